This design comes from an exercise in tuning for small area, a short achievable clock period and few clock cycles on the open sky130 flow, not from production work. Where RTL was checked, it was by simulation tests only, not by an equivalence proof against the original. The runs stand in the order in which they began. Some may have run side by side, so a run need not build on the results above it, and the first need not be the original design. Not every run is shown, and edits may drop behaviour that the tests do not exercise. No functional check of the RTL was part of run 15.

==> run.sh <==
#!/bin/bash
# synth_recipe.tcl (not shown) runs the flow's synth.tcl, then flattens the netlist and writes it again
# the make line also repeats each setting of config.mk as NAME=value (left out here)
make -C /OpenROAD-flow-scripts/flow DESIGN_CONFIG=/design/flow/config.mk WORK_HOME=/design/flow/orfs CLKGATE_MAP_FILE= SYNTH_SCRIPT=/design/flow/synth_recipe.tcl finish
==> config.mk <==
export PLATFORM = sky130hd
export DESIGN_NAME = expr_unit
export DESIGN_NICKNAME = expr_unit
export VERILOG_FILES = /design/flow/design.v
export SDC_FILE = /design/flow/constraint.sdc
export NUM_CORES = 4
export LEC_CHECK = 0
export CAP_MARGIN = 20
export CORE_MARGIN = 2
export CORE_UTILIZATION = 40
export SLEW_MARGIN = 20
==> constraint.sdc <==
create_clock -name core_clock -period 90.0 [get_ports {clk}]
set_input_delay 18.0000 -clock core_clock [delete_from_list [all_inputs] [get_ports {clk}]]
set_output_delay 18.0000 -clock core_clock [all_outputs]
set_load 0.01 [all_outputs]
==> design.v <==
module controller(
  input clk, rst, start,
  output reg op_ready,
  output reg [3:0] alu1_sel1, alu1_sel2, log1_sel1, log1_sel2, mul1_sel1, mul1_sel2,
  output reg alu1_op,
  output reg [1:0] log1_op,
  output reg mul1_op,
  output reg done_next, result_en,
  output reg reg_alu0_en, reg_alu5_en, reg_log3_en, reg_mul1_en, reg_mul2_en, reg_mul4_en
);
reg [2:0] state, next_state;
localparam S_IDLE = 0, S_DONE = 5;
localparam S_CYCLE_1 = 1;
localparam S_CYCLE_2 = 2;
localparam S_CYCLE_3 = 3;
localparam S_CYCLE_4 = 4;
always @(posedge clk or posedge rst) begin
  if (rst) state <= S_IDLE;
  else state <= next_state;
end
always @(*) begin
  op_ready = 1'b0;
  next_state = state;
  reg_alu0_en = 0;
  reg_mul1_en = 0;
  reg_mul2_en = 0;
  reg_log3_en = 0;
  reg_mul4_en = 0;
  reg_alu5_en = 0;
  alu1_sel1 = 0;
  alu1_sel2 = 0;
  mul1_sel1 = 0;
  mul1_sel2 = 0;
  log1_sel1 = 0;
  log1_sel2 = 0;
  alu1_op = 0;
  mul1_op = 0;
  log1_op = 0;
  result_en = 0;
  done_next = 0;
  case (state)
    S_IDLE: begin
      op_ready = 1'b1;
      if (start) next_state = S_CYCLE_1;
    end
    S_CYCLE_1: begin
      alu1_op = 1'b0;
      alu1_sel1 = 0;
      alu1_sel2 = 1;
      reg_alu0_en = 1'b1;
      mul1_op = 1'b1;
      mul1_sel1 = 0;
      mul1_sel2 = 2;
      reg_mul1_en = 1'b1;
      log1_op = 2'b00;
      log1_sel1 = 1;
      log1_sel2 = 2;
      reg_log3_en = 1'b1;
      next_state = S_CYCLE_2;
    end
    S_CYCLE_2: begin
      mul1_op = 1'b0;
      mul1_sel1 = 3;
      mul1_sel2 = 4;
      reg_mul2_en = 1'b1;
      next_state = S_CYCLE_3;
    end
    S_CYCLE_3: begin
      mul1_op = 1'b0;
      mul1_sel1 = 6;
      mul1_sel2 = 0;
      reg_mul4_en = 1'b1;
      next_state = S_CYCLE_4;
    end
    S_CYCLE_4: begin
      alu1_op = 1'b0;
      alu1_sel1 = 5;
      alu1_sel2 = 7;
      reg_alu5_en = 1'b1;
      result_en = 1'b1;
      next_state = S_DONE;
    end
    S_DONE: begin
      done_next = 1'b1;
      next_state = S_IDLE;
    end
  endcase
end
endmodule
module datapath(
  input clk, rst,
  input [31:0] i1,
  input [31:0] i2,
  input [31:0] i3,
  input [3:0] alu1_sel1,
  input [3:0] alu1_sel2,
  input [3:0] log1_sel1,
  input [3:0] log1_sel2,
  input [3:0] mul1_sel1,
  input [3:0] mul1_sel2,
  input alu1_op,
  input [1:0] log1_op,
  input mul1_op,
  input done_next,
  input result_en,
  input reg_alu0_en,
  input reg_alu5_en,
  input reg_log3_en,
  input reg_mul1_en,
  input reg_mul2_en,
  input reg_mul4_en,
  output reg [31:0] result,
  output reg done
);
wire [31:0] alu1_out;
wire [31:0] alu1_op1, alu1_op2;
wire [31:0] mul1_out;
wire [31:0] mul1_op1, mul1_op2;
wire [31:0] log1_out;
wire [31:0] log1_op1, log1_op2;
reg [31:0] reg_alu0;
reg [31:0] reg_alu5;
reg [31:0] reg_log3;
reg [31:0] reg_mul1;
reg [31:0] reg_mul2;
reg [31:0] reg_mul4;
reg [31:0] alu1_op1_reg;
always @(*) begin
  case (alu1_sel1)
    4'd0: alu1_op1_reg = i1;
    4'd1: alu1_op1_reg = i2;
    4'd2: alu1_op1_reg = i3;
    4'd3: alu1_op1_reg = reg_alu0;
    4'd4: alu1_op1_reg = reg_mul1;
    4'd5: alu1_op1_reg = reg_mul2;
    4'd6: alu1_op1_reg = reg_log3;
    4'd7: alu1_op1_reg = reg_mul4;
    4'd8: alu1_op1_reg = reg_alu5;
    default: alu1_op1_reg = 0;
  endcase
end
assign alu1_op1 = alu1_op1_reg;
reg [31:0] alu1_op2_reg;
always @(*) begin
  case (alu1_sel2)
    4'd0: alu1_op2_reg = i1;
    4'd1: alu1_op2_reg = i2;
    4'd2: alu1_op2_reg = i3;
    4'd3: alu1_op2_reg = reg_alu0;
    4'd4: alu1_op2_reg = reg_mul1;
    4'd5: alu1_op2_reg = reg_mul2;
    4'd6: alu1_op2_reg = reg_log3;
    4'd7: alu1_op2_reg = reg_mul4;
    4'd8: alu1_op2_reg = reg_alu5;
    default: alu1_op2_reg = 0;
  endcase
end
assign alu1_op2 = alu1_op2_reg;
reg [31:0] mul1_op1_reg;
always @(*) begin
  case (mul1_sel1)
    4'd0: mul1_op1_reg = i1;
    4'd1: mul1_op1_reg = i2;
    4'd2: mul1_op1_reg = i3;
    4'd3: mul1_op1_reg = reg_alu0;
    4'd4: mul1_op1_reg = reg_mul1;
    4'd5: mul1_op1_reg = reg_mul2;
    4'd6: mul1_op1_reg = reg_log3;
    4'd7: mul1_op1_reg = reg_mul4;
    4'd8: mul1_op1_reg = reg_alu5;
    default: mul1_op1_reg = 0;
  endcase
end
assign mul1_op1 = mul1_op1_reg;
reg [31:0] mul1_op2_reg;
always @(*) begin
  case (mul1_sel2)
    4'd0: mul1_op2_reg = i1;
    4'd1: mul1_op2_reg = i2;
    4'd2: mul1_op2_reg = i3;
    4'd3: mul1_op2_reg = reg_alu0;
    4'd4: mul1_op2_reg = reg_mul1;
    4'd5: mul1_op2_reg = reg_mul2;
    4'd6: mul1_op2_reg = reg_log3;
    4'd7: mul1_op2_reg = reg_mul4;
    4'd8: mul1_op2_reg = reg_alu5;
    default: mul1_op2_reg = 0;
  endcase
end
assign mul1_op2 = mul1_op2_reg;
reg [31:0] log1_op1_reg;
always @(*) begin
  case (log1_sel1)
    4'd0: log1_op1_reg = i1;
    4'd1: log1_op1_reg = i2;
    4'd2: log1_op1_reg = i3;
    4'd3: log1_op1_reg = reg_alu0;
    4'd4: log1_op1_reg = reg_mul1;
    4'd5: log1_op1_reg = reg_mul2;
    4'd6: log1_op1_reg = reg_log3;
    4'd7: log1_op1_reg = reg_mul4;
    4'd8: log1_op1_reg = reg_alu5;
    default: log1_op1_reg = 0;
  endcase
end
assign log1_op1 = log1_op1_reg;
reg [31:0] log1_op2_reg;
always @(*) begin
  case (log1_sel2)
    4'd0: log1_op2_reg = i1;
    4'd1: log1_op2_reg = i2;
    4'd2: log1_op2_reg = i3;
    4'd3: log1_op2_reg = reg_alu0;
    4'd4: log1_op2_reg = reg_mul1;
    4'd5: log1_op2_reg = reg_mul2;
    4'd6: log1_op2_reg = reg_log3;
    4'd7: log1_op2_reg = reg_mul4;
    4'd8: log1_op2_reg = reg_alu5;
    default: log1_op2_reg = 0;
  endcase
end
assign log1_op2 = log1_op2_reg;
reg [31:0] alu1_out_reg;
always @(*) begin
  case (alu1_op)
    1'b0: alu1_out_reg = alu1_op1 + alu1_op2;
    1'b1: alu1_out_reg = alu1_op1 - alu1_op2;
    default: alu1_out_reg = 0;
  endcase
end
assign alu1_out = alu1_out_reg;
reg [31:0] mul1_out_reg;
always @(*) begin
  case (mul1_op)
    1'b0: mul1_out_reg = mul1_op1 * mul1_op2;
    1'b1: mul1_out_reg = (mul1_op2 == 32'd0) ? 32'hFFFFFFFF : mul1_op1 / mul1_op2;  
    default: mul1_out_reg = 0;
  endcase
end
assign mul1_out = mul1_out_reg;
reg [31:0] log1_out_reg;
always @(*) begin
  case (log1_op)
    2'b00: log1_out_reg = log1_op1 & log1_op2;
    2'b01: log1_out_reg = log1_op1 | log1_op2;
    2'b10: log1_out_reg = log1_op1 ^ log1_op2;
    default: log1_out_reg = 0;
  endcase
end
assign log1_out = log1_out_reg;
always @(posedge clk or posedge rst) begin
  if (rst) begin
    reg_alu0 <= 0;
    reg_alu5 <= 0;
    reg_log3 <= 0;
    reg_mul1 <= 0;
    reg_mul2 <= 0;
    reg_mul4 <= 0;
    result <= 0;
    done <= 0;
  end else begin
    done <= done_next;
    if (reg_alu0_en) reg_alu0 <= alu1_out;
    if (reg_mul1_en) reg_mul1 <= mul1_out;
    if (reg_mul2_en) reg_mul2 <= mul1_out;
    if (reg_log3_en) reg_log3 <= log1_out;
    if (reg_mul4_en) reg_mul4 <= mul1_out;
    if (reg_alu5_en) reg_alu5 <= alu1_out;
    if (result_en) result <= alu1_out;
  end
end
endmodule
module expr_unit(
  input clk,
  input rst,
  input start,
  input [31:0] i1,
  input [31:0] i2,
  input [31:0] i3,
  output op_ready,
  output done,
  output [31:0] result
);
wire [3:0] alu1_sel1, alu1_sel2, log1_sel1, log1_sel2, mul1_sel1, mul1_sel2;
wire alu1_op;
wire [1:0] log1_op;
wire mul1_op;
wire done_next, result_en;
wire reg_alu0_en, reg_alu5_en, reg_log3_en, reg_mul1_en, reg_mul2_en, reg_mul4_en;
controller u_ctrl(
  .clk(clk), .rst(rst), .start(start),
  .op_ready(op_ready),
  .alu1_sel1(alu1_sel1), .alu1_sel2(alu1_sel2),
  .log1_sel1(log1_sel1), .log1_sel2(log1_sel2),
  .mul1_sel1(mul1_sel1), .mul1_sel2(mul1_sel2),
  .alu1_op(alu1_op), .log1_op(log1_op), .mul1_op(mul1_op),
  .done_next(done_next), .result_en(result_en),
  .reg_alu0_en(reg_alu0_en), .reg_alu5_en(reg_alu5_en), .reg_log3_en(reg_log3_en),
  .reg_mul1_en(reg_mul1_en), .reg_mul2_en(reg_mul2_en), .reg_mul4_en(reg_mul4_en)
);
datapath u_dp(
  .clk(clk), .rst(rst),
  .i1(i1), .i2(i2), .i3(i3),
  .alu1_sel1(alu1_sel1), .alu1_sel2(alu1_sel2),
  .log1_sel1(log1_sel1), .log1_sel2(log1_sel2),
  .mul1_sel1(mul1_sel1), .mul1_sel2(mul1_sel2),
  .alu1_op(alu1_op), .log1_op(log1_op), .mul1_op(mul1_op),
  .done_next(done_next), .result_en(result_en),
  .reg_alu0_en(reg_alu0_en), .reg_alu5_en(reg_alu5_en), .reg_log3_en(reg_log3_en),
  .reg_mul1_en(reg_mul1_en), .reg_mul2_en(reg_mul2_en), .reg_mul4_en(reg_mul4_en),
  .result(result), .done(done)
);
endmodule
==> results.yml, run 1 <==
clock_network:
  clock-root-buffer: "clkbuf_16"
  tritoncts: "built"
  cts_hold_buf: 0
  numCtsBuffers: 17
  clockBufferDepth: 2
  clkLatencyLatePin_ps: 540
  clock-sinks: 196
  htree_levels: 4
  clkSlewWorstSetupHoldPaths_ps: 80
cells_and_area:
  stdcell_area_mm2: 0.0697
  drive_above_1_share_pct: 21.3
  nets: 9745
  areaGrowthSynthToFinish_pct: 27.1
synth:
  synth_commonest_cells: "1279 x nand2_1, 687 x ha_1, 686 x inv_1"
  netlist_top_cells_area: "ha_1 16%, fa_1 15%, dfrtp_1 8.9%, nand2_1 8.8%, inv_1 4.7%"
  synth_edf_count: 0
  yosys.area.top_type: "ha_1"
  syn_nets: 8596
  async_flop_share_pct: 100
  netlist_area_mm2: 0.0548
  yosysMostFrequentCell: "nand2_1"
  synthFlopType: "dfrtp_1"
  synth.avg_cell_area_um2: 7.41
  yosys_warnings: 2
  ys_types: 99
  yosysTopAreaCellShare_pct: 15.7
  syn_inst: 7401
  ys_ff_latch: 196
  ys_seq_area_share_pct: 8.94
worst_setup_path:
  max_stage_delay_ps: 570
  crit_path_max_fanout: 15
  critical_path.most_common_cell: "o21a_1"
  cp-start-kind: "input pin"
  cp_num_buf_inv: 40
  path_delay_family: "compound AO/OA/AOI/OAI gates"
  worst_path_max_delay_cell: "or4_4"
  worstSetupEndpointType: "register"
  crit_type: "in2reg"
  arrival_ps: 87750
  crit_required_ps: 90380
sta:
  finalCritPeriodShare_pct: 97.1
  slew-limit-headroom_pct: 15.9
  min_period_ps: 87370
  slew_viol_final: 0
  hold_viol: 0
  tns_ps: 0
  setup_viol: 0
  clock_skew_ps: 39.5
  tightest_slew_ps: 1250
  max_freq_ghz: 0.0114
floorplanning:
  initial_utilization_pct: 40.4
  dieHeight_um: 374
  fp-row-count: 135
  num_io_pins: 133
  core_mm2: 0.136
  dieWidth_um: 374
  die_area_mm2: 0.140
job:
  drv_cap: 0
drt:
  via_per_inst: 5.81
  wire_per_inst_um: 23.3
  dr.pass1.iters: 9
  route.detailed.drc: 0
  drtIter0Drc: 6020
  vias: 60100
  ant_nets: 0
  wl_mm: 241
global_route:
  track_usage_pct: 33.3
  antenna_found_initial: 11
  grt_max_degree: 89
  grt_pass1_wl_mm: 359
  grt_pass1_vias: 58000
  grt_overflow: 0
min_path:
  min_path_type: "reg2reg"
status:
  status: "finished clean"
placed_design:
  dp_hpwl_mm: 188
  gp_congestion: 0.989
  port_buffers: 132
  placed_area_mm2: 0.0665
## path summary, 6_finish.rpt
path,to,slack (ps),cells past startpoint,startpoint
setup / recovery,u_dp.reg_mul4[0],2630,349,i3[20]
hold / removal,u_dp.reg_log3[3],470,2,u_dp.reg_log3[3]
setup reg to reg,u_dp.reg_mul4[0],18750,349,u_ctrl.state[1]
hold reg to reg,u_dp.reg_log3[3],470,2,u_dp.reg_log3[3]
max in group asynchronous,u_ctrl.state[1],69690,4,rst
min in group asynchronous,u_dp.reg_mul1[2],17950,2,rst
## what timing repair did
action                                 4_1_cts  5_1_grt
endpoints found under the hold margin        0        0
buffers inserted                             7      110
pin swaps                                    9      150
setup endpoints to repair                    3        5
gates cloned                                 0        2
resized for setup                           48      333
## metal layers
metal  track usage, %  vias up  share of wire (%)
met2             51.5     2628                 43
met5                0        -              0.027
met1             45.8    29100                 43
met3             6.17      536                9.0
met4             13.1        8                4.7
li1                 -    27900                  -
## through the flow
| step | hold slack [ps] | util (%) | instances | setup slack (ps) |
|---|---|---|---|---|
| after CTS | 469 | 49.6 | 10200 | 18.9 |
| after detailed placement | 450 | 48.9 | 10200 | -3020 |
| final | 470 | 51.3 | 10300 | 2630 |
| after floorplan | 433 | - | 7401 | 11.0 |
| after global routing | 492 | 51.3 | 10300 | -726 |
| after global placement | 443 | 48.9 | 10200 | -2050 |
## state kept, by name, summed over array words and instances (netlist names)
register,cells
u_dp.done,1
u_dp.result,32
u_dp.reg_alu0,32
u_ctrl.state,3
u_dp.reg_mul1,32
u_dp.reg_log3,32
u_dp.reg_mul2,32
u_dp.reg_mul4,32
## worst reg2reg max path, delay by kind of cell (launching register included)
kind                     cells  cell delay, ps
AO/OA/AOI/OAI              196           38070
adder cells (fa/ha/maj)     31            8720
buffers and inverters       40            6560
flip-flops                   1             840
multiplexers                 7            2010
AND/OR/NAND/NOR             75           14960
## final cells by class
| cell class | instances | area [um^2] |
|---|---|---|
| diodes | 5 | 12.5 |
| clock buffers | 17 | 425 |
| clock inverters | 15 | 165 |
| fillers | 13300 | 66100 |
| multi-input cells | 6207 | 48000 |
| inverters | 691 | 2610 |
| flip-flops and latches | 196 | 4910 |
| well taps | 1781 | 2230 |
| repair buffers | 1437 | 11400 |
## logic make-up after synthesis
group           after synthesis  synth area share, %
simple gates               2740                 22.1
compound gates             1804                 21.8
fa+ha+maj                  1096                 30.6
buf+inv                     998                 7.08
xor+xnor                    433                 6.92
flops                       196                 8.94
mux                         134                 2.62
## cell usage in the layout (no fill, tap or decap), types with 73 or more instances in the layout
cell type | synthesis | routed
ha_1 | 687 | 665
mux2_2 | 74 | 73
nor2_1 | 660 | 636
nand2b_1 | 87 | 83
nor2b_1 | 74 | 73
clkdlybuf4s50_1 | 0 | 110
inv_1 | 686 | 681
o21a_1 | 156 | 149
buf_4 | 6 | 1277
o21ai_0 | 375 | 317
nand3_1 | 155 | 151
nand2_1 | 1279 | 1275
nor3_1 | 151 | 141
fa_1 | 409 | 409
o211ai_1 | 83 | 83
a21o_1 | 166 | 166
xor2_1 | 149 | 149
a21oi_1 | 422 | 372
xnor2_1 | 284 | 284
dfrtp_1 | 196 | 193
Testbench counts, summed over its fixed seeds: cycles 3,072.
Power of run 1 is not shown: default switching activity piles up to over one toggle a cycle in this logic, so the estimate is an artifact.
==> inputs of run 2 (changes only) <==
==> design.v (replaced) <==
module expr_unit(
  input clk,
  input rst,
  input start,
  input [31:0] i1,
  input [31:0] i2,
  input [31:0] i3,
  output op_ready,
  output reg done,
  output [31:0] result
);
localparam SB = 5;                  
localparam NG = 7;                  
localparam W  = SB * NG;
reg [31:0] a_q, b_q, d_q;           
reg [31:0] r_q;                     
reg [31:0] acc_q;                   
reg [2:0]  grp_q;                   
reg        busy_q, first_q;
assign op_ready = ~busy_q;
assign result   = acc_q;
always @(posedge clk) begin
  a_q <= i1;
  b_q <= i2;
  d_q <= i3;
end
wire [W-1:0] ap = {{(W-32){1'b0}}, a_q};
wire [31:0]  s_w = a_q + b_q;
wire [31:0]  m_w = b_q & d_q;
wire         d_zero = (d_q == 32'd0);
reg [2:0] g0;
integer gi;
always @(*) begin
  g0 = NG - 1;
  for (gi = NG - 1; gi >= 0; gi = gi - 1)
    if (ap[W-1-SB*gi -: SB] != 0) g0 = gi;
  if (d_zero) g0 = 0;
end
wire [2:0] grp = first_q ? g0 : grp_q;
wire [SB-1:0] abits = ap[W-1-SB*grp -: SB];
wire last = (grp == NG - 1);
reg [32:0] rr, t;
reg [31:0] rc, ac;
reg q;
integer k;
always @(*) begin
  rc = first_q ? 32'd0 : r_q;
  ac = first_q ? 32'd0 : acc_q;
  for (k = 0; k < SB; k = k + 1) begin
    rr = {rc, abits[SB-1-k]};
    t  = rr - {1'b0, d_q};
    q  = ~t[32];
    rc = q ? t[31:0] : rr[31:0];
    ac = {ac[30:0], 1'b0} + (q ? s_w : 32'd0) + (abits[SB-1-k] ? m_w : 32'd0);
  end
end
always @(posedge clk) begin
  if (busy_q) begin
    r_q   <= rc;
    acc_q <= ac;
    grp_q <= grp + 3'd1;
  end
end
always @(posedge clk or posedge rst) begin
  if (rst) begin
    busy_q  <= 1'b0;
    first_q <= 1'b0;
    done    <= 1'b0;
  end else begin
    done <= busy_q & last;
    if (~busy_q) begin
      busy_q  <= start;
      first_q <= 1'b1;
    end else begin
      first_q <= 1'b0;
      if (last) busy_q <= 1'b0;
    end
  end
end
endmodule
==> run 2 against run 1 <==
Area after synthesis is 48% lower; hold slack improved by 400 ps; utilization decreased by 6.7 points; non-clock buffer count decreased by 1273; synthesized cell count shrank 51%; global-route usage decreased by 8.2 points; first-iteration DRC count fell by 70%; die area is 47% lower; largest cell class unchanged.
==> results.yml, run 2 <==
synth:
  ys_seq_area_share_pct: 14.0
  syn_inst: 3597
  yosysTopAreaCellShare_pct: 14.9
  async_flop_share_pct: 1.81
  synthFlopType: "dfxtp_1"
  netlist_area_mm2: 0.0286
  netlist_top_cells_area: "ha_1 15%, fa_1 11%, edfxtp_1 7.0%, dfxtp_1 6.7%, xnor2_1 5.4%"
  yosys.area.top_type: "ha_1"
  ys_ff_latch: 166
  ys_types: 88
  synth.avg_cell_area_um2: 7.96
  synth_commonest_cells: "383 x inv_1, 367 x nand2_1, 341 x ha_1"
  synth_edf_count: 67
  yosysMostFrequentCell: "inv_1"
  yosys_warnings: 1
  syn_nets: 4191
placed_design:
  placed_area_mm2: 0.0311
  dp_hpwl_mm: 75.0
  preCtsSetupSlack_ps: 58390
  gp_congestion: 0.929
  dp.cells: 4625
  port_buffers: 132
global_route:
  grt_pass1_vias: 26200
  grt_pass1_wl_mm: 146
  grt_overflow: 0
  track_usage_pct: 25.1
  antenna_found_initial: 2
  grt_max_degree: 64
status:
  status: "finished clean"
drt:
  dr.pass1.iters: 5
  route.detailed.drc: 0
  via_per_inst: 5.71
  wire_per_inst_um: 19.8
  ant_nets: 0
  vias: 26600
  wl_mm: 92.3
  drtIter0Drc: 1817
worst_setup_path:
  cp_num_buf_inv: 12
  crit_required_ps: 90270
  crit_path_max_fanout: 63
  cp-start-kind: "register"
  critical_path.most_common_cell: "a21oi_1"
  worstSetupEndpointType: "register"
  arrival_ps: 31950
  r2r_start: "d_q[0]"
  path_delay_family: "compound AO/OA/AOI/OAI gates"
  worst_path_max_delay_cell: "xor2_1"
  crit_type: "reg2reg"
  worstRegToRegCells: 114
  r2r_slack_ps: 58320
  r2r-end: "acc_q[31]"
  max_stage_delay_ps: 780
min_path:
  min_path_type: "reg2reg"
  min_to: "acc_q[30]"
  hold_start: "busy_q"
  min_path_cells: 0
clock_network:
  clock-root-buffer: "clkbuf_16"
  clockBufferDepth: 2
  cts_setup_buffers: 0
  cts_hold_buf: 0
  clkSlewWorstSetupHoldPaths_ps: 80
  clock-sinks: 166
  clkLatencyLatePin_ps: 520
  htree_levels: 4
  tritoncts: "built"
  cts_resized: 0
  numCtsBuffers: 17
floorplanning:
  initial_utilization_pct: 40.2
  num_io_pins: 133
  fp-row-count: 98
  die_area_mm2: 0.0737
  core_mm2: 0.0711
  dieWidth_um: 272
  dieHeight_um: 272
sta:
  tns_ps: 0
  min_period_ps: 31680
  clock_skew_ps: 15.0
  layout_setup_ws_ps: 58320
  slew_viol_final: 0
  tightest_slew_ps: 967
  setup_viol: 0
  max_freq_ghz: 0.0316
  hold_viol: 0
  slew-limit-headroom_pct: 34.7
  rsz0062_at_grt: "false"
  finalCritPeriodShare_pct: 35.2
cells_and_area:
  areaGrowthSynthToFinish_pct: 10.7
  final_common_cell: "inv_1"
  stdcell_area_mm2: 0.0317
  nets: 4288
  drive_above_1_share_pct: 4.64
  antenna_cells: 0
  final_cells: 4657
  mostFrequentLayoutCells: "383 x inv_1, 365 x nand2_1, 341 x ha_1, 283 x a21oi_1, 218 x nor2_1"
job:
  drv_cap: 0
-- run 2: worst reg2reg max path, delay by kind of cell (launching register included) --
kind / cells / cell delay (ps)
xor+xnor: 6 / 2510
simple gates: 21 / 4410
compound gates: 61 / 15260
mux: 3 / 1150
buf+inv: 12 / 3420
flops: 1 / 440
fa+ha+maj: 11 / 4300
-- run 2: per-layer routing --
layer | track usage [%] | routed length, um | up-vias
met5 | 0 | 13 | -
met3 | 3.10 | 4940 | 112
met4 | 6.78 | 1970 | 2
met1 | 34.1 | 42500 | 12700
met2 | 42.0 | 42900 | 799
li1 | - | - | 13000
-- run 2: cell type report --
cell class | instances | area, um^2
clock inverters | 15 | 145
fillers | 7181 | 39400
multi-input cells | 2959 | 22900
well taps | 950 | 1190
repair buffers | 164 | 1560
clock buffers | 17 | 425
inverters | 386 | 1450
flip-flops and latches | 166 | 4010
-- run 2: logic make-up (layout without fill, tap and decap cells) --
kind of cell | Yosys count | after routing | synth area share (%)
flops | 166 | 166 | 14.0
compound gates | 920 | 920 | 21.3
buf+inv | 472 | 582 | 6.32
simple gates | 1175 | 1175 | 19.5
fa+ha+maj | 495 | 495 | 25.7
mux | 75 | 75 | 3.79
xor+xnor | 294 | 294 | 9.40
-- run 2: metrics by stage --
| step | util [%] | hold slack, ps |
|---|---|---|
| finish | 44.6 | 873 |
| global route | 44.6 | 909 |
| CTS | 44.6 | 893 |
| detailed placement | 43.8 | 876 |
| global placement | 43.8 | 879 |
| floorplan | - | 723 |
-- run 2: worst max-delay path by stage --
| stage | start | to | slack (ps) | cells after the start |
|---|---|---|---|---|
| floorplan | a_q[20] | acc_q[31] | 63580 | 122 |
| global placement | d_q[0] | acc_q[31] | 58780 | 114 |
| detailed placement | d_q[0] | acc_q[31] | 58390 | 114 |
| CTS | d_q[0] | acc_q[31] | 58290 | 114 |
| global route | d_q[0] | acc_q[31] | 56170 | 116 |
| finish | d_q[0] | acc_q[31] | 58320 | 114 |
Testbench counts for the RTL of run 2, summed over its fixed seeds: cycles 2,336.
Power of run 2 is left out for the same reason.
==> inputs of run 3 (changes only) <==
==> design.v (replaced) <==
module expr_unit(
  input clk,
  input rst,
  input start,
  input [31:0] i1,
  input [31:0] i2,
  input [31:0] i3,
  output op_ready,
  output reg done,
  output [31:0] result
);
localparam SB = 5;                
localparam NG = (32 + SB - 1) / SB;  
localparam W  = SB * NG;
reg [31:0]   a_q, b_q, d_q;          
reg [31:0]   r_q;                    
reg [31:0]   acc_q;                  
reg [NG-1:0] grp_q;                  
reg          busy_q;
assign op_ready = ~busy_q;
assign result   = acc_q;
always @(posedge clk) begin
  a_q <= i1;
  b_q <= i2;
  d_q <= i3;
end
wire [W-1:0] ip = {{(W-32){1'b0}}, i1};
reg [NG-1:0] g0;
reg          seen;
integer gi;
always @(*) begin
  seen = (i3 == 32'd0);
  for (gi = 0; gi < NG; gi = gi + 1) begin
    g0[gi] = ~seen & ((ip[W-1-SB*gi -: SB] != 0) | (gi == NG - 1));
    seen   = seen | (ip[W-1-SB*gi -: SB] != 0);
  end
  if (i3 == 32'd0) g0 = {{(NG-1){1'b0}}, 1'b1};
end
wire [W-1:0] ap = {{(W-32){1'b0}}, a_q};
reg [SB-1:0] abits;
integer bi;
always @(*) begin
  abits = {SB{1'b0}};
  for (bi = 0; bi < NG; bi = bi + 1)
    abits = abits | (ap[W-1-SB*bi -: SB] & {SB{grp_q[bi]}});
end
wire last = grp_q[NG-1];
wire [31:0] s_w = a_q + b_q;
wire [31:0] m_w = b_q & d_q;
reg [32:0] rr, t;
reg [31:0] rc;
reg [SB-1:0] q;
integer k;
always @(*) begin
  rc = r_q;
  for (k = 0; k < SB; k = k + 1) begin
    rr = {rc, abits[SB-1-k]};
    t  = rr - {1'b0, d_q};
    q[SB-1-k] = ~t[32];
    rc = q[SB-1-k] ? t[31:0] : rr[31:0];
  end
end
reg [31:0] cs, cc, v, ns, nc, x0, x1;
integer j;
always @(*) begin
  cs = acc_q << SB;
  cc = 32'd0;
  for (j = 0; j < SB; j = j + 1) begin
    v  = abits[j] ? (m_w << j) : 32'd0;
    ns = cs ^ cc ^ v;
    nc = (cs & cc) | (cs & v) | (cc & v);
    cs = ns;
    cc = {nc[30:0], 1'b0};
  end
  for (j = SB - 1; j >= 1; j = j - 1) begin
    v  = q[j] ? (s_w << j) : 32'd0;
    ns = cs ^ cc ^ v;
    nc = (cs & cc) | (cs & v) | (cc & v);
    cs = ns;
    cc = {nc[30:0], 1'b0};
  end
  x0 = cs + cc;
  ns = cs ^ cc ^ s_w;
  nc = (cs & cc) | (cs & s_w) | (cc & s_w);
  x1 = ns + {nc[30:0], 1'b0};
end
wire [31:0] acc_n = q[0] ? x1 : x0;
always @(posedge clk) begin
  if (busy_q) begin
    r_q   <= rc;
    acc_q <= acc_n;
    grp_q <= grp_q << 1;
  end else begin
    r_q   <= 32'd0;
    acc_q <= 32'd0;
    grp_q <= g0;
  end
end
always @(posedge clk or posedge rst) begin
  if (rst) begin
    busy_q <= 1'b0;
    done   <= 1'b0;
  end else begin
    done <= busy_q & last;
    if (~busy_q) busy_q <= start;
    else if (last) busy_q <= 1'b0;
  end
end
endmodule
==> run 3 against run 2 <==
Still clean on timing, DRC and antenna; setup slack improved by 11000 ps; fmax grew 54%; count of clock-buffer cells in the layout up 3; non-clock buffer count shrank 14; die area down 9.7%; synthesized cell count is 13% lower; critical path depth is 40 lower; final area shrank 9.6%; via count down 16%; utilization rose by 0.11 points; hold slack got worse by 340 ps; area after synthesis down 9.9%; critical path type unchanged; largest cell class unchanged; highest routed layer unchanged.
==> results.yml, run 3 <==
status:
  status: "finished clean"
floorplanning:
  die_area_mm2: 0.0665
  dieHeight_um: 258
  core_mm2: 0.0641
  dieWidth_um: 258
  fp-row-count: 93
  num_io_pins: 133
  initial_utilization_pct: 40.2
cells_and_area:
  final_cells: 4111
  nets: 3885
  n_fill_cell: 6449
  drive_above_1_share_pct: 4.02
  final_common_cell: "inv_1"
  antenna_cells: 0
  multiInputGateArea_mm2: 0.0209
  areaGrowthSynthToFinish_pct: 11.0
  regArea_mm2: 0.00339
  mostFrequentLayoutCells: "342 x inv_1, 340 x nand2_1, 290 x ha_1, 264 x nor2_1, 253 x fa_1"
  utilization_pct: 44.7
worst_setup_path:
  arrival_ps: 21020
  path_delay_family: "compound AO/OA/AOI/OAI gates"
  r2r_start: "grp_q[3]"
  max_stage_delay_ps: 850
  worst_path_max_delay_cell: "xnor2_4"
  worstSetupEndpointType: "register"
  path_depth: 74
  r2r_slack_ps: 69410
  cp_num_buf_inv: 9
  crit_path_max_fanout: 51
  worstRegToRegCells: 74
  crit_required_ps: 90430
  cp-start-kind: "register"
  r2r-end: "acc_q[31]"
  crit_type: "reg2reg"
sta:
  setup_viol: 0
  slew-limit-headroom_pct: 30.5
  tightest_slew_ps: 1040
  layout_setup_ws_ps: 69410
  max_freq_ghz: 0.0486
  tns_ps: 0
  slew_viol_final: 0
  finalCritPeriodShare_pct: 22.9
  min_period_ps: 20590
  clock_skew_ps: 19.1
  rsz0062_at_grt: "false"
  hold_viol: 0
synth:
  async_flop_share_pct: 1.18
  synth_commonest_cells: "343 x inv_1, 341 x nand2_1, 290 x ha_1"
  ys_types: 98
  netlist_top_cells_area: "fa_1 20%, ha_1 14%, dfxtp_1 13%, xnor2_1 5.3%, inv_1 5.0%"
  yosysMostFrequentCell: "inv_1"
  yosys_warnings: 1
  ys_seq_area_share_pct: 13.2
  synth_edf_count: 0
  syn_nets: 3785
  yosys.area.top_type: "fa_1"
  ys_ff_latch: 169
  syn_inst: 3143
  synth.avg_cell_area_um2: 8.21
  yosysTopAreaCellShare_pct: 19.6
  netlist_area_mm2: 0.0258
  synthFlopType: "dfxtp_1"
drt:
  dr_wl_met2_mm: 35.7
  wl_met1_mm: 35.1
  route.detailed.drc: 0
  drtIter0Drc: 1228
  ant_nets: 0
  wl_met3_mm: 4.54
  via_per_inst: 5.45
  dr.pass1.iters: 5
  wl_mm: 77.8
  vias: 22400
  top_layer: "met5"
  wire_per_inst_um: 18.9
global_route:
  grt_max_degree: 52
  track_usage_pct: 23.9
  antenna_found_initial: 1
  grt_pass1_vias: 22600
  grt_pass1_wl_mm: 124
  grt_overflow: 0
clock_network:
  clockBufferDepth: 2
  numCtsBuffers: 17
  tritoncts: "built"
  clock-sinks: 169
  htree_levels: 4
  cts_setup_buffers: 0
  cts_hold_buf: 0
  clkLatencyLatePin_ps: 510
  clock-root-buffer: "clkbuf_16"
  cts_resized: 0
  clkSlewWorstSetupHoldPaths_ps: 90
min_path:
  hold_start: "grp_q[0]"
  min_to: "grp_q[1]"
  min_path_cells: 1
  min_path_type: "reg2reg"
job:
  drv_cap: 0
placed_design:
  dp.cells: 4079
  dp_hpwl_mm: 64.4
  preCtsSetupSlack_ps: 69130
  port_buffers: 132
  gp_congestion: 0.931
## run 3: layout make-up
type                       instances  area share [%]
sequential                       169            11.8
timing repair buffer             150            5.09
clock inverter                    12           0.489
tap                              855            3.74
clock buffer                      20            1.52
multi-input combinational       2561            72.8
inverter                         344            4.51
## run 3: how the worst max path moves through the flow
stage / from / endpoint / slack (ps)
finish: grp_q[3] / acc_q[31] / 69410
global route: grp_q[3] / acc_q[31] / 67890
CTS: grp_q[6] / acc_q[31] / 69440
detailed placement: i3[1] / grp_q[5] / 69130
global placement: i3[1] / grp_q[5] / 69180
floorplan: i1[28] / grp_q[5] / 70110
## run 3: metal layers
layer / track usage (%) / vias up
li1: - / 10900
met1: 31.9 / 10800
met2: 39.2 / 559
met3: 3.85 / 96
met4: 8.48 / 2
met5: 0 / -
## run 3: logic make-up after synthesis
group / Yosys count / share of synthesized area, %
XOR/XNOR: 234 / 8.22
multiplexers: 63 / 2.70
buffers and inverters: 413 / 6.23
AO/OA/AOI/OAI: 714 / 18.2
flip-flops: 169 / 13.2
AND/OR/NAND/NOR: 1007 / 17.8
adder cells (fa/ha/maj): 543 / 33.7
## run 3: stage by stage
step | hold WS [ps] | instance area [um^2]
after global placement | 514 | 28100
after floorplan | 469 | 25800
final | 530 | 28600
after detailed placement | 514 | 28100
after CTS | 519 | 28600
after global routing | 532 | 28600
Testbench counts for the RTL of run 3, summed over its fixed seeds: cycles 2,336.
Power of run 3 is left out for the same reason.
==> inputs of run 4 (changes only) <==
==> design.v (replaced) <==
module divstage(
  input  [31:0] r,
  input         a,
  input  [31:0] d,
  output [31:0] rn,
  output        q
);
  wire [32:0] rr = {r, a};
  wire [32:0] t  = rr - {1'b0, d};
  assign q  = ~t[32];
  assign rn = q ? t[31:0] : rr[31:0];
endmodule
module and2k(input a, input b, output y);
  assign y = a & b;
endmodule
module sfxzero(input [31:0] x, output [31:0] z);
  wire [31:0] l0 = ~x;
  wire [31:0] l1, l2, l3, l4, l5;
  genvar j;
  generate
    for (j = 0; j < 32; j = j + 1) begin : g
      if (j + 1 < 32) begin : a1 and2k u(l0[j], l0[j + 1], l1[j]); end else begin : b1 assign l1[j] = l0[j]; end
      if (j + 2 < 32) begin : a2 and2k u(l1[j], l1[j + 2], l2[j]); end else begin : b2 assign l2[j] = l1[j]; end
      if (j + 4 < 32) begin : a3 and2k u(l2[j], l2[j + 4], l3[j]); end else begin : b3 assign l3[j] = l2[j]; end
      if (j + 8 < 32) begin : a4 and2k u(l3[j], l3[j + 8], l4[j]); end else begin : b4 assign l4[j] = l3[j]; end
      if (j + 16 < 32) begin : a5 and2k u(l4[j], l4[j + 16], l5[j]); end else begin : b5 assign l5[j] = l4[j]; end
    end
  endgenerate
  assign z = l5;
endmodule
module grpsel #(parameter SB = 4, parameter NG = 8) (
  input  [31:0]   az,                
  input  [31:0]   d,
  input  [31:0]   m,
  output [NG-1:0] g1
);
  localparam W = SB * NG;
  wire [32:0] azx = {1'b1, az};
  reg [NG-1:0] need, oh;
  reg skq, mzp;
  integer gi, pg, kk;
  always @(*) begin
    for (gi = 0; gi < NG; gi = gi + 1) begin
      pg = W - SB * (gi + 1);
      skq = 1'b0;
      for (kk = 0; kk < 32; kk = kk + 1)
        if (pg + kk <= 32) skq = skq | (d[kk] & azx[pg + kk]);
        else skq = skq | d[kk];
      mzp = (pg >= 32) ? 1'b1 : ~|(m >> pg);
      need[gi] = (gi == NG - 1) | ~(skq & (azx[pg > 32 ? 32 : pg] | mzp));
    end
    for (gi = 0; gi < NG; gi = gi + 1)
      oh[gi] = need[gi] & ((need & ((1 << gi) - 1)) == 0);
  end
  assign g1 = oh;
endmodule
module hacc #(parameter SB = 4) (
  input  [31:0]   acc,
  input  [31:0]   x,
  input  [31:0]   s,
  input  [SB-1:0] yb,
  input  [SB-1:0] q,
  output [31:0]   accn
);
  reg [31:0] cs, cc, v, ns, nc, x0, x1;
  integer j;
  always @(*) begin
    cs = acc << SB;
    cc = 32'd0;
    for (j = 0; j < SB; j = j + 1) begin
      v  = yb[j] ? (x << j) : 32'd0;
      ns = cs ^ cc ^ v;
      nc = (cs & cc) | (cs & v) | (cc & v);
      cs = ns;
      cc = {nc[30:0], 1'b0};
    end
    for (j = SB - 1; j >= 1; j = j - 1) begin
      v  = q[j] ? (s << j) : 32'd0;
      ns = cs ^ cc ^ v;
      nc = (cs & cc) | (cs & v) | (cc & v);
      cs = ns;
      cc = {nc[30:0], 1'b0};
    end
    x0 = cs + cc;
    ns = cs ^ cc ^ s;
    nc = (cs & cc) | (cs & s) | (cc & s);
    x1 = ns + {nc[30:0], 1'b0};
  end
  assign accn = q[0] ? x1 : x0;
endmodule
module expr_unit(
  input clk,
  input rst,
  input start,
  input [31:0] i1,
  input [31:0] i2,
  input [31:0] i3,
  output op_ready,
  output reg done,
  output [31:0] result
);
localparam SB = 4;                
localparam NG = (32 + SB - 1) / SB;  
localparam W  = SB * NG;
reg [31:0]   a_q, b_q, d_q;          
reg [31:0]   az_q;                   
reg [31:0]   r_q;                    
reg [31:0]   acc_q;                  
reg [NG-1:0] grp_q;                  
reg          busy_q, first_q;
assign op_ready = ~busy_q;
assign result   = acc_q;
wire [31:0] az_in;
sfxzero u_az(.x(i1), .z(az_in));
always @(posedge clk) begin
  a_q  <= i1;
  b_q  <= i2;
  d_q  <= i3;
  az_q <= az_in;
end
wire [31:0] m_w = b_q & d_q;
wire [NG-1:0] g1;
grpsel #(.SB(SB), .NG(NG)) u_grp(.az(az_q), .d(d_q), .m(m_w), .g1(g1));
wire [NG-1:0] grp = first_q ? g1 : grp_q;
wire last = grp[NG-1];
wire        sel_m = (m_w <= a_q);
wire [31:0] x_w   = sel_m ? a_q : m_w;
wire [31:0] y_w   = sel_m ? m_w : a_q;
wire [31:0] s_w   = a_q + b_q;
wire [W-1:0] ap = {{(W-32){1'b0}}, a_q};
wire [W-1:0] yp = {{(W-32){1'b0}}, y_w};
reg [SB-1:0] abits, ybits;
reg [31:0]   rinit;
integer bi;
always @(*) begin
  abits = {SB{1'b0}};
  ybits = {SB{1'b0}};
  rinit = 32'd0;
  for (bi = 0; bi < NG; bi = bi + 1) begin
    abits = abits | (ap[W-1-SB*bi -: SB] & {SB{grp[bi]}});
    ybits = ybits | (yp[W-1-SB*bi -: SB] & {SB{grp[bi]}});
    rinit = rinit | ((a_q >> (W - SB * bi)) & {32{grp[bi]}});
  end
end
wire [31:0] rs [0:SB];
wire [SB-1:0] q;
assign rs[0] = first_q ? rinit : r_q;
genvar k;
generate
  for (k = 0; k < SB; k = k + 1) begin : st
    divstage u(.r(rs[k]), .a(abits[SB-1-k]), .d(d_q), .rn(rs[k+1]), .q(q[SB-1-k]));
  end
endgenerate
wire [31:0] acc_n;
hacc #(.SB(SB)) u_acc(.acc(acc_q), .x(x_w), .s(s_w), .yb(ybits), .q(q), .accn(acc_n));
always @(posedge clk) begin
  if (busy_q) begin
    r_q   <= rs[SB];
    acc_q <= acc_n;
    grp_q <= grp << 1;
  end else begin
    r_q   <= 32'd0;
    acc_q <= 32'd0;
  end
end
always @(posedge clk or posedge rst) begin
  if (rst) begin
    busy_q  <= 1'b0;
    first_q <= 1'b0;
    done    <= 1'b0;
  end else begin
    done    <= busy_q & last;
    first_q <= ~busy_q;
    if (~busy_q) busy_q <= start;
    else if (last) busy_q <= 1'b0;
  end
end
endmodule
--- a/config.mk
+++ b/config.mk
@@ -10,2 +10,3 @@
 export CORE_UTILIZATION = 40
 export SLEW_MARGIN = 20
+export SYNTH_HIERARCHICAL = 1
==> run 4 against run 3 <==
Fmax up 1.5%; area after synthesis up 14%; non-clock buffer count down 5; global-route usage up 2.2 points; first-iteration DRC count up 100%; wire length up 26%; flip-flop and latch count up 29; hold slack better by 310 ps.
==> results.yml, run 4 <==
status:
  status: "finished clean"
clock_network:
  htree_levels: 4
  clockBufferDepth: 2
  cts_hold_buf: 0
  clock-root-buffer: "clkbuf_16"
  cts_setup_buffers: 0
  clkLatencyLatePin_ps: 540
  tritoncts: "built"
  clock-sinks: 198
  numCtsBuffers: 17
  clkSlewWorstSetupHoldPaths_ps: 110
  cts_resized: 0
global_route:
  grt_pass1_vias: 26000
  grt_max_degree: 82
  antenna_found_initial: 4
  grt_overflow: 0
  track_usage_pct: 26.2
  grt_pass1_wl_mm: 151
floorplanning:
  num_io_pins: 133
  dieWidth_um: 275
  dieHeight_um: 275
  core_mm2: 0.0730
  fp-row-count: 99
  initial_utilization_pct: 40.4
  die_area_mm2: 0.0758
min_path:
  min_path_type: "reg2reg"
  hold_start: "grp_q[1]"
cells_and_area:
  stdcell_area_mm2: 0.0318
  areaGrowthSynthToFinish_pct: 7.83
  antenna_cells: 0
  nets: 4070
  drive_above_1_share_pct: 8.15
  final_common_cell: "inv_1"
  utilization_pct: 43.5
  mostFrequentLayoutCells: "367 x inv_1, 318 x nand2_1, 286 x ha_1, 262 x and2_1, 204 x a21oi_1"
  final_cells: 4456
synth:
  syn_nets: 4045
  netlist_area_mm2: 0.0294
  yosys_warnings: 9
  synth.avg_cell_area_um2: 8.51
  syn_inst: 3459
job:
  drv_cap: 0
worst_setup_path:
  startpoint: "busy_q"
  worstSetupEndpointType: "output port"
  cp-start-kind: "register"
  crit_type: "reg2out"
  arrival_ps: 2290
  crit_required_ps: 72000
  r2r_start: "d_q[25]"
  r2r_slack_ps: 71710
  crit_path_max_fanout: 73
sta:
  tightest_slew_ps: 1110
  slew-limit-headroom_pct: 25.2
  clock_skew_ps: 38.2
  min_period_ps: 20290
  finalCritPeriodShare_pct: 22.5
  setup_viol: 0
  slew_viol_final: 0
  hold_viol: 0
  max_freq_ghz: 0.0493
  rsz0062_at_grt: "false"
  tns_ps: 0
placed_design:
  port_buffers: 132
  placed_area_mm2: 0.0311
  gp_congestion: 0.971
  dp.cells: 4424
  dp_hpwl_mm: 77.9
drt:
  wl_mm: 98.4
  drtIter0Drc: 2461
  via_per_inst: 5.82
  vias: 26000
  route.detailed.drc: 0
  wire_per_inst_um: 22.1
  dr.pass1.iters: 6
  ant_nets: 0
[run 4: final timing paths]
kind,to,cells past startpoint
max,op_ready,3
min,grp_q[2],1
max reg2reg,acc_q[31],60
min reg2reg,grp_q[2],1
max in group asynchronous,done,2
min in group asynchronous,busy_q,2
[run 4: metrics by stage]
step                      hold WS, ps  worst slack (ps)
after detailed placement          832             70260
after global placement            832             70260
after global routing              864             69560
after floorplan                   656             71140
after CTS                         835             69640
final                             844             69710
[run 4: area by class of cell]
cell class	instances	area, um^2
clock buffers	17	425
clock inverters	15	233
fillers	7326	41200
inverters	371	1420
multi-input cells	2751	23000
flip-flops and latches	198	4050
well taps	959	1200
repair buffers	145	1420
[run 4: routing by layer]
layer / track usage [%] / wire length (um)
met3: 4.51 / 6550
met5: 0 / 16
met2: 42.5 / 44100
met4: 12.0 / 4720
met1: 33.9 / 43000
[run 4: critical path: stages, from the launching register on]
cell	delay [ps]
dfrtp_2	360
buf_4	660
inv_1	190
clkdlybuf4s50_1	530
Testbench counts for the RTL of run 4, summed over its fixed seeds: cycles 2,079.
Power of run 4 is left out for the same reason.
==> inputs of run 5 (changes only) <==
==> design.v (replaced) <==
module and2k(input a, input b, output y);
  assign y = a & b;
endmodule
module sfxzero(input [31:0] x, output [31:0] z);
  wire [31:0] l0 = ~x;
  wire [31:0] l1, l2, l3, l4, l5;
  genvar j;
  generate
    for (j = 0; j < 32; j = j + 1) begin : g
      if (j + 1 < 32) begin : a1 and2k u(l0[j], l0[j + 1], l1[j]); end else begin : b1 assign l1[j] = l0[j]; end
      if (j + 2 < 32) begin : a2 and2k u(l1[j], l1[j + 2], l2[j]); end else begin : b2 assign l2[j] = l1[j]; end
      if (j + 4 < 32) begin : a3 and2k u(l2[j], l2[j + 4], l3[j]); end else begin : b3 assign l3[j] = l2[j]; end
      if (j + 8 < 32) begin : a4 and2k u(l3[j], l3[j + 8], l4[j]); end else begin : b4 assign l4[j] = l3[j]; end
      if (j + 16 < 32) begin : a5 and2k u(l4[j], l4[j + 16], l5[j]); end else begin : b5 assign l5[j] = l4[j]; end
    end
  endgenerate
  assign z = l5;
endmodule
module expr_unit(
  input clk,
  input rst,
  input start,
  input [31:0] i1,
  input [31:0] i2,
  input [31:0] i3,
  output op_ready,
  output reg done,
  output [31:0] result
);
localparam SB = 4;                
localparam NG = (32 + SB - 1) / SB;  
localparam W  = SB * NG;
reg [31:0]   a_q, b_q, d_q;          
reg [31:0]   r_q;                    
reg [31:0]   acc_q;                  
reg [NG-1:0] grp_q;                  
reg          busy_q, first_q;
assign op_ready = ~busy_q;
assign result   = acc_q;
always @(posedge clk) begin
  a_q <= i1;
  b_q <= i2;
  d_q <= i3;
end
reg [31:0] az_q;
wire [31:0] az_in;
sfxzero u_az(.x(i1), .z(az_in));
always @(posedge clk) az_q <= az_in;
wire [32:0] az = {1'b1, az_q};
reg [NG-1:0] g1, need;
reg skq, mzp;
integer gi, pg, kk;
always @(*) begin
  for (gi = 0; gi < NG; gi = gi + 1) begin
    pg = W - SB * (gi + 1);
    skq = 1'b0;
    for (kk = 0; kk < 32; kk = kk + 1)
      if (pg + kk <= 32) skq = skq | (d_q[kk] & az[pg + kk]);
      else skq = skq | d_q[kk];
    mzp = (pg >= 32) ? 1'b1 : ~|((b_q & d_q) >> pg);
    need[gi] = (gi == NG - 1) | ~(skq & (az[pg > 32 ? 32 : pg] | mzp));
  end
  for (gi = 0; gi < NG; gi = gi + 1)
    g1[gi] = need[gi] & ((need & ((1 << gi) - 1)) == 0);
end
wire [NG-1:0] grp = first_q ? g1 : grp_q;
wire [31:0] m_w   = b_q & d_q;
wire        sel_m = (m_w <= a_q);
wire [31:0] x_w   = sel_m ? a_q : m_w;
wire [31:0] y_w   = sel_m ? m_w : a_q;
wire [31:0] s_w   = a_q + b_q;
wire [W-1:0] ap = {{(W-32){1'b0}}, a_q};
wire [W-1:0] yp = {{(W-32){1'b0}}, y_w};
reg [SB-1:0] abits, ybits;
reg [31:0]   rinit;
integer bi;
always @(*) begin
  abits = {SB{1'b0}};
  ybits = {SB{1'b0}};
  rinit = 32'd0;
  for (bi = 0; bi < NG; bi = bi + 1) begin
    abits = abits | (ap[W-1-SB*bi -: SB] & {SB{grp[bi]}});
    ybits = ybits | (yp[W-1-SB*bi -: SB] & {SB{grp[bi]}});
    rinit = rinit | ((a_q >> (W - SB * bi)) & {32{grp[bi]}});
  end
end
wire last = grp[NG-1];
reg [32:0] rr, t;
reg [31:0] rc;
reg [SB-1:0] q;
integer k;
always @(*) begin
  rc = first_q ? rinit : r_q;
  for (k = 0; k < SB; k = k + 1) begin
    rr = {rc, abits[SB-1-k]};
    t  = rr - {1'b0, d_q};
    q[SB-1-k] = ~t[32];
    rc = q[SB-1-k] ? t[31:0] : rr[31:0];
  end
end
reg [31:0] cs, cc, v, ns, nc, x0, x1;
integer j;
always @(*) begin
  cs = acc_q << SB;
  cc = 32'd0;
  for (j = 0; j < SB; j = j + 1) begin
    v  = ybits[j] ? (x_w << j) : 32'd0;
    ns = cs ^ cc ^ v;
    nc = (cs & cc) | (cs & v) | (cc & v);
    cs = ns;
    cc = {nc[30:0], 1'b0};
  end
  for (j = SB - 1; j >= 1; j = j - 1) begin
    v  = q[j] ? (s_w << j) : 32'd0;
    ns = cs ^ cc ^ v;
    nc = (cs & cc) | (cs & v) | (cc & v);
    cs = ns;
    cc = {nc[30:0], 1'b0};
  end
  x0 = cs + cc;
  ns = cs ^ cc ^ s_w;
  nc = (cs & cc) | (cs & s_w) | (cc & s_w);
  x1 = ns + {nc[30:0], 1'b0};
end
wire [31:0] acc_n = q[0] ? x1 : x0;
always @(posedge clk) begin
  if (busy_q) begin
    r_q   <= rc;
    acc_q <= acc_n;
    grp_q <= grp << 1;
  end else begin
    r_q   <= 32'd0;
    acc_q <= 32'd0;
  end
end
always @(posedge clk or posedge rst) begin
  if (rst) begin
    busy_q  <= 1'b0;
    first_q <= 1'b0;
    done    <= 1'b0;
  end else begin
    done    <= busy_q & last;
    first_q <= ~busy_q;
    if (~busy_q) busy_q <= start;
    else if (last) busy_q <= 1'b0;
  end
end
endmodule
==> run 5 against run 4 <==
Still clean; global-route usage increased by 0.17 points; die area decreased by 4.0%; final cell count increased by 1.6%; critical path type unchanged; critical endpoint unchanged; largest cell class unchanged.
==> results.yml, run 5 <==
cells_and_area:
  final_common_cell: "inv_1"
  areaGrowthSynthToFinish_pct: 9.96
  drive_above_1_share_pct: 5.16
  mostFrequentLayoutCells: "436 x inv_1, 312 x nand2_1, 288 x ha_1, 244 x nor2_1, 228 x a21oi_1"
  nets: 4160
  final_cells: 4526
global_route:
  grt_pass1_wl_mm: 149
  grt_pass1_vias: 25400
  antenna_found_initial: 1
  grt_overflow: 0
  grt_max_degree: 57
  track_usage_pct: 26.3
sta:
  min_period_ps: 20120
  setup_viol: 0
  clock_skew_ps: 27.4
  tightest_slew_ps: 1140
  slew-limit-headroom_pct: 23.3
  layout_setup_ws_ps: 69880
  hold_viol: 0
  rsz0062_at_grt: "false"
  tns_ps: 0
  max_freq_ghz: 0.0497
  finalCritPeriodShare_pct: 22.4
  slew_viol_final: 0
clock_network:
  cts_setup_buffers: 0
  cts_hold_buf: 0
  clockBufferDepth: 2
  cts_resized: 0
  htree_levels: 4
  clock-sinks: 198
  clkLatencyLatePin_ps: 520
  numCtsBuffers: 17
  clock-root-buffer: "clkbuf_16"
  clkSlewWorstSetupHoldPaths_ps: 90
  tritoncts: "built"
floorplanning:
  dieWidth_um: 270
  die_area_mm2: 0.0727
  core_mm2: 0.0699
  fp-row-count: 97
  num_io_pins: 133
  dieHeight_um: 270
  initial_utilization_pct: 40.4
synth:
  syn_nets: 4109
  syn_inst: 3521
  synth.avg_cell_area_um2: 8.02
  netlist_area_mm2: 0.0282
  yosys_warnings: 7
drt:
  ant_nets: 0
  via_per_inst: 5.71
  dr.pass1.iters: 10
  vias: 25800
  drtIter0Drc: 2479
  wl_mm: 96.1
  route.detailed.drc: 0
  wire_per_inst_um: 21.2
status:
  status: "finished clean"
job:
  drv_cap: 0
placed_design:
  preCtsSetupSlack_ps: 70420
  gp_congestion: 1.00
  dp.cells: 4493
  dp_hpwl_mm: 78.2
  port_buffers: 132
min_path:
  min_path_type: "reg2reg"
worst_setup_path:
  arrival_ps: 2120
  cp-start-kind: "register"
  crit_path_max_fanout: 28
  worstSetupEndpointType: "output port"
  crit_type: "reg2out"
  crit_required_ps: 72000
[run 5: worst paths after layout]
kind	from	end	slack, ps	cells past startpoint
worst min-delay path	busy_q	first_q	810	1
worst min register to register	busy_q	first_q	810	1
worst max-delay path	busy_q	op_ready	69880	2
min in group asynchronous	rst	busy_q	17750	2
max in group asynchronous	rst	first_q	71980	2
worst max register to register	d_q[30]	r_q[16]	70750	61
[run 5: through the flow]
step           utilization (%)  instance area [um^2]  hold slack (ps)
6_report                  44.4                 31100              809
5_1_grt                   44.4                 31000              849
4_1_cts                   44.4                 31000              799
3_5_place_dp              43.5                 30400              784
3_3_place_gp              43.5                 30400              767
2_1_floorplan                -                 28200              659
[run 5: worst max-delay path, stage by stage, from the launching register on]
cell and delay, ps:
dfrtp_1 390, inv_2 530, clkdlybuf4s50_1 670
[run 5: per-layer routing]
layer,global-route usage [%],vias to the layer above,part of all wire [%]
met3,3.88,245,6.2
met4,13.2,0,5.4
li1,-,12300,-
met1,34.1,12300,44
met2,42.7,933,45
met5,0,-,0
[run 5: cell type report]
class	instances	area (um^2)
Antenna cell	1	2.50
Clock buffer	17	425
Clock inverter	15	218
Fill cell	7136	38900
Inverter	438	1640
Multi-Input combinational cell	2758	22000
Sequential cell	198	4050
Tap cell	940	1180
Timing Repair Buffer	159	1520
Testbench counts for the RTL of run 5, summed over its fixed seeds: cycles 2,079.
Power of run 5 is left out for the same reason.
==> inputs of run 6 (changes only) <==
--- a/design.v
+++ b/design.v
@@ -36,5 +36,6 @@
 reg [NG-1:0] grp_q;                  
 reg          busy_q, first_q;
-assign op_ready = ~busy_q;
+reg          ready_q;                 
+assign op_ready = ready_q;
 assign result   = acc_q;
 always @(posedge clk) begin
@@ -102,5 +103,5 @@
 integer j;
 always @(*) begin
-  cs = acc_q << SB;
+  cs = first_q ? 32'd0 : (acc_q << SB);
   cc = 32'd0;
   for (j = 0; j < SB; j = j + 1) begin
@@ -125,12 +126,11 @@
 wire [31:0] acc_n = q[0] ? x1 : x0;
 always @(posedge clk) begin
-  if (busy_q) begin
-    r_q   <= rc;
-    acc_q <= acc_n;
-    grp_q <= grp << 1;
-  end else begin
-    r_q   <= 32'd0;
-    acc_q <= 32'd0;
-  end
+  r_q   <= rc;
+  acc_q <= acc_n;
+  grp_q <= grp << 1;
+end
+always @(posedge clk or posedge rst) begin
+  if (rst) ready_q <= 1'b1;
+  else     ready_q <= busy_q ? last : ~start;
 end
 always @(posedge clk or posedge rst) begin
==> run 6 against run 5 <==
Non-clock buffer count grew 8; largest cell class unchanged; setup slack gained 150 ps; hold slack lost 370 ps; area after synthesis shrank 3.1%; critical endpoint is now acc_q[22]; final cell count shrank 4.2%.
==> results.yml, run 6 <==
synth:
  synth.avg_cell_area_um2: 8.08
  syn_inst: 3386
  netlist_area_mm2: 0.0274
  syn_nets: 3974
  yosys_warnings: 7
placed_design:
  dp_hpwl_mm: 77.7
  port_buffers: 132
  placed_area_mm2: 0.0296
  dp.cells: 4305
  gp_congestion: 1.10
floorplanning:
  die_area_mm2: 0.0705
  num_io_pins: 133
  dieWidth_um: 266
  dieHeight_um: 266
  core_mm2: 0.0674
  initial_utilization_pct: 40.6
  fp-row-count: 95
worst_setup_path:
  worst_path_max_delay_cell: "xnor2_4"
  crit_required_ps: 90370
  arrival_ps: 20350
  worstSetupEndpointType: "register"
  crit_path_max_fanout: 56
  max_stage_delay_ps: 860
  cp-start-kind: "register"
  crit_type: "reg2reg"
clock_network:
  clkSlewWorstSetupHoldPaths_ps: 80
  clockBufferDepth: 2
  numCtsBuffers: 17
  clock-sinks: 199
  cts_resized: 0
  cts_setup_buffers: 0
  clock-root-buffer: "clkbuf_16"
  clkLatencyLatePin_ps: 510
  htree_levels: 4
  cts_hold_buf: 0
  tritoncts: "built"
drt:
  wl_mm: 95.1
  drtIter0Drc: 2594
  route.detailed.drc: 0
  via_per_inst: 5.72
  wire_per_inst_um: 21.9
  dr.pass1.iters: 9
  vias: 24800
  ant_nets: 0
cells_and_area:
  mostFrequentLayoutCells: "396 x inv_1, 320 x nand2_1, 288 x ha_1, 237 x nor2_1, 217 x a21oi_1"
  nets: 4039
  final_common_cell: "inv_1"
  multiInputGateArea_mm2: 0.0214
  areaGrowthSynthToFinish_pct: 10.3
  utilization_pct: 44.8
  final_cells: 4338
  n_fill_cell: 6796
  drive_above_1_share_pct: 4.94
  stdcell_area_mm2: 0.0302
  regArea_mm2: 0.00401
sta:
  setup_viol: 0
  slew_viol_final: 0
  slew-limit-headroom_pct: 30.4
  hold_viol: 0
  clock_skew_ps: 23.7
  finalCritPeriodShare_pct: 22.2
  max_freq_ghz: 0.0501
  rsz0062_at_grt: "false"
  tns_ps: 0
  min_period_ps: 19970
  tightest_slew_ps: 1040
global_route:
  track_usage_pct: 27.0
  grt_pass1_vias: 24500
  grt_max_degree: 57
  antenna_found_initial: 3
  grt_overflow: 0
  grt_pass1_wl_mm: 146
job:
  drv_cap: 0
min_path:
  min_path_type: "reg2reg"
status:
  status: "finished clean"
run 6: cell types whose count changed in the layout (fill, tap and decap cells not counted), sizes merged, moves of 11 or more:
cell / before / now
inv: 451 / 401
a211oi: 47 / 18
mux2i: 45 / 18
a22oi: 56 / 82
nor2b: 69 / 88
or3: 26 / 8
xor2: 51 / 69
nand3: 57 / 42
nand4: 35 / 21
a221oi: 35 / 22
mux2: 73 / 85
a21oi: 229 / 218
run 6: final timing paths:
path / startpoint / to / slack (ps) / depth (start not counted)
worst max-delay path: d_q[30] / acc_q[22] / 70030 / 63
worst min-delay path: busy_q / first_q / 440 / 1
worst max register to register: d_q[30] / acc_q[22] / 70030 / 63
worst min register to register: busy_q / first_q / 440 / 1
max in group asynchronous: rst / ready_q / 72080 / 2
min in group asynchronous: rst / busy_q / 17700 / 2
run 6: routing by layer:
metal	vias to the layer above	track usage, %	share of wire, %
met1	11800	36.9	45
met4	2	8.24	3.0
li1	11800	-	-
met2	1015	42.8	44
met5	-	0	0.16
met3	195	5.80	8.0
run 6: cell type report:
class / instances / area share, %
Inverter: 397 / 4.94
Tap cell: 873 / 3.62
Timing Repair Buffer: 167 / 5.25
Antenna cell: 1 / 0.00829
Clock buffer: 20 / 1.51
Clock inverter: 12 / 0.514
Multi-Input combinational cell: 2669 / 70.9
Sequential cell: 199 / 13.3
run 6: through the flow:
step                      setup WS, ps  hold WS (ps)
final                            70030           441
after detailed placement         70370           432
after CTS                        70310           441
after global placement           70460           423
after floorplan                  71140           406
after global routing             68560           455
run 6: critical path, delay by kind of cell, from the launching register on:
kind / cells / cell delay (ps)
AO/OA/AOI/OAI: 34 / 9220
AND/OR/NAND/NOR: 8 / 2440
flip-flops: 1 / 470
buffers and inverters: 8 / 2850
multiplexers: 5 / 1750
adder cells (fa/ha/maj): 5 / 1710
XOR/XNOR: 3 / 1190
Testbench counts for the RTL of run 6, summed over its fixed seeds: cycles 2,079.
Power of run 6 is left out for the same reason.
==> inputs of run 7 (changes only) <==
==> flow/run.sh (new file) <==
#!/bin/bash
# The standard layout (standard.sh: the ORFS flow with the standard
# synthesis), with the port buffers that ORFS inserts made plain buf_2
# cells instead of the delay buffers buffer_ports picks by default.
set -euo pipefail
export BUFFER_PORTS_ARGS="-buffer_cell sky130_fd_sc_hd__buf_2"
bash standard.sh > flow.log 2>&1
==> standard.sh (new file) <==
#!/bin/bash
# synth_recipe.tcl (not shown) runs the flow's synth.tcl, then flattens the netlist and writes it again
# the make line also repeats each setting of config.mk as NAME=value (left out here)
make -C /OpenROAD-flow-scripts/flow DESIGN_CONFIG=/design/flow/config.mk WORK_HOME=/design/flow/orfs CLKGATE_MAP_FILE= SYNTH_SCRIPT=/design/flow/synth_recipe.tcl "${@:-finish}"
removed: run.sh
==> run 7 against run 6 <==
Die area stayed put; fmax increased by 0.94%; hold slack lost 19 ps; register-to-register slack gained 190 ps; highest routed layer is now met4; first-iteration DRC count decreased by 1.2%.
==> results.yml, run 7 <==
status:
  status: "finished clean"
worst_setup_path:
  critical_path.most_common_cell: "o21ai_0"
  cp_num_buf_inv: 6
  worst_path_max_delay_cell: "xnor2_4"
  worstSetupEndpointType: "register"
  r2r-end: "acc_q[31]"
  worstRegToRegCells: 64
  max_stage_delay_ps: 790
  crit_required_ps: 90410
  crit_type: "reg2reg"
  path_delay_family: "compound AO/OA/AOI/OAI gates"
  cp-start-kind: "register"
  arrival_ps: 20200
  crit_path_max_fanout: 43
  r2r_slack_ps: 70210
  r2r_start: "d_q[30]"
floorplanning:
  fp-row-count: 95
  dieWidth_um: 266
  dieHeight_um: 266
  num_io_pins: 133
  die_area_mm2: 0.0705
  core_mm2: 0.0674
  initial_utilization_pct: 40.6
min_path:
  min_path_type: "reg2reg"
  min_path_cells: 1
  hold_start: "busy_q"
  min_to: "first_q"
global_route:
  grt_max_degree: 57
  grt_pass1_vias: 24000
  track_usage_pct: 26.8
  grt_pass1_wl_mm: 145
  antenna_found_initial: 5
  grt_overflow: 0
synth:
  yosys_warnings: 7
  syn_inst: 3386
  netlist_area_mm2: 0.0274
  synth.avg_cell_area_um2: 8.08
  syn_nets: 3974
cells_and_area:
  stdcell_area_mm2: 0.0295
  areaGrowthSynthToFinish_pct: 7.72
  final_common_cell: "inv_1"
  nets: 4032
  drive_above_1_share_pct: 8.59
  mostFrequentLayoutCells: "396 x inv_1, 320 x nand2_1, 288 x ha_1, 237 x nor2_1, 217 x a21oi_1"
sta:
  max_freq_ghz: 0.0505
  slew-limit-headroom_pct: 34.8
  setup_viol: 0
  min_period_ps: 19790
  tightest_slew_ps: 978
  finalCritPeriodShare_pct: 22.0
  clock_skew_ps: 23.5
  hold_viol: 0
  tns_ps: 0
  rsz0062_at_grt: "false"
  slew_viol_final: 0
placed_design:
  port_buffers: 132
  dp_hpwl_mm: 77.3
  gp_congestion: 1.09
  placed_area_mm2: 0.0289
job:
  drv_cap: 0
drt:
  drtIter0Drc: 2563
  wl_mm: 94.4
  vias: 24600
  dr.pass1.iters: 10
  route.detailed.drc: 0
  via_per_inst: 5.68
  ant_nets: 0
  wire_per_inst_um: 21.8
clock_network:
  clockBufferDepth: 2
  cts_resized: 0
  tritoncts: "built"
  clkLatencyLatePin_ps: 520
  clkSlewWorstSetupHoldPaths_ps: 90
  cts_setup_buffers: 0
  htree_levels: 4
  clock-sinks: 199
  numCtsBuffers: 17
  clock-root-buffer: "clkbuf_16"
  cts_hold_buf: 0
==> run 7: worst max-delay path by stage <==
stage	startpoint	to	slack, ps	depth (start not counted)
3_5_place_dp	d_q[30]	acc_q[31]	70570	66
4_1_cts	d_q[30]	acc_q[31]	70490	66
2_1_floorplan	i1[31]	az_q[16]	71140	6
3_3_place_gp	d_q[30]	acc_q[31]	70520	66
5_1_grt	d_q[1]	acc_q[31]	68610	64
6_report	d_q[30]	acc_q[31]	70210	64
==> run 7: metrics by stage <==
stage          util [%]  setup slack (ps)  hold slack [ps]  std cells
2_1_floorplan         -             71140              406       3386
3_3_place_gp       42.8             70520              424       4298
3_5_place_dp       42.8             70570              426       4298
4_1_cts            43.7             70490              428       4330
5_1_grt            43.7             68610              450       4330
6_report           43.7             70210              422       4331
==> run 7: cell type report <==
class,count,area (um^2)
Fill cell,6843,37900
Multi-Input combinational cell,2669,21400
Sequential cell,199,4010
Inverter,397,1490
Tap cell,873,1090
Timing Repair Buffer,160,871
Clock buffer,18,439
Clock inverter,14,185
Antenna cell,1,2.50
==> run 7: per-layer routing <==
metal  share of wire, %  track usage, %  vias to the layer above
li1                   -               -                    11800
met1                 45            37.1                    11700
met2                 44            41.7                      986
met3                8.3            6.05                      186
met4                2.9            7.96                        0
met5                  0               0                        -
Power of run 7 is left out for the same reason.
==> inputs of run 8 (changes only) <==
==> flow/run.sh (replaced) <==
#!/bin/bash
# The standard layout (standard.sh: the ORFS flow with the standard
# synthesis), with
#  - the port buffers that ORFS inserts made plain buf_2 cells instead of
#    the delay buffers buffer_ports picks by default;
#  - ORFS's own timing repair (after CTS and after global routing) asked to
#    keep a setup slack margin, so that it sizes the few paths that set the
#    achieved period instead of stopping as soon as the 90 ns clock is met.
set -euo pipefail
export BUFFER_PORTS_ARGS="-buffer_cell sky130_fd_sc_hd__buf_2"
export SETUP_SLACK_MARGIN=70.9
bash standard.sh > flow.log 2>&1
==> run 8 against run 7 <==
Register-to-register slack better by 1400 ps; sequential share of layout area is 0.055 points lower; still clean on timing, DRC and antenna; area after synthesis stayed put; global-route usage is 0.11 points higher; setup slack better by 660 ps; hold slack worse by 2.3 ps; first-iteration DRC count is 3.6% higher; via count is 0.23% higher; flip-flop and latch count stayed put; utilization is 0.23 points higher; fmax is 3.5% higher.
==> results.yml, run 8 <==
cells_and_area:
  stdcell_area_mm2: 0.0296
  nets: 4035
  mostFrequentLayoutCells: "396 x inv_1, 320 x nand2_1, 288 x ha_1, 237 x nor2_1, 215 x a21oi_1"
  final_common_cell: "inv_1"
  final_cells: 4336
  drive_above_1_share_pct: 9.02
  n_fill_cell: 6824
  areaGrowthSynthToFinish_pct: 8.29
worst_setup_path:
  r2r_start: "d_q[16]"
  crit_path_max_fanout: 1
  r2r_slack_ps: 71590
  r2r-end: "acc_q[31]"
  max_stage_delay_ps: 530
  crit_required_ps: 72000
  cp_num_buf_inv: 1
  path_cells: "buf_6"
  crit_type: "reg2out"
  worstRegToRegCells: 67
  path_delay_family: "flip-flops"
  cp-start-kind: "register"
  worstSetupEndpointType: "output port"
  startpoint: "ready_q"
  arrival_ps: 1120
  worst_path_max_delay_cell: "dfstp_2"
global_route:
  grt_max_degree: 57
  track_usage_pct: 26.9
  grt_overflow: 0
  grt_pass1_wl_mm: 145
  antenna_found_initial: 5
  grt_pass1_vias: 24100
clock_network:
  clockBufferDepth: 2
  clkSlewWorstSetupHoldPaths_ps: 90
  htree_levels: 4
  clkLatencyLatePin_ps: 520
  clock-sinks: 199
  clock-root-buffer: "clkbuf_16"
  numCtsBuffers: 17
  tritoncts: "built"
  cts_hold_buf: 0
drt:
  wl_mm: 95.0
  drtIter0Drc: 2654
  via_per_inst: 5.69
  wire_per_inst_um: 21.9
  route.detailed.drc: 0
  ant_nets: 0
  vias: 24700
  dr.pass1.iters: 10
sta:
  layout_setup_ws_ps: 70880
  min_period_ps: 19120
  rsz0062_at_grt: "true"
  clock_skew_ps: 25.2
  max_freq_ghz: 0.0523
  hold_viol: 0
  slew-limit-headroom_pct: 33.8
  tns_ps: 0
  tightest_slew_ps: 993
  setup_viol: 0
  slew_viol_final: 0
  finalCritPeriodShare_pct: 21.2
synth:
  syn_inst: 3386
  syn_nets: 3974
  synth.avg_cell_area_um2: 8.08
  netlist_area_mm2: 0.0274
  yosys_warnings: 7
floorplanning:
  die_area_mm2: 0.0705
  dieWidth_um: 266
  core_mm2: 0.0674
  initial_utilization_pct: 40.6
  dieHeight_um: 266
  fp-row-count: 95
  num_io_pins: 133
min_path:
  min_path_type: "reg2reg"
  min_to: "first_q"
  min_path_cells: 1
  hold_start: "busy_q"
placed_design:
  placed_area_mm2: 0.0289
  preCtsSetupSlack_ps: 70570
  dp_hpwl_mm: 77.3
  port_buffers: 132
  dp.cells: 4298
  gp_congestion: 1.09
status:
  status: "finished clean"
job:
  drv_cap: 0
-- run 8: per-stage QoR --
step           utilization (%)  hold slack (ps)
2_1_floorplan                -              406
3_3_place_gp              42.8              424
3_5_place_dp              42.8              426
4_1_cts                   43.8              428
5_1_grt                   44.0              450
6_report                  44.0              420
-- run 8: per-layer routing --
metal | routed length (um) | global-route usage, % | part of all wire, % | up-vias
met2 | 41100 | 42.0 | 43 | 1024
met3 | 8140 | 6.09 | 8.6 | 224
met1 | 42600 | 37.1 | 45 | 11600
met5 | 99 | 0 | 0.10 | -
li1 | - | - | - | 11800
met4 | 3120 | 8.02 | 3.3 | 2
-- run 8: how the worst max path moves through the flow --
stage	to	cells after the start	slack, ps
6_report	op_ready	1	70880
4_1_cts	op_ready	1	70840
2_1_floorplan	az_q[16]	6	71140
5_1_grt	op_ready	1	70840
3_5_place_dp	acc_q[31]	66	70570
3_3_place_gp	acc_q[31]	66	70520
-- run 8: what timing repair did --
action	in CTS	in global routing
setup endpoints to repair	34	66
pin swaps	1	1
resized for setup	3	24
gates cloned	1	0
endpoints found under the hold margin	0	0
buffers inserted	1	1
-- run 8: area by class of cell --
| type | instances | area (um^2) | area share (%) |
|---|---|---|---|
| Antenna cell | 3 | 7.51 | 0.0253 |
| Clock buffer | 18 | 439 | 1.48 |
| Clock inverter | 14 | 185 | 0.625 |
| Inverter | 397 | 1490 | 5.03 |
| Multi-Input combinational cell | 2670 | 21500 | 72.5 |
| Sequential cell | 199 | 4010 | 13.5 |
| Tap cell | 873 | 1090 | 3.69 |
| Timing Repair Buffer | 162 | 925 | 3.12 |
-- run 8: worst register-to-register path: cells and delay by family (launching register included) --
family          cells  cell delay [ps]
mux                 4              940
fa+ha+maj           7             3010
buf+inv             7             1370
compound gates     35             9280
flops               1              770
xor+xnor            5             1010
simple gates        9             1920
Power of run 8 is left out for the same reason.
==> inputs of run 9 (changes only) <==
--- a/design.v
+++ b/design.v
@@ -1,2 +1,14 @@
+module divstage(
+  input  [31:0] r,
+  input         a,
+  input  [31:0] d,
+  output [31:0] rn,
+  output        q
+);
+  wire [32:0] rr = {r, a};
+  wire [32:0] t  = rr - {1'b0, d};
+  assign q  = ~t[32];
+  assign rn = q ? t[31:0] : rr[31:0];
+endmodule
 module and2k(input a, input b, output y);
   assign y = a & b;
@@ -17,4 +29,64 @@
   assign z = l5;
 endmodule
+module grpsel #(parameter SB = 4, parameter NG = 8) (
+  input  [31:0]   az,                
+  input  [31:0]   d,
+  input  [31:0]   m,
+  output [NG-1:0] g1
+);
+  localparam W = SB * NG;
+  wire [32:0] azx = {1'b1, az};
+  reg [NG-1:0] need, oh;
+  reg skq, mzp;
+  integer gi, pg, kk;
+  always @(*) begin
+    for (gi = 0; gi < NG; gi = gi + 1) begin
+      pg = W - SB * (gi + 1);
+      skq = 1'b0;
+      for (kk = 0; kk < 32; kk = kk + 1)
+        if (pg + kk <= 32) skq = skq | (d[kk] & azx[pg + kk]);
+        else skq = skq | d[kk];
+      mzp = (pg >= 32) ? 1'b1 : ~|(m >> pg);
+      need[gi] = (gi == NG - 1) | ~(skq & (azx[pg > 32 ? 32 : pg] | mzp));
+    end
+    for (gi = 0; gi < NG; gi = gi + 1)
+      oh[gi] = need[gi] & ((need & ((1 << gi) - 1)) == 0);
+  end
+  assign g1 = oh;
+endmodule
+module hacc #(parameter SB = 4) (
+  input  [31:0]   acc,
+  input  [31:0]   x,
+  input  [31:0]   s,
+  input  [SB-1:0] yb,
+  input  [SB-1:0] q,
+  output [31:0]   accn
+);
+  reg [31:0] cs, cc, v, ns, nc, x0, x1;
+  integer j;
+  always @(*) begin
+    cs = acc << SB;
+    cc = 32'd0;
+    for (j = 0; j < SB; j = j + 1) begin
+      v  = yb[j] ? (x << j) : 32'd0;
+      ns = cs ^ cc ^ v;
+      nc = (cs & cc) | (cs & v) | (cc & v);
+      cs = ns;
+      cc = {nc[30:0], 1'b0};
+    end
+    for (j = SB - 1; j >= 1; j = j - 1) begin
+      v  = q[j] ? (s << j) : 32'd0;
+      ns = cs ^ cc ^ v;
+      nc = (cs & cc) | (cs & v) | (cc & v);
+      cs = ns;
+      cc = {nc[30:0], 1'b0};
+    end
+    x0 = cs + cc;
+    ns = cs ^ cc ^ s;
+    nc = (cs & cc) | (cs & s) | (cc & s);
+    x1 = ns + {nc[30:0], 1'b0};
+  end
+  assign accn = q[0] ? x1 : x0;
+endmodule
 module expr_unit(
   input clk,
@@ -32,4 +104,5 @@
 localparam W  = SB * NG;
 reg [31:0]   a_q, b_q, d_q;          
+reg [31:0]   az_q;                   
 reg [31:0]   r_q;                    
 reg [31:0]   acc_q;                  
@@ -39,32 +112,17 @@
 assign op_ready = ready_q;
 assign result   = acc_q;
-always @(posedge clk) begin
-  a_q <= i1;
-  b_q <= i2;
-  d_q <= i3;
-end
-reg [31:0] az_q;
 wire [31:0] az_in;
 sfxzero u_az(.x(i1), .z(az_in));
-always @(posedge clk) az_q <= az_in;
-wire [32:0] az = {1'b1, az_q};
-reg [NG-1:0] g1, need;
-reg skq, mzp;
-integer gi, pg, kk;
-always @(*) begin
-  for (gi = 0; gi < NG; gi = gi + 1) begin
-    pg = W - SB * (gi + 1);
-    skq = 1'b0;
-    for (kk = 0; kk < 32; kk = kk + 1)
-      if (pg + kk <= 32) skq = skq | (d_q[kk] & az[pg + kk]);
-      else skq = skq | d_q[kk];
-    mzp = (pg >= 32) ? 1'b1 : ~|((b_q & d_q) >> pg);
-    need[gi] = (gi == NG - 1) | ~(skq & (az[pg > 32 ? 32 : pg] | mzp));
-  end
-  for (gi = 0; gi < NG; gi = gi + 1)
-    g1[gi] = need[gi] & ((need & ((1 << gi) - 1)) == 0);
+always @(posedge clk) begin
+  a_q  <= i1;
+  b_q  <= i2;
+  d_q  <= i3;
+  az_q <= az_in;
 end
+wire [31:0] m_w = b_q & d_q;
+wire [NG-1:0] g1;
+grpsel #(.SB(SB), .NG(NG)) u_grp(.az(az_q), .d(d_q), .m(m_w), .g1(g1));
 wire [NG-1:0] grp = first_q ? g1 : grp_q;
-wire [31:0] m_w   = b_q & d_q;
+wire last = grp[NG-1];
 wire        sel_m = (m_w <= a_q);
 wire [31:0] x_w   = sel_m ? a_q : m_w;
@@ -86,45 +144,18 @@
   end
 end
-wire last = grp[NG-1];
-reg [32:0] rr, t;
-reg [31:0] rc;
-reg [SB-1:0] q;
-integer k;
-always @(*) begin
-  rc = first_q ? rinit : r_q;
-  for (k = 0; k < SB; k = k + 1) begin
-    rr = {rc, abits[SB-1-k]};
-    t  = rr - {1'b0, d_q};
-    q[SB-1-k] = ~t[32];
-    rc = q[SB-1-k] ? t[31:0] : rr[31:0];
+wire [31:0] rs [0:SB];
+wire [SB-1:0] q;
+assign rs[0] = first_q ? rinit : r_q;
+genvar k;
+generate
+  for (k = 0; k < SB; k = k + 1) begin : st
+    divstage u(.r(rs[k]), .a(abits[SB-1-k]), .d(d_q), .rn(rs[k+1]), .q(q[SB-1-k]));
   end
-end
-reg [31:0] cs, cc, v, ns, nc, x0, x1;
-integer j;
-always @(*) begin
-  cs = first_q ? 32'd0 : (acc_q << SB);
-  cc = 32'd0;
-  for (j = 0; j < SB; j = j + 1) begin
-    v  = ybits[j] ? (x_w << j) : 32'd0;
-    ns = cs ^ cc ^ v;
-    nc = (cs & cc) | (cs & v) | (cc & v);
-    cs = ns;
-    cc = {nc[30:0], 1'b0};
-  end
-  for (j = SB - 1; j >= 1; j = j - 1) begin
-    v  = q[j] ? (s_w << j) : 32'd0;
-    ns = cs ^ cc ^ v;
-    nc = (cs & cc) | (cs & v) | (cc & v);
-    cs = ns;
-    cc = {nc[30:0], 1'b0};
-  end
-  x0 = cs + cc;
-  ns = cs ^ cc ^ s_w;
-  nc = (cs & cc) | (cs & s_w) | (cc & s_w);
-  x1 = ns + {nc[30:0], 1'b0};
-end
-wire [31:0] acc_n = q[0] ? x1 : x0;
+endgenerate
+wire [31:0] acc_n;
+wire [31:0] acc_in = first_q ? 32'd0 : acc_q;
+hacc #(.SB(SB)) u_acc(.acc(acc_in), .x(x_w), .s(s_w), .yb(ybits), .q(q), .accn(acc_n));
 always @(posedge clk) begin
-  r_q   <= rc;
+  r_q   <= rs[SB];
   acc_q <= acc_n;
   grp_q <= grp << 1;
==> flow/run.sh (replaced) <==
#!/bin/bash
# The standard layout (standard.sh: the ORFS flow with the standard
# synthesis), with the port buffers that ORFS inserts made plain buf_2
# cells instead of the delay buffers buffer_ports picks by default.
set -euo pipefail
export BUFFER_PORTS_ARGS="-buffer_cell sky130_fd_sc_hd__buf_2"
bash standard.sh > flow.log 2>&1
==> run 9 against run 8 <==
Clock skew shrank 5.1 ps; fmax is essentially flat; register-to-register slack gained 1100 ps; flip-flop and latch count is the same; final area grew 3.1%; count of clock-buffer cells in the layout is the same; global-route usage shrank 2.4 points; wire length shrank 4.1%; hold slack gained 9.6 ps; utilization shrank 0.55 points; non-clock buffer count shrank 4; final cell count grew 1.9%.
==> results.yml, run 9 <==
cells_and_area:
  utilization_pct: 43.4
  mostFrequentLayoutCells: "386 x inv_1, 319 x nand2_1, 286 x ha_1, 220 x a21oi_1, 202 x and2_1"
  final_common_cell: "inv_1"
  nets: 4049
  n_fill_cell: 7193
  areaGrowthSynthToFinish_pct: 6.99
  multiInputGateArea_mm2: 0.0225
  drive_above_1_share_pct: 12.1
  regArea_mm2: 0.00401
synth:
  syn_nets: 4022
  synth.avg_cell_area_um2: 8.31
  syn_inst: 3436
  netlist_area_mm2: 0.0286
  yosys_warnings: 9
sta:
  slew-limit-headroom_pct: 29.5
  hold_viol: 0
  max_freq_ghz: 0.0523
  tns_ps: 0
  slew_viol_final: 0
  rsz0062_at_grt: "false"
  tightest_slew_ps: 1050
  clock_skew_ps: 20.1
  setup_viol: 0
  finalCritPeriodShare_pct: 21.3
  min_period_ps: 19130
clock_network:
  clock-root-buffer: "clkbuf_16"
  cts_setup_buffers: 0
  clkLatencyLatePin_ps: 520
  cts_hold_buf: 0
  clkSlewWorstSetupHoldPaths_ps: 80
  clockBufferDepth: 2
  clock-sinks: 199
  numCtsBuffers: 17
  htree_levels: 4
  tritoncts: "built"
  cts_resized: 0
floorplanning:
  num_io_pins: 133
  dieHeight_um: 271
  fp-row-count: 97
  initial_utilization_pct: 40.6
  dieWidth_um: 271
  core_mm2: 0.0704
  die_area_mm2: 0.0736
drt:
  dr.pass1.iters: 9
  wl_mm: 91.1
  wire_per_inst_um: 20.6
  ant_nets: 0
  route.detailed.drc: 0
  drtIter0Drc: 2228
  vias: 25100
  via_per_inst: 5.68
job:
  drv_cap: 0
worst_setup_path:
  arrival_ps: 1130
  worstRegToRegCells: 65
  worst_path_max_delay_cell: "dfstp_2"
  crit_type: "reg2out"
  path_cells: "buf_2"
  cp-start-kind: "register"
  worstSetupEndpointType: "output port"
  crit_required_ps: 72000
  r2r_start: "d_q[9]"
  crit_path_max_fanout: 1
  r2r-end: "acc_q[31]"
  r2r_slack_ps: 72720
  cp_num_buf_inv: 1
  path_delay_family: "flip-flops"
  max_stage_delay_ps: 520
global_route:
  grt_max_degree: 51
  track_usage_pct: 24.6
  grt_pass1_vias: 24600
  grt_overflow: 0
  antenna_found_initial: 1
  grt_pass1_wl_mm: 142
status:
  status: "finished clean"
min_path:
  min_path_cells: 1
  hold_start: "busy_q"
  min_to: "first_q"
  min_path_type: "reg2reg"
placed_design:
  port_buffers: 132
  gp_congestion: 0.960
  dp_hpwl_mm: 74.4
-- run 9: per-layer routing --
| layer | vias to the layer above | share of wire, % | wire, um | GRT usage (%) |
|---|---|---|---|---|
| met5 | - | 0 | 0 | 0 |
| met4 | 0 | 4.2 | 3840 | 10.2 |
| met3 | 196 | 6.1 | 5590 | 4.11 |
| met2 | 864 | 45 | 40600 | 39.1 |
| met1 | 12000 | 45 | 41000 | 33.0 |
| li1 | 12000 | - | - | - |
-- run 9: layout make-up --
cell class / count / area share [%]
timing repair buffer: 158 / 2.80
tap: 940 / 3.85
antenna: 2 / 0.0164
inverter: 387 / 4.75
multi-input combinational: 2700 / 73.5
sequential: 199 / 13.1
clock buffer: 18 / 1.40
clock inverter: 14 / 0.614
-- run 9: how the worst max path moves through the flow --
stage | startpoint | end | slack [ps] | cells after the start
floorplan | i1[31] | az_q[16] | 71140 | 6
global placement | i1[14] | az_q[14] | 70970 | 7
detailed placement | i1[19] | az_q[15] | 70970 | 7
CTS | ready_q | op_ready | 70830 | 1
global route | ready_q | op_ready | 70800 | 1
finish | ready_q | op_ready | 70870 | 1
-- run 9: stage by stage --
step	cells	area (um^2)	setup slack [ps]	hold slack, ps
global route	4416	30600	70800	478
CTS	4416	30600	70830	431
detailed placement	4384	29900	70970	419
finish	4418	30600	70870	429
global placement	4384	29900	70970	422
floorplan	3436	28600	71140	406
Testbench counts for the RTL of run 9, summed over its fixed seeds: cycles 2,079.
Power of run 9 is left out for the same reason.
==> inputs of run 10 (changes only) <==
--- a/design.v
+++ b/design.v
@@ -6,8 +6,28 @@
   output        q
 );
-  wire [32:0] rr = {r, a};
-  wire [32:0] t  = rr - {1'b0, d};
-  assign q  = ~t[32];
-  assign rn = q ? t[31:0] : rr[31:0];
+  wire [32:0] x = {r, a};
+  wire [32:0] y = ~{1'b0, d};
+  reg  [32:0] g, p, gg, pp, t;
+  integer i, l;
+  always @(*) begin
+    g = x & y;
+    p = x ^ y;
+    g[0] = g[0] | p[0];                
+    gg = g;
+    pp = p;
+    for (l = 1; l < 33; l = l * 2)     
+      for (i = 2 * l - 1; i < 33; i = i + 2 * l) begin
+        gg[i] = gg[i] | (pp[i] & gg[i - l]);
+        pp[i] = pp[i] & pp[i - l];
+      end
+    for (l = 16; l >= 1; l = l / 2)    
+      for (i = 3 * l - 1; i < 33; i = i + 2 * l) begin
+        gg[i] = gg[i] | (pp[i] & gg[i - l]);
+        pp[i] = pp[i] & pp[i - l];
+      end
+    t = p ^ {gg[31:0], 1'b1};          
+  end
+  assign q  = gg[32];
+  assign rn = q ? t[31:0] : x[31:0];
 endmodule
 module and2k(input a, input b, output y);
@@ -48,5 +68,5 @@
         else skq = skq | d[kk];
       mzp = (pg >= 32) ? 1'b1 : ~|(m >> pg);
-      need[gi] = (gi == NG - 1) | ~(skq & (azx[pg > 32 ? 32 : pg] | mzp));
+      need[gi] = (gi == NG - 1) | (|d & ~(skq & (azx[pg > 32 ? 32 : pg] | mzp)));
     end
     for (gi = 0; gi < NG; gi = gi + 1)
@@ -57,4 +77,5 @@
 module hacc #(parameter SB = 4) (
   input  [31:0]   acc,
+  input           cin,               
   input  [31:0]   x,
   input  [31:0]   s,
@@ -63,9 +84,9 @@
   output [31:0]   accn
 );
-  reg [31:0] cs, cc, v, ns, nc, x0, x1;
+  reg [31:0] cs, cc, v, ns, nc;
   integer j;
   always @(*) begin
     cs = acc << SB;
-    cc = 32'd0;
+    cc = {{(31-SB){1'b0}}, cin, {SB{1'b0}}};
     for (j = 0; j < SB; j = j + 1) begin
       v  = yb[j] ? (x << j) : 32'd0;
@@ -75,5 +96,5 @@
       cc = {nc[30:0], 1'b0};
     end
-    for (j = SB - 1; j >= 1; j = j - 1) begin
+    for (j = SB - 1; j >= 0; j = j - 1) begin
       v  = q[j] ? (s << j) : 32'd0;
       ns = cs ^ cc ^ v;
@@ -82,10 +103,6 @@
       cc = {nc[30:0], 1'b0};
     end
-    x0 = cs + cc;
-    ns = cs ^ cc ^ s;
-    nc = (cs & cc) | (cs & s) | (cc & s);
-    x1 = ns + {nc[30:0], 1'b0};
   end
-  assign accn = q[0] ? x1 : x0;
+  assign accn = cs + cc;
 endmodule
 module expr_unit(
@@ -154,6 +171,8 @@
 endgenerate
 wire [31:0] acc_n;
-wire [31:0] acc_in = first_q ? 32'd0 : acc_q;
-hacc #(.SB(SB)) u_acc(.acc(acc_in), .x(x_w), .s(s_w), .yb(ybits), .q(q), .accn(acc_n));
+wire        d_zero = (d_q == 32'd0);
+wire [31:0] acc_in = first_q ? (d_zero ? ~s_w : 32'd0) : acc_q;
+wire        acc_ci = first_q & d_zero;
+hacc #(.SB(SB)) u_acc(.acc(acc_in), .cin(acc_ci), .x(x_w), .s(s_w), .yb(ybits), .q(q), .accn(acc_n));
 always @(posedge clk) begin
   r_q   <= rs[SB];
==> flow/run.sh (replaced) <==
#!/bin/bash
# The standard layout (standard.sh: the ORFS flow with the standard
# synthesis), with
#  - the port buffers that ORFS inserts made plain buf_2 cells instead of
#    the delay buffers buffer_ports picks by default;
#  - ORFS's own timing repair (after CTS and after global routing) asked to
#    keep a setup slack margin, so that it sizes the few paths that set the
#    achieved period instead of stopping as soon as the 90 ns clock is met.
set -euo pipefail
export BUFFER_PORTS_ARGS="-buffer_cell sky130_fd_sc_hd__buf_2"
export SETUP_SLACK_MARGIN=70.9
bash standard.sh > flow.log 2>&1
==> run 10 against run 9 <==
Still clean; critical path type unchanged; fmax about the same; via count is 13% lower; synthesized cell count down 17%; flip-flop and latch count unchanged; hold slack improved by 17 ps; die area is 9.2% lower.
==> results.yml, run 10 <==
drt:
  vias: 21700
  wl_mm: 82.1
  route.detailed.drc: 0
  via_per_inst: 5.72
  ant_nets: 0
  wire_per_inst_um: 21.6
  dr.pass1.iters: 6
  drtIter0Drc: 1945
sta:
  setup_viol: 0
  max_freq_ghz: 0.0522
  hold_viol: 0
  rsz0062_at_grt: "true"
  clock_skew_ps: 25.8
  finalCritPeriodShare_pct: 21.3
  slew_viol_final: 0
  slew-limit-headroom_pct: 31.4
  tns_ps: 0
  tightest_slew_ps: 1030
  min_period_ps: 19140
  holdWs_ps: 446
clock_network:
  clkSlewWorstSetupHoldPaths_ps: 90
  clock-root-buffer: "clkbuf_16"
  tritoncts: "built"
  numCtsBuffers: 17
  cts_setup_buffers: 0
  clkLatencyLatePin_ps: 530
  htree_levels: 4
  clockBufferDepth: 2
  clock-sinks: 199
worst_setup_path:
  crit_path_max_fanout: 1
  cp_num_buf_inv: 1
  max_stage_delay_ps: 540
  path_cells: "buf_6"
  r2r_start: "d_q[28]"
  worstSetupEndpointType: "output port"
  worst_path_max_delay_cell: "dfstp_2"
  crit_required_ps: 72000
  cp-start-kind: "register"
  r2r-end: "acc_q[26]"
  arrival_ps: 1140
  r2r_slack_ps: 72690
  cp-endpoint: "op_ready"
  crit_type: "reg2out"
  path_delay_family: "flip-flops"
  startpoint: "ready_q"
  path_depth: 1
  worstRegToRegCells: 58
placed_design:
  gp_congestion: 0.950
  port_buffers: 132
  dp_hpwl_mm: 65.3
  dp.cells: 3762
synth:
  syn_nets: 3466
  netlist_area_mm2: 0.0259
  syn_inst: 2854
  yosys_warnings: 10
  synth.avg_cell_area_um2: 9.08
global_route:
  grt_overflow: 0
  grt_pass1_wl_mm: 129
  antenna_found_initial: 2
  grt_pass1_vias: 22400
  grt_max_degree: 61
  track_usage_pct: 24.9
cells_and_area:
  n_fill_cell: 6321
  mostFrequentLayoutCells: "395 x inv_1, 280 x nand2_1, 261 x fa_1, 252 x ha_1, 211 x and2_1"
  areaGrowthSynthToFinish_pct: 8.03
  drive_above_1_share_pct: 13.9
  nets: 3539
  final_cells: 3796
  final_common_cell: "inv_1"
floorplanning:
  dieHeight_um: 259
  die_area_mm2: 0.0668
  num_io_pins: 133
  fp-row-count: 93
  core_mm2: 0.0642
  initial_utilization_pct: 40.3
  dieWidth_um: 259
status:
  status: "finished clean"
job:
  drv_cap: 0
min_path:
  min_path_type: "reg2reg"
run 10: cell types whose count changed in the layout (fill, tap and decap cells not counted), moves of 47 or more:
cell | previous run | this run
a21oi_1 | 220 | 135
fa_1 | 201 | 261
mux2_2 | 137 | 54
mux2_4 | 30 | 84
nor2_1 | 158 | 80
nor2b_1 | 70 | 23
xnor2_1 | 135 | 65
run 10: worst min-delay path by stage:
stage	to	start	slack (ps)	cells after the start
after global routing	first_q	busy_q	490	1
after detailed placement	first_q	busy_q	440	1
after floorplan	first_q	busy_q	410	1
after CTS	first_q	busy_q	450	1
final	first_q	busy_q	450	1
after global placement	first_q	busy_q	430	1
run 10: worst register-to-register path, delay by kind of cell, from the launching register on:
family          cells  cell delay, ps
compound gates     27            6340
flops               1             560
buf+inv            11            2570
mux                 4            1770
fa+ha+maj           6            2390
simple gates        9            3310
xor+xnor            1             270
run 10: area by class of cell:
| type | instances | area [um^2] | share of cell area, % |
|---|---|---|---|
| multi-input cells | 2145 | 19800 | 70.9 |
| flip-flops and latches | 199 | 4010 | 14.3 |
| inverters | 400 | 1500 | 5.36 |
| well taps | 855 | 1070 | 3.82 |
| repair buffers | 164 | 915 | 3.27 |
| clock buffers | 17 | 425 | 1.52 |
| clock inverters | 15 | 236 | 0.845 |
| diodes | 1 | 2.50 | 0.00894 |
run 10: repair_timing:
item	CTS	global route
resized for setup	1	0
hold buffers	0	0
endpoints found under the hold margin	0	0
endpoints found under the setup margin	1	1
gates cloned	0	0
run 10: layer usage:
metal / routed length (um) / global-route usage [%]
met5: 14 / 0
met4: 2940 / 9.41
met3: 5790 / 4.32
met2: 36800 / 40.1
met1: 36600 / 33.4
run 10: metrics by stage:
stage | area [um^2] | setup WS, ps | utilization, %
final | 28000 | 70860 | 43.6
after CTS | 28000 | 70820 | 43.6
after global routing | 28000 | 70810 | 43.6
after global placement | 27300 | 70940 | 42.5
after floorplan | 25900 | 71140 | -
after detailed placement | 27300 | 70940 | 42.5
Testbench counts for the RTL of run 10, summed over its fixed seeds: cycles 2,016.
Power of run 10 is left out for the same reason.
==> inputs of run 11 (changes only) <==
--- a/design.v
+++ b/design.v
@@ -117,5 +117,5 @@
   output [31:0] result
 );
-localparam SB = 4;                
+localparam SB = 5;                
 localparam NG = (32 + SB - 1) / SB;  
 localparam W  = SB * NG;
==> run 11 against run 10 <==
Still clean; largest cell class unchanged; global-route usage is 1.1 points lower; critical endpoint unchanged; final cell count grew 11%; critical path type unchanged; flip-flop and latch count shrank 2; highest routed layer is now met4.
==> results.yml, run 11 <==
status:
  status: "finished clean"
worst_setup_path:
  worstSetupEndpointType: "output port"
  worst_path_max_delay_cell: "dfstp_2"
  cp_num_buf_inv: 1
  path_cells: "buf_6"
  cp-start-kind: "register"
  crit_required_ps: 72000
  crit_type: "reg2out"
  arrival_ps: 1150
  r2r_slack_ps: 71790
  max_stage_delay_ps: 540
  crit_path_max_fanout: 1
  path_delay_family: "flip-flops"
clock_network:
  clkLatencyLatePin_ps: 510
  htree_levels: 4
  clock-root-buffer: "clkbuf_16"
  clkSlewWorstSetupHoldPaths_ps: 100
  clockBufferDepth: 2
  numCtsBuffers: 17
  clock-sinks: 197
  cts_hold_buf: 0
  tritoncts: "built"
floorplanning:
  num_io_pins: 133
  die_area_mm2: 0.0747
  dieHeight_um: 273
  initial_utilization_pct: 40.5
  fp-row-count: 98
  dieWidth_um: 273
  core_mm2: 0.0716
drt:
  wire_per_inst_um: 20.7
  via_per_inst: 5.48
  wl_mm: 87.5
  dr.pass1.iters: 8
  route.detailed.drc: 0
  drtIter0Drc: 2078
  vias: 23100
  ant_nets: 0
sta:
  clock_skew_ps: 21.6
  setup_viol: 0
  finalCritPeriodShare_pct: 21.3
  tns_ps: 0
  hold_viol: 0
  min_period_ps: 19150
  holdWs_ps: 442
  slew-limit-headroom_pct: 28.9
  max_freq_ghz: 0.0522
  tightest_slew_ps: 1070
  rsz0062_at_grt: "true"
  slew_viol_final: 0
global_route:
  grt_pass1_vias: 23400
  track_usage_pct: 23.8
  antenna_found_initial: 2
  grt_pass1_wl_mm: 137
  grt_overflow: 0
  grt_max_degree: 67
synth:
  syn_inst: 3174
  syn_nets: 3886
  netlist_area_mm2: 0.0290
  yosys_warnings: 10
  synth.avg_cell_area_um2: 9.14
cells_and_area:
  n_fill_cell: 7203
  mostFrequentLayoutCells: "476 x inv_1, 335 x nand2_1, 328 x fa_1, 285 x ha_1, 214 x and2_1"
  areaGrowthSynthToFinish_pct: 7.70
  drive_above_1_share_pct: 13.7
  regArea_mm2: 0.00398
  final_common_cell: "inv_1"
  multiInputGateArea_mm2: 0.0226
  utilization_pct: 43.7
  nets: 3967
min_path:
  min_path_type: "reg2reg"
placed_design:
  dp_hpwl_mm: 70.2
  gp_congestion: 0.966
  port_buffers: 132
job:
  drv_cap: 0
-- run 11: cell types whose count changed in the layout (fill, tap and decap cells not counted), sizes merged, moves of 11 or more --
cell / delta
o2bb2ai: -30
xnor2: +14
nand2: +55
mux2: +26
inv: +83
ha: +33
o211ai: +11
o22ai: +26
fa: +67
-- run 11: metal layers --
metal / global-route usage (%) / share of wire, % / vias up / routed length, um
li1: - / - / 10800 / -
met3: 4.55 / 6.9 / 182 / 6010
met5: 0 / 0 / - / 0
met2: 37.3 / 44 / 838 / 38800
met1: 32.4 / 45 / 11300 / 39300
met4: 9.30 / 3.9 / 0 / 3400
-- run 11: stage by stage --
step	area [um^2]	std cells	worst slack (ps)
6_report	31300	4221	70850
5_1_grt	31300	4219	70820
4_1_cts	31200	4217	70810
3_5_place_dp	30500	4185	70570
3_3_place_gp	30500	4185	70850
2_1_floorplan	29000	3174	71140
-- run 11: area by class of cell --
type,instances,share of cell area (%)
diodes,3,0.0240
clock buffers,17,1.36
clock inverters,15,0.741
inverters,481,5.78
multi-input cells,2387,72.4
flip-flops and latches,197,12.7
well taps,950,3.80
repair buffers,171,3.17
-- run 11: final timing paths --
path | startpoint | end | cells after the start
max | ready_q | op_ready | 1
max in group asynchronous | rst | ready_q | 2
min in group asynchronous | rst | busy_q | 2
min | busy_q | first_q | 1
min reg2reg | busy_q | first_q | 1
max reg2reg | d_q[31] | acc_q[25] | 71
-- run 11: timing repair --
action / CTS / global route
endpoints found under the setup margin: 16 / 26
cloned: 0 / 0
buffers inserted: 0 / 1
pin swaps: 0 / 1
gates resized for setup: 14 / 13
Testbench counts for the RTL of run 11, summed over its fixed seeds: cycles 1,766.
Power of run 11 is left out for the same reason.
==> inputs of run 12 (changes only) <==
--- a/design.v
+++ b/design.v
@@ -117,5 +117,5 @@
   output [31:0] result
 );
-localparam SB = 5;                
+localparam SB = 4;                
 localparam NG = (32 + SB - 1) / SB;  
 localparam W  = SB * NG;
@@ -180,8 +180,5 @@
   grp_q <= grp << 1;
 end
-always @(posedge clk or posedge rst) begin
-  if (rst) ready_q <= 1'b1;
-  else     ready_q <= busy_q ? last : ~start;
-end
+always @(posedge clk) ready_q <= busy_q ? last : ~start;
 always @(posedge clk or posedge rst) begin
   if (rst) begin
==> run 12 against run 11 <==
Non-clock buffer count decreased by 8; wire length decreased by 10%; hold slack improved by 10 ps; first-iteration DRC count decreased by 3.8%; flip-flop and latch count increased by 2; setup slack improved by 160 ps; sequential share of layout area increased by 1.5 points.
==> results.yml, run 12 <==
status:
  status: "finished clean"
worst_setup_path:
  arrival_ps: 990
  crit_required_ps: 72000
  startpoint: "acc_q[27]"
  worstSetupEndpointType: "output port"
  worst_path_max_delay_cell: "dfxtp_1"
  r2r_start: "d_q[25]"
  max_stage_delay_ps: 340
  cp-start-kind: "register"
  path_cells: "buf_2"
  path_delay_family: "flip-flops"
  cp_num_buf_inv: 1
  crit_type: "reg2out"
  crit_path_max_fanout: 2
clock_network:
  tritoncts: "built"
  htree_levels: 4
  clkLatencyLatePin_ps: 520
  clkSlewWorstSetupHoldPaths_ps: 100
  clock-sinks: 199
  clockBufferDepth: 2
  cts_setup_buffers: 0
  numCtsBuffers: 17
  cts_resized: 0
  cts_hold_buf: 0
  clock-root-buffer: "clkbuf_16"
cells_and_area:
  nets: 3584
  final_common_cell: "inv_1"
  areaGrowthSynthToFinish_pct: 7.61
  drive_above_1_share_pct: 14.0
  mostFrequentLayoutCells: "426 x inv_1, 283 x nand2_1, 261 x fa_1, 252 x ha_1, 211 x and2_1"
sta:
  rsz0062_at_grt: "false"
  min_period_ps: 18990
  setup_viol: 0
  tns_ps: 0
  slew-limit-headroom_pct: 28.4
  max_freq_ghz: 0.0527
  finalCritPeriodShare_pct: 21.1
  tightest_slew_ps: 1070
  slew_viol_final: 0
  clock_skew_ps: 19.0
  hold_viol: 0
global_route:
  grt_pass1_wl_mm: 124
  grt_overflow: 0
  antenna_found_initial: 0
  grt_max_degree: 57
  busiest_layer: "met2"
  grt_use_met2_pct: 37.2
  grtUsageMet3_pct: 4.77
  grt_pass1_vias: 21700
  track_usage_pct: 23.8
  grt_util_met1_pct: 32.5
drt:
  dr.pass1.iters: 12
  drtIter0Drc: 1999
  vias: 21200
  route.detailed.drc: 0
  wire_per_inst_um: 20.4
  wl_mm: 78.4
  via_per_inst: 5.51
  ant_nets: 0
synth:
  yosys_warnings: 10
  syn_nets: 3514
  netlist_area_mm2: 0.0262
  syn_inst: 2902
  synth.avg_cell_area_um2: 9.02
min_path:
  min_path_type: "reg2reg"
  hold_start: "busy_q"
floorplanning:
  initial_utilization_pct: 40.5
  dieHeight_um: 260
  num_io_pins: 133
  fp-row-count: 93
  core_mm2: 0.0646
  die_area_mm2: 0.0675
  dieWidth_um: 260
placed_design:
  port_buffers: 132
  dp_hpwl_mm: 63.2
  gp_congestion: 0.961
job:
  drv_cap: 0
==> run 12: cell count changes in the layout (fill, tap and decap cells not counted), moves of 13 or more <==
cell,delta
fa_1,-67
ha_1,-33
inv_1,-50
mux2_2,+26
mux2_4,-52
nand2_1,-52
xnor2_1,-13
==> run 12: final cells by class <==
class,instances,area [um^2]
inverter,431,1620
clock inverter,15,226
sequential,199,4000
tap,855,1070
clock buffer,17,425
antenna,1,2.50
fill,6461,36400
multi-input combinational,2160,19900
timing repair buffer,163,901
==> run 12: worst paths after layout <==
check                      depth (start not counted)  slack (ps)    endpoint
max                                                1       71010  result[27]
min                                                1         450     first_q
max reg2reg                                       58       72880   acc_q[29]
min reg2reg                                        1         450     first_q
max in group asynchronous                          2       72500     first_q
min in group asynchronous                          2       17340      busy_q
==> run 12: metal layers <==
layer / routed length [um] / up-vias
met2: 34200 / 738
met1: 36100 / 10200
met3: 5230 / 175
li1: - / 10000
met5: 0 / -
met4: 2760 / 0
==> run 12: metrics by stage <==
step                      instance area (um^2)  util, %  hold WS (ps)  setup slack (ps)  instances
after floorplan                          26200        -           406             71140       2902
after global placement                   27500     42.6           428             70930       3807
after detailed placement                 27500     42.6           434             70920       3808
after CTS                                28200     43.6           454             70960       3840
after global routing                     28200     43.6           490             70940       3840
final                                    28200     43.6           452             71010       3841
Testbench counts for the RTL of run 12, summed over its fixed seeds: cycles 2,016.
Power of run 12 is left out for the same reason.
==> inputs of run 13 (changes only) <==
--- a/design.v
+++ b/design.v
@@ -117,5 +117,5 @@
   output [31:0] result
 );
-localparam SB = 4;                
+localparam SB = 5;                
 localparam NG = (32 + SB - 1) / SB;  
 localparam W  = SB * NG;
==> run 13 against run 12 <==
Setup slack got worse by 69 ps; clock skew up 29 ps; global-route usage barely moved; wire length is 12% higher; largest cell class unchanged; first-iteration DRC count fell by 7.2%; fmax down 0.36%; highest routed layer unchanged; register-to-register slack lost 1000 ps; utilization down 0.27 points.
==> results.yml, run 13 <==
sta:
  slew-limit-headroom_pct: 28.8
  tns_ps: 0
  finalCritPeriodShare_pct: 21.2
  tightest_slew_ps: 1070
  min_period_ps: 19060
  hold_viol: 0
  setup_viol: 0
  clock_skew_ps: 47.7
  rsz0062_at_grt: "false"
  max_freq_ghz: 0.0525
  slew_viol_final: 0
synth:
  syn_nets: 3880
  synth.avg_cell_area_um2: 9.21
  syn_inst: 3168
  netlist_area_mm2: 0.0292
  yosys_warnings: 10
min_path:
  min_path_type: "reg2reg"
worst_setup_path:
  path_delay_family: "flip-flops"
  crit_required_ps: 72000
  crit_path_max_fanout: 2
  path_cells: "buf_2"
  cp_num_buf_inv: 1
  worst_path_max_delay_cell: "dfxtp_4"
  arrival_ps: 1060
  crit_type: "reg2out"
  worstSetupEndpointType: "output port"
  max_stage_delay_ps: 400
  cp-start-kind: "register"
cells_and_area:
  final_common_cell: "inv_1"
  nets: 3967
  n_fill_cell: 7247
  mostFrequentLayoutCells: "445 x inv_1, 345 x nand2_1, 328 x fa_1, 285 x ha_1, 218 x and2_1"
  regArea_mm2: 0.00402
  multiInputGateArea_mm2: 0.0229
  drive_above_1_share_pct: 14.6
  areaGrowthSynthToFinish_pct: 7.86
floorplanning:
  core_mm2: 0.0726
  die_area_mm2: 0.0751
  fp-row-count: 99
  dieHeight_um: 274
  dieWidth_um: 274
  initial_utilization_pct: 40.2
  num_io_pins: 133
global_route:
  antenna_found_initial: 5
  grt_max_degree: 57
  grt_overflow: 0
  grt_pass1_wl_mm: 138
  grt_pass1_vias: 23500
  track_usage_pct: 23.8
clock_network:
  clockBufferDepth: 2
  cts_hold_buf: 0
  tritoncts: "built"
  clock-root-buffer: "clkbuf_16"
  clkLatencyLatePin_ps: 530
  clock-sinks: 197
  numCtsBuffers: 17
  htree_levels: 4
  clkSlewWorstSetupHoldPaths_ps: 120
drt:
  vias: 23300
  dr.pass1.iters: 10
  via_per_inst: 5.51
  route.detailed.drc: 0
  wire_per_inst_um: 20.8
  drtIter0Drc: 1856
  wl_mm: 88.0
  ant_nets: 0
status:
  status: "finished clean"
placed_design:
  dp_hpwl_mm: 71.1
  port_buffers: 132
  gp_congestion: 0.968
job:
  drv_cap: 0
run 13: layer usage:
layer  track usage [%]  routed length (um)  part of all wire, %  vias up
met5                 0                   0                    0        -
met4              8.17                3130                  3.6        0
met3              4.21                5580                  6.3      190
met2              38.6               40200                   46      763
met1              31.9               39100                   44    11500
li1                  -                   -                    -    10900
run 13: worst paths after layout:
path                           start          to  slack (ps)  cells past startpoint
min in group asynchronous        rst      busy_q       17330                      2
setup reg to reg             d_q[13]   acc_q[29]       71860                     69
setup / recovery           acc_q[18]  result[18]       70940                      1
hold reg to reg               busy_q     first_q         430                      1
max in group asynchronous        rst     first_q       72530                      2
hold / removal                busy_q     first_q         430                      1
run 13: timing repair:
item | 4_1_cts | 5_1_grt
buffers inserted | 2 | 9
setup endpoints to repair | 27 | 28
pin swaps | 0 | 2
resized for setup | 36 | 13
endpoints found under the hold margin | 0 | 0
run 13: area by class of cell:
type | instances | area share, %
antenna | 2 | 0.0159
clock buffer | 18 | 1.40
clock inverter | 14 | 0.604
inverter | 451 | 5.38
multi-input combinational | 2410 | 72.8
sequential | 197 | 12.8
tap | 959 | 3.81
timing repair buffer | 178 | 3.28
run 13: metrics by stage:
stage / setup WS, ps / util, % / hold slack (ps) / std cells / instance area, um^2
CTS: 70900 / 43.2 / 437 / 4218 / 31400
finish: 70940 / 43.3 / 431 / 4229 / 31500
floorplan: 71140 / - / 411 / 3168 / 29200
global route: 70900 / 43.3 / 461 / 4227 / 31500
global placement: 70850 / 42.2 / 417 / 4184 / 30600
detailed placement: 70760 / 42.2 / 421 / 4184 / 30600
Testbench counts for the RTL of run 13, summed over its fixed seeds: cycles 1,766.
Power of run 13 is left out for the same reason.
==> inputs of run 14 (changes only) <==
--- a/config.mk
+++ b/config.mk
@@ -8,5 +8,5 @@
 export CAP_MARGIN = 20
 export CORE_MARGIN = 2
-export CORE_UTILIZATION = 40
+export CORE_UTILIZATION = 55
 export SLEW_MARGIN = 20
 export SYNTH_HIERARCHICAL = 1
==> run 14 against run 13 <==
Fmax is essentially flat; flip-flop and latch count is the same; final cell count shrank 6.5%; via count grew 2.0%; critical path depth is the same; clock skew shrank 25 ps; count of clock-buffer cells in the layout shrank 1; critical endpoint is now result[22]; sequential share of layout area grew 0.062 points; utilization grew 16 points; still clean.
==> results.yml, run 14 <==
sta:
  setup_viol: 0
  clock_skew_ps: 23.1
  finalCritPeriodShare_pct: 21.2
  tns_ps: 0
  hold_viol: 0
  tightest_slew_ps: 1070
  layout_setup_ws_ps: 70940
  rsz0062_at_grt: "false"
  holdWs_ps: 444
  slew_viol_final: 0
  max_freq_ghz: 0.0525
  min_period_ps: 19060
  slew-limit-headroom_pct: 28.3
global_route:
  antenna_found_initial: 3
  grt_pass1_vias: 24400
  grt_max_degree: 57
  track_usage_pct: 33.7
  grt_pass1_wl_mm: 140
  grt_overflow: 0
synth:
  syn_nets: 3880
  syn_inst: 3168
  yosys_warnings: 10
  synth.avg_cell_area_um2: 9.21
  netlist_area_mm2: 0.0292
worst_setup_path:
  cp_num_buf_inv: 1
  path_cells: "buf_2"
  cp-start-kind: "register"
  path_delay_family: "flip-flops"
  arrival_ps: 1060
  crit_type: "reg2out"
  r2r_start: "d_q[13]"
  worstRegToRegCells: 72
  worstSetupEndpointType: "output port"
  max_stage_delay_ps: 390
  startpoint: "acc_q[22]"
  crit_path_max_fanout: 2
  r2r-end: "acc_q[29]"
  crit_required_ps: 72000
  r2r_slack_ps: 71710
  worst_path_max_delay_cell: "dfxtp_1"
placed_design:
  port_buffers: 132
  gp_congestion: 1.03
  dp_hpwl_mm: 73.7
  preCtsSetupSlack_ps: 70180
  placed_area_mm2: 0.0304
drt:
  wire_per_inst_um: 22.8
  via_per_inst: 6.00
  route.detailed.drc: 0
  dr.pass1.iters: 9
  ant_nets: 0
  vias: 23800
  drtIter0Drc: 1841
  wl_mm: 90.1
cells_and_area:
  mostFrequentLayoutCells: "446 x inv_1, 345 x nand2_1, 328 x fa_1, 285 x ha_1, 218 x and2_1"
  drive_above_1_share_pct: 14.4
  antenna_cells: 0
  nets: 3968
  final_common_cell: "inv_1"
  areaGrowthSynthToFinish_pct: 6.50
  stdcell_area_mm2: 0.0311
clock_network:
  clock-sinks: 197
  numCtsBuffers: 17
  clkLatencyLatePin_ps: 520
  cts_hold_buf: 0
  htree_levels: 4
  tritoncts: "built"
  clockBufferDepth: 2
  clkSlewWorstSetupHoldPaths_ps: 100
  clock-root-buffer: "clkbuf_16"
floorplanning:
  core_mm2: 0.0526
  fp-row-count: 84
  dieWidth_um: 234
  initial_utilization_pct: 55.5
  dieHeight_um: 234
  num_io_pins: 133
  die_area_mm2: 0.0549
status:
  status: "finished clean"
min_path:
  min_path_cells: 1
  min_to: "first_q"
  min_path_type: "reg2reg"
  hold_start: "busy_q"
job:
  drv_cap: 0
==> run 14: cell type report <==
cell class / count / area, um^2
multi-input combinational: 2410 / 22900
fill: 4703 / 21500
sequential: 197 / 3980
inverter: 451 / 1690
timing repair buffer: 179 / 1040
tap: 688 / 861
clock buffer: 17 / 425
clock inverter: 14 / 190
==> run 14: stage by stage <==
stage / instances / util, %
finish: 3956 / 59.1
floorplan: 3168 / -
global route: 3956 / 59.1
detailed placement: 3920 / 57.8
CTS: 3952 / 59.0
global placement: 3920 / 57.8
==> run 14: routing by layer <==
metal / wire, um / global-route usage, % / up-vias
met5: 42 / 0 / -
met4: 4620 / 16.3 / 6
met3: 5400 / 5.47 / 267
met2: 42600 / 56.2 / 805
met1: 37400 / 42.5 / 11800
li1: - / - / 10900
==> run 14: worst max path at each step <==
stage                 end  slack, ps  depth (start not counted)
6_report       result[22]      70940                          1
3_3_place_gp    acc_q[29]      70610                         71
5_1_grt        result[15]      70900                          1
3_5_place_dp    acc_q[29]      70180                         69
2_1_floorplan    az_q[16]      71140                          6
4_1_cts         acc_q[29]      70900                         73
==> run 14: repair_timing <==
item / in CTS / in global routing
buffers inserted: 1 / 4
endpoints found under the hold margin: 0 / 0
endpoints found under the setup margin: 34 / 31
resized for setup: 18 / 14
pin swaps: 1 / 1
cloned: 0 / 0
Power of run 14 is left out for the same reason.
==> inputs of run 15 (changes only) <==
--- a/design.v
+++ b/design.v
@@ -121,5 +121,4 @@
 localparam W  = SB * NG;
 reg [31:0]   a_q, b_q, d_q;          
-reg [31:0]   az_q;                   
 reg [31:0]   r_q;                    
 reg [31:0]   acc_q;                  
@@ -129,15 +128,14 @@
 assign op_ready = ready_q;
 assign result   = acc_q;
-wire [31:0] az_in;
-sfxzero u_az(.x(i1), .z(az_in));
 always @(posedge clk) begin
   a_q  <= i1;
   b_q  <= i2;
   d_q  <= i3;
-  az_q <= az_in;
 end
 wire [31:0] m_w = b_q & d_q;
 wire [NG-1:0] g1;
-grpsel #(.SB(SB), .NG(NG)) u_grp(.az(az_q), .d(d_q), .m(m_w), .g1(g1));
+wire [31:0] az_w;                    
+sfxzero u_az(.x(a_q), .z(az_w));
+grpsel #(.SB(SB), .NG(NG)) u_grp(.az(az_w), .d(d_q), .m(m_w), .g1(g1));
 wire [NG-1:0] grp = first_q ? g1 : grp_q;
 wire last = grp[NG-1];
--- a/config.mk
+++ b/config.mk
@@ -8,5 +8,5 @@
 export CAP_MARGIN = 20
 export CORE_MARGIN = 2
-export CORE_UTILIZATION = 55
+export CORE_UTILIZATION = 40
 export SLEW_MARGIN = 20
 export SYNTH_HIERARCHICAL = 1
==> run 15 against run 14 <==
Final area rose by 1.7%; register-to-register slack improved by 60 ps; utilization down 15 points; global-route usage is 8.1 points lower; sequential share of layout area decreased by 1.8 points; final cell count increased by 6.6%; hold slack lost 10 ps; via count decreased by 0.70%; still clean; die area increased by 35%.
==> results.yml, run 15 <==
clock_network:
  clock-sinks: 170
  htree_levels: 4
  clockBufferDepth: 2
  cts_hold_buf: 0
  numCtsBuffers: 17
  clock-root-buffer: "clkbuf_16"
  clkSlewWorstSetupHoldPaths_ps: 90
  tritoncts: "built"
  clkLatencyLatePin_ps: 520
cells_and_area:
  areaGrowthSynthToFinish_pct: 9.51
  utilization_pct: 44.2
  mostFrequentLayoutCells: "455 x inv_1, 328 x fa_1, 325 x nand2_1, 285 x ha_1, 209 x and2_1"
  nets: 3964
  drive_above_1_share_pct: 16.7
  final_common_cell: "inv_1"
  stdcell_area_mm2: 0.0316
worst_setup_path:
  worstSetupEndpointType: "output port"
  cp-start-kind: "register"
  worst_path_max_delay_cell: "dfxtp_4"
  max_stage_delay_ps: 410
  worstRegToRegCells: 74
  crit_type: "reg2out"
  path_cells: "buf_2"
  startpoint: "acc_q[23]"
  cp-endpoint: "result[23]"
  r2r-end: "acc_q[25]"
  crit_required_ps: 72000
  r2r_slack_ps: 71770
  cp_num_buf_inv: 1
  crit_path_max_fanout: 2
  arrival_ps: 1070
  path_depth: 1
  r2r_start: "a_q[31]"
  path_delay_family: "flip-flops"
placed_design:
  dp_hpwl_mm: 73.2
  gp_congestion: 0.940
  placed_area_mm2: 0.0302
  port_buffers: 132
drt:
  vias: 23600
  route.detailed.drc: 0
  ant_nets: 0
  wl_mm: 95.3
  via_per_inst: 5.59
  drtIter0Drc: 1953
  dr.pass1.iters: 8
  wire_per_inst_um: 22.6
floorplanning:
  fp-row-count: 98
  die_area_mm2: 0.0743
  dieWidth_um: 273
  core_mm2: 0.0715
  num_io_pins: 133
  initial_utilization_pct: 40.4
  dieHeight_um: 273
sta:
  slew-limit-headroom_pct: 25.6
  max_freq_ghz: 0.0524
  rsz0062_at_grt: "false"
  tightest_slew_ps: 1110
  slew_viol_final: 0
  setup_viol: 0
  finalCritPeriodShare_pct: 21.2
  tns_ps: 0
  min_period_ps: 19070
  hold_viol: 0
  clock_skew_ps: 23.0
global_route:
  antenna_found_initial: 1
  track_usage_pct: 25.6
  grt_max_degree: 57
  grt_pass1_wl_mm: 145
  grt_overflow: 0
  grt_pass1_vias: 23800
synth:
  netlist_area_mm2: 0.0289
  syn_nets: 3843
  syn_inst: 3131
  yosys_warnings: 10
  synth.avg_cell_area_um2: 9.22
min_path:
  hold_start: "busy_q"
  min_path_type: "reg2reg"
job:
  drv_cap: 0
status:
  status: "finished clean"
-- run 15: worst min path at each step --
stage / to / slack [ps] / depth (start not counted)
after floorplan: first_q / 410 / 1
after global placement: first_q / 430 / 1
after detailed placement: first_q / 430 / 1
after CTS: first_q / 430 / 1
after global routing: first_q / 470 / 1
final: first_q / 430 / 1
-- run 15: repair_timing --
| action | CTS | global route |
|---|---|---|
| endpoints found under the setup margin | 88 | 28 |
| gates cloned | 3 | 8 |
| gates resized for setup | 57 | 51 |
| setup buffers | 10 | 19 |
| pin swaps | 7 | 11 |
-- run 15: metal layers --
layer  wire length (um)  GRT usage, %  vias to the layer above
met5                  0             0                        -
met1              42200          34.5                    11700
met4               3900          10.4                        0
li1                   -             -                    10900
met2              42800          40.6                      837
met3               6520          4.28                      201
-- run 15: cell type report --
type	instances	area, um^2
Sequential cell	170	3500
Inverter	456	1720
Antenna cell	1	2.50
Clock buffer	17	425
Timing Repair Buffer	207	1410
Fill cell	7054	39900
Multi-Input combinational cell	2400	23100
Tap cell	950	1190
Clock inverter	15	218
-- run 15: per-stage QoR --
step	hold WS, ps	worst slack (ps)	instances
6_report	434	70930	4216
5_1_grt	469	70890	4215
4_1_cts	432	70900	4188
3_5_place_dp	428	66750	4143
3_3_place_gp	426	67130	4143
2_1_floorplan	411	71620	3131
Power of run 15 is left out for the same reason.
==> inputs of run 16 (changes only) <==
--- a/design.v
+++ b/design.v
@@ -2,10 +2,10 @@
   input  [31:0] r,
   input         a,
-  input  [31:0] d,
+  input  [31:0] nd,                  
   output [31:0] rn,
   output        q
 );
   wire [32:0] x = {r, a};
-  wire [32:0] y = ~{1'b0, d};
+  wire [32:0] y = {1'b1, nd};
   reg  [32:0] g, p, gg, pp, t;
   integer i, l;
@@ -51,5 +51,5 @@
 module grpsel #(parameter SB = 4, parameter NG = 8) (
   input  [31:0]   az,                
-  input  [31:0]   d,
+  input  [31:0]   nd,                
   input  [31:0]   m,
   output [NG-1:0] g1
@@ -65,8 +65,8 @@
       skq = 1'b0;
       for (kk = 0; kk < 32; kk = kk + 1)
-        if (pg + kk <= 32) skq = skq | (d[kk] & azx[pg + kk]);
-        else skq = skq | d[kk];
+        if (pg + kk <= 32) skq = skq | (~nd[kk] & azx[pg + kk]);
+        else skq = skq | ~nd[kk];
       mzp = (pg >= 32) ? 1'b1 : ~|(m >> pg);
-      need[gi] = (gi == NG - 1) | (|d & ~(skq & (azx[pg > 32 ? 32 : pg] | mzp)));
+      need[gi] = (gi == NG - 1) | (~&nd & ~(skq & (azx[pg > 32 ? 32 : pg] | mzp)));
     end
     for (gi = 0; gi < NG; gi = gi + 1)
@@ -120,5 +120,6 @@
 localparam NG = (32 + SB - 1) / SB;  
 localparam W  = SB * NG;
-reg [31:0]   a_q, b_q, d_q;          
+reg [31:0]   a_q, b_q, nd_q;         
+reg [31:0]   az_q;                   
 reg [31:0]   r_q;                    
 reg [31:0]   acc_q;                  
@@ -128,14 +129,15 @@
 assign op_ready = ready_q;
 assign result   = acc_q;
+wire [31:0] az_in;
+sfxzero u_az(.x(i1), .z(az_in));
 always @(posedge clk) begin
   a_q  <= i1;
   b_q  <= i2;
-  d_q  <= i3;
+  nd_q <= ~i3;
+  az_q <= az_in;
 end
-wire [31:0] m_w = b_q & d_q;
+wire [31:0] m_w = b_q & ~nd_q;
 wire [NG-1:0] g1;
-wire [31:0] az_w;                    
-sfxzero u_az(.x(a_q), .z(az_w));
-grpsel #(.SB(SB), .NG(NG)) u_grp(.az(az_w), .d(d_q), .m(m_w), .g1(g1));
+grpsel #(.SB(SB), .NG(NG)) u_grp(.az(az_q), .nd(nd_q), .m(m_w), .g1(g1));
 wire [NG-1:0] grp = first_q ? g1 : grp_q;
 wire last = grp[NG-1];
@@ -165,9 +167,9 @@
 generate
   for (k = 0; k < SB; k = k + 1) begin : st
-    divstage u(.r(rs[k]), .a(abits[SB-1-k]), .d(d_q), .rn(rs[k+1]), .q(q[SB-1-k]));
+    divstage u(.r(rs[k]), .a(abits[SB-1-k]), .nd(nd_q), .rn(rs[k+1]), .q(q[SB-1-k]));
   end
 endgenerate
 wire [31:0] acc_n;
-wire        d_zero = (d_q == 32'd0);
+wire        d_zero = &nd_q;
 wire [31:0] acc_in = first_q ? (d_zero ? ~s_w : 32'd0) : acc_q;
 wire        acc_ci = first_q & d_zero;
==> run 16 against run 15 <==
Register-to-register slack got worse by 60 ps; setup slack improved by 20 ps; flip-flop and latch count rose by 27; first-iteration DRC count rose by 4.1%; critical path depth did not move; critical path type unchanged; global-route usage fell by 1.4 points; final cell count fell by 0.45%; critical endpoint is now result[14]; still clean; final area fell by 2.2%.
==> results.yml, run 16 <==
global_route:
  antenna_found_initial: 11
  track_usage_pct: 24.1
  grt_pass1_wl_mm: 137
  grt_pass1_vias: 23400
  grt_overflow: 0
  grt_max_degree: 63
synth:
  syn_nets: 3854
  synth.avg_cell_area_um2: 9.10
  syn_inst: 3142
  yosys_warnings: 10
  netlist_area_mm2: 0.0286
cells_and_area:
  drive_above_1_share_pct: 13.1
  final_cells: 4197
  n_fill_cell: 7140
  areaGrowthSynthToFinish_pct: 8.11
  final_common_cell: "inv_1"
  mostFrequentLayoutCells: "468 x inv_1, 328 x fa_1, 327 x nand2_1, 285 x ha_1, 193 x dfxtp_1"
  multiInputGateArea_mm2: 0.0223
  nets: 3945
  stdcell_area_mm2: 0.0309
  regArea_mm2: 0.00397
clock_network:
  clkSlewWorstSetupHoldPaths_ps: 80
  numCtsBuffers: 17
  clock-root-buffer: "clkbuf_16"
  tritoncts: "built"
  htree_levels: 4
  clkLatencyLatePin_ps: 530
  clock-sinks: 197
  clockBufferDepth: 2
drt:
  vias: 23000
  wl_mm: 87.2
  dr.pass1.iters: 9
  drtIter0Drc: 2034
  via_per_inst: 5.48
  wire_per_inst_um: 20.8
  route.detailed.drc: 0
  ant_nets: 0
floorplanning:
  die_area_mm2: 0.0736
  fp-row-count: 98
  num_io_pins: 133
  dieHeight_um: 271
  initial_utilization_pct: 40.2
  core_mm2: 0.0711
  dieWidth_um: 271
sta:
  tns_ps: 0
  finalCritPeriodShare_pct: 21.2
  tightest_slew_ps: 1050
  rsz0062_at_grt: "false"
  slew_viol_final: 0
  setup_viol: 0
  min_period_ps: 19050
  clock_skew_ps: 30.3
  slew-limit-headroom_pct: 30.1
  hold_viol: 0
  max_freq_ghz: 0.0525
min_path:
  min_path_type: "reg2reg"
  min_to: "first_q"
  min_path_cells: 1
  hold_start: "busy_q"
worst_setup_path:
  path_cells: "buf_2"
  crit_path_max_fanout: 2
  r2r_start: "nd_q[3]"
  path_delay_family: "flip-flops"
  path_depth: 1
  cp_num_buf_inv: 1
  cp-start-kind: "register"
  crit_type: "reg2out"
  worstSetupEndpointType: "output port"
  arrival_ps: 1050
  r2r-end: "acc_q[29]"
  worst_path_max_delay_cell: "dfxtp_1"
  worstRegToRegCells: 66
  crit_required_ps: 72000
  max_stage_delay_ps: 390
  r2r_slack_ps: 71710
placed_design:
  dp_hpwl_mm: 70.0
  port_buffers: 132
  placed_area_mm2: 0.0302
  gp_congestion: 0.985
  dp.cells: 4156
status:
  status: "finished clean"
job:
  drv_cap: 0
## run 16: per-layer routing
metal  track usage (%)  share of wire (%)  vias up  routed length [um]
li1                  -                  -    10700                   -
met1              33.6                 46    11300               40400
met2              36.3                 43      788               37300
met3              6.66                8.1      145                7030
met4              7.17                2.7       18                2330
met5             0.385               0.17        -                 146
## run 16: worst max path at each step
| stage | from | to | slack (ps) |
|---|---|---|---|
| after floorplan | i1[31] | az_q[16] | 71140 |
| after global placement | nd_q[26] | acc_q[29] | 70460 |
| after detailed placement | nd_q[26] | acc_q[29] | 70340 |
| after CTS | acc_q[20] | result[20] | 70910 |
| after global routing | nd_q[3] | acc_q[29] | 70900 |
| final | acc_q[14] | result[14] | 70950 |
## run 16: worst register-to-register path: cells and delay by family, from the launching register on
| kind | cells | cell delay (ps) |
|---|---|---|
| simple gates | 9 | 2150 |
| fa+ha+maj | 11 | 3830 |
| compound gates | 33 | 7690 |
| buf+inv | 7 | 1470 |
| flops | 1 | 940 |
| mux | 6 | 2160 |
## run 16: final cells by class
class	instances	share of cell area, %
clock inverters	14	0.567
repair buffers	178	3.32
clock buffers	18	1.42
flip-flops and latches	197	12.8
well taps	950	3.85
diodes	1	0.00810
inverters	468	5.68
multi-input cells	2371	72.3
## run 16: repair_timing
item | CTS | global route
hold buffers | 0 | 0
pin swaps | 0 | 2
cloned | 0 | 1
endpoints found under the setup margin | 19 | 26
buffers inserted | 0 | 6
resized for setup | 4 | 11
## run 16: through the flow
stage          setup WS, ps  util [%]  hold WS, ps
3_5_place_dp          70340      42.4          419
2_1_floorplan         71140         -          411
3_3_place_gp          70460      42.4          430
6_report              70950      43.5          427
5_1_grt               70900      43.5          455
4_1_cts               70910      43.3          431
Testbench counts for the RTL of run 16, summed over its fixed seeds: cycles 1,766.
Power of run 16 is left out for the same reason.
==> inputs of run 17 (changes only) <==
--- a/design.v
+++ b/design.v
@@ -34,11 +34,13 @@
   assign y = a & b;
 endmodule
+module nor2k(input a, input b, output y);
+  assign y = ~(a | b);
+endmodule
 module sfxzero(input [31:0] x, output [31:0] z);
-  wire [31:0] l0 = ~x;
   wire [31:0] l1, l2, l3, l4, l5;
   genvar j;
   generate
     for (j = 0; j < 32; j = j + 1) begin : g
-      if (j + 1 < 32) begin : a1 and2k u(l0[j], l0[j + 1], l1[j]); end else begin : b1 assign l1[j] = l0[j]; end
+      if (j + 1 < 32) begin : a1 nor2k u(x[j], x[j + 1], l1[j]); end else begin : b1 assign l1[j] = ~x[j]; end
       if (j + 2 < 32) begin : a2 and2k u(l1[j], l1[j + 2], l2[j]); end else begin : b2 assign l2[j] = l1[j]; end
       if (j + 4 < 32) begin : a3 and2k u(l2[j], l2[j + 4], l3[j]); end else begin : b3 assign l3[j] = l2[j]; end
==> run 17 against run 16 <==
Non-clock buffer count increased by 7; count of clock-buffer cells in the layout fell by 1; critical endpoint is now result[18]; clock skew shrank 3.7 ps; hold slack better by 150 ps.
==> results.yml, run 17 <==
clock_network:
  clkLatencyLatePin_ps: 520
  htree_levels: 4
  tritoncts: "built"
  clockBufferDepth: 2
  clock-sinks: 197
  clock-root-buffer: "clkbuf_16"
  numCtsBuffers: 17
  clkSlewWorstSetupHoldPaths_ps: 80
drt:
  vias: 23300
  dr.pass1.iters: 10
  route.detailed.drc: 0
  drtIter0Drc: 1967
  ant_nets: 0
  wire_per_inst_um: 20.9
  via_per_inst: 5.58
  wl_mm: 87.1
worst_setup_path:
  r2r-end: "acc_q[29]"
  path_cells: "buf_2"
  cp-start-kind: "register"
  worstSetupEndpointType: "output port"
  worstRegToRegCells: 67
  path_delay_family: "flip-flops"
  startpoint: "acc_q[18]"
  cp_num_buf_inv: 1
  crit_path_max_fanout: 2
  r2r_start: "nd_q[3]"
  path_depth: 1
  max_stage_delay_ps: 390
  arrival_ps: 1050
  cp-endpoint: "result[18]"
  worst_path_max_delay_cell: "dfxtp_1"
  r2r_slack_ps: 71940
  crit_required_ps: 72000
  crit_type: "reg2out"
floorplanning:
  fp-row-count: 97
  die_area_mm2: 0.0732
  dieHeight_um: 271
  initial_utilization_pct: 40.5
  dieWidth_um: 271
  num_io_pins: 133
  core_mm2: 0.0701
sta:
  slew_viol_final: 0
  finalCritPeriodShare_pct: 21.2
  tns_ps: 0
  setup_viol: 0
  hold_viol: 0
  max_freq_ghz: 0.0525
  slew-limit-headroom_pct: 30.5
  rsz0062_at_grt: "false"
  tightest_slew_ps: 1040
  clock_skew_ps: 26.6
  min_period_ps: 19050
cells_and_area:
  nets: 3925
  multiInputGateArea_mm2: 0.0224
  final_common_cell: "inv_1"
  drive_above_1_share_pct: 13.8
  areaGrowthSynthToFinish_pct: 8.64
  regArea_mm2: 0.00397
  n_fill_cell: 7062
  mostFrequentLayoutCells: "432 x inv_1, 328 x fa_1, 327 x nand2_1, 285 x ha_1, 188 x dfxtp_1"
global_route:
  grt_pass1_vias: 23400
  grt_overflow: 0
  track_usage_pct: 24.1
  grt_pass1_wl_mm: 136
  antenna_found_initial: 4
  grt_max_degree: 60
synth:
  syn_inst: 3108
  yosys_warnings: 10
  netlist_area_mm2: 0.0284
  synth.avg_cell_area_um2: 9.15
  syn_nets: 3820
status:
  status: "finished clean"
min_path:
  min_path_type: "reg2reg"
placed_design:
  gp_congestion: 1.01
  port_buffers: 132
  dp_hpwl_mm: 69.5
job:
  drv_cap: 0
run 17: how the worst min path moves through the flow:
stage	start	endpoint	depth (start not counted)
5_1_grt	busy_q	first_q	1
6_report	busy_q	first_q	1
3_3_place_gp	busy_q	first_q	1
3_5_place_dp	busy_q	first_q	1
4_1_cts	busy_q	first_q	1
2_1_floorplan	busy_q	first_q	1
run 17: metal layers:
layer  track usage (%)  share of wire (%)
met1              33.9                 46
met2              36.8                 43
met3              5.59                8.2
met4              6.92                2.5
met5                 0              0.062
run 17: stage by stage:
| step | setup WS (ps) | util, % | area, um^2 | std cells | hold WS (ps) |
|---|---|---|---|---|---|
| finish | 70950 | 44.0 | 30900 | 4168 | 579 |
| global route | 70880 | 44.0 | 30900 | 4166 | 611 |
| CTS | 70910 | 43.7 | 30700 | 4149 | 578 |
| detailed placement | 69190 | 42.7 | 30000 | 4114 | 553 |
| global placement | 69630 | 42.7 | 30000 | 4114 | 601 |
| floorplan | 71270 | - | 28400 | 3108 | 411 |
run 17: layout make-up:
| cell class | instances | share of cell area (%) |
|---|---|---|
| Antenna cell | 2 | 0.0162 |
| Clock buffer | 17 | 1.38 |
| Tap cell | 940 | 3.81 |
| Inverter | 434 | 5.29 |
| Timing Repair Buffer | 185 | 3.57 |
| Clock inverter | 15 | 0.616 |
| Multi-Input combinational cell | 2377 | 72.4 |
| Timing Repair inverter | 1 | 0.0243 |
| Sequential cell | 197 | 12.9 |
run 17: timing repair:
| action | 4_1_cts | 5_1_grt |
|---|---|---|
| pin swaps | 2 | 9 |
| hold buffers | 0 | 0 |
| setup buffers | 1 | 17 |
| cloned | 2 | 0 |
| endpoints found under the setup margin | 31 | 27 |
| resized for setup | 16 | 23 |
Testbench counts for the RTL of run 17, summed over its fixed seeds: cycles 1,766.
Power of run 17 is left out for the same reason.

## static timing again, ports no longer ideal
In the flow no input, the clock included, has a driving cell. The finished layouts below were timed again as built, in two steps. Step 1 sets driving cells, clkbuf_16 on the clock port and buf_2 on the other inputs (assumed; they add their load-dependent delay and slew). Step 2 times the ports against the registers' clock, not the clock port: input delays grow and output delays shrink by t, the midpoint of the rising clock arrivals with the driver on. Three values: ideal, step 1, step 2; two values: the first two.
| run | t (ns) | setup WS [ns] | latest minus earliest clock arrival (ns) | worst slew at a driven data input, ns | cell pins on the clock port's net |
|---|---|---|---|---|---|
| run 1 | 0.572 | 2.632 / 2.660 / 2.089 | 0.039 / 0.039 | 0.09 | 1 |
| run 2 | 0.571 | 58.317 / 58.317 / 58.317 | 0.015 / 0.015 | 0.13 | 1 |
| run 3 | 0.562 | 69.410 / 69.410 / 69.087 | 0.020 / 0.020 | 0.05 | 1 |
| run 4 | 0.586 | 69.713 / 69.648 / 70.234 | 0.038 / 0.038 | 0.07 | 1 |
| run 5 | 0.575 | 69.880 / 69.811 / 70.386 | 0.027 / 0.027 | 0.06 | 1 |
| run 6 | 0.554 | 70.027 / 70.027 / 70.027 | 0.024 / 0.024 | 0.06 | 1 |
| run 7 | 0.569 | 70.214 / 70.214 / 70.214 | 0.023 / 0.024 | 0.06 | 1 |
| run 8 | 0.571 | 70.878 / 70.818 / 70.915 | 0.025 / 0.025 | 0.06 | 1 |
| run 9 | 0.566 | 70.866 / 70.806 / 70.957 | 0.023 / 0.023 | 0.05 | 1 |
| run 10 | 0.578 | 70.856 / 70.792 / 70.925 | 0.026 / 0.026 | 0.04 | 1 |
| run 11 | 0.567 | 70.850 / 70.785 / 70.907 | 0.023 / 0.023 | 0.06 | 1 |
| run 12 | 0.573 | 71.009 / 70.944 / 70.916 | 0.019 / 0.019 | 0.05 | 1 |
| run 13 | 0.575 | 70.940 / 70.875 / 70.863 | 0.048 / 0.048 | 0.06 | 1 |
| run 14 | 0.572 | 70.935 / 70.870 / 70.916 | 0.023 / 0.023 | 0.05 | 1 |
| run 15 | 0.579 | 70.927 / 70.860 / 71.438 | 0.023 / 0.023 | 0.04 | 1 |
| run 16 | 0.579 | 70.947 / 70.881 / 70.956 | 0.031 / 0.031 | 0.10 | 1 |
| run 17 | 0.569 | 70.953 / 70.895 / 71.043 | 0.027 / 0.026 | 0.05 | 1 |
After both steps setup and hold are still met in every run listed. For run 1, which loses most, drivers alone change the setup slack by +0.028 ns; drivers and shift together by -0.543 ns.
